This is an optimization exercise on Yosys and OpenROAD, whose aim is small area, not a production implementation. At most, simulation tests tie the RTL to the original design; equivalence was not proved. Order is by start time. A run may have started before the one above it ended, and the first run may already hold edits. Some runs may be left out. An edit can pass the tests and still lose a function that they never use. No functional check of the RTL was part of runs 2 to 5. The clock cells of runs 8 to 13 come from the design's own scripts or RTL, not from TritonCTS. The clock input has no modelled driver; a real chip could not lean on it and would need a root buffer or a full tree. Power figures rest on the tool's default switching activity, not on a simulated workload.

===== design/flow/constraint.sdc =====
create_clock -name core_clock -period 10.0 [get_ports {PCLK}]
set_input_delay 2.0000 -clock core_clock [delete_from_list [all_inputs] [get_ports {PCLK}]]
set_output_delay 2.0000 -clock core_clock [all_outputs]
set_load 0.01 [all_outputs]

===== design/flow/run.sh =====
#!/bin/bash
# synth_recipe.tcl (not shown) runs the flow's synth.tcl, then flattens the netlist and writes it again
# the make line also repeats each setting of config.mk as NAME=value (left out here)
make -C /OpenROAD-flow-scripts/flow DESIGN_CONFIG=/design/flow/config.mk WORK_HOME=/design/flow/orfs CLKGATE_MAP_FILE= SYNTH_SCRIPT=/design/flow/synth_recipe.tcl finish

===== design/flow/config.mk =====
export PLATFORM = sky130hd
export DESIGN_NAME = apb_uart
export DESIGN_NICKNAME = apb_uart
export VERILOG_FILES = /design/flow/design.v
export SDC_FILE = /design/flow/constraint.sdc
export NUM_CORES = 4
export LEC_CHECK = 0
export CAP_MARGIN = 20
export CORE_MARGIN = 2
export CORE_UTILIZATION = 40
export PLACE_DENSITY = 0.6
export SLEW_MARGIN = 20

===== design/flow/design.v =====
module baudrate_gen #(
    parameter integer BAUDRATE = 9600,
    parameter integer CLK_FREQ = 100_000_000
)(
    input  wire clk,
    input  wire reset,
    output reg  tick
);
    localparam integer DIVISOR = (CLK_FREQ + (16*BAUDRATE - 1)) / (16*BAUDRATE);
    reg [15:0] cnt;
    always @(posedge clk or posedge reset) begin
        if (reset) begin
            cnt  <= 0;
            tick <= 0;
        end else if (cnt == DIVISOR-1) begin
            cnt  <= 0;
            tick <= 1;
        end else begin
            cnt  <= cnt + 1;
            tick <= 0;
        end
    end
endmodule
module uart_tx #(
    parameter DATAWIDTH = 8,
    parameter SB_TICK   = 16
)(
    input  wire clk,
    input  wire rst_n,
    input  wire tx_rst,
    input  wire tx_en,
    input  wire tx_start,
    input  wire [DATAWIDTH-1:0] din,
    input  wire s_tick,
    output reg tx,
    output reg tx_done,
    output reg tx_busy
);
    localparam IDLE  = 2'b00,
               START = 2'b01,
               DATA  = 2'b10,
               STOP  = 2'b11;
    reg [1:0] state, state_n;
    reg [7:0] s_cnt, s_cnt_n;
    reg [3:0] bit_cnt, bit_cnt_n;
    reg [DATAWIDTH-1:0] shift, shift_n;
    reg tx_n, done_n;
    always @(posedge clk or negedge rst_n) begin
        if (!rst_n) begin
            state   <= IDLE;
            s_cnt   <= 0;
            bit_cnt <= 0;
            shift   <= 0;
            tx      <= 1;
            tx_done <= 0;
            tx_busy <= 0;
        end else if (tx_rst) begin
            state   <= IDLE;
            s_cnt   <= 0;
            bit_cnt <= 0;
            shift   <= 0;
            tx      <= 1;
            tx_done <= 0;
            tx_busy <= 0;
        end else begin
            state   <= state_n;
            s_cnt   <= s_cnt_n;
            bit_cnt <= bit_cnt_n;
            shift   <= shift_n;
            tx      <= tx_n;
            tx_done <= done_n;
            tx_busy <= (state_n != IDLE);
        end
    end
    always @* begin
        state_n   = state;
        s_cnt_n   = s_cnt;
        bit_cnt_n = bit_cnt;
        shift_n   = shift;
        tx_n      = tx;
        done_n    = 0;
        if (tx_en) begin
            case (state)
                IDLE: begin
                    tx_n = 1;
                    if (tx_start) begin
                        shift_n = din;
                        s_cnt_n = 0;
                        state_n = START;
                    end
                end
                START: begin
                    tx_n = 0;
                    if (s_tick) begin
                        if (s_cnt == SB_TICK-1) begin
                            s_cnt_n   = 0;
                            bit_cnt_n = 0;
                            state_n   = DATA;
                        end else s_cnt_n = s_cnt + 1;
                    end
                end
                DATA: begin
                    tx_n = shift[bit_cnt];
                    if (s_tick) begin
                        if (s_cnt == SB_TICK-1) begin
                            s_cnt_n = 0;
                            if (bit_cnt == DATAWIDTH-1)
                                state_n = STOP;
                            else
                                bit_cnt_n = bit_cnt + 1;
                        end else s_cnt_n = s_cnt + 1;
                    end
                end
                STOP: begin
                    tx_n = 1;
                    if (s_tick) begin
                        if (s_cnt == SB_TICK-1) begin
                            state_n = IDLE;
                            done_n  = 1;
                            s_cnt_n = 0;
                        end else s_cnt_n = s_cnt + 1;
                    end
                end
            endcase
        end
    end
endmodule
module uart_rx #(
    parameter DATAWIDTH = 8,
    parameter SB_TICK   = 16
)(
    input  wire clk,
    input  wire rst_n,
    input  wire rx_rst,
    input  wire rx_en,
    input  wire rx,
    input  wire s_tick,
    output reg [DATAWIDTH-1:0] dout,
    output reg rx_done,
    output reg rx_busy,
    output reg rx_error
);
    localparam IDLE  = 2'b00,
               START = 2'b01,
               DATA  = 2'b10,
               STOP  = 2'b11;
    reg [1:0] state, state_n;
    reg [DATAWIDTH-1:0] data, data_n;
    reg [3:0] bit_cnt, bit_cnt_n;
    reg [7:0] s_cnt, s_cnt_n;
    always @(posedge clk or negedge rst_n) begin
        if (!rst_n) begin
            state   <= IDLE;
            data    <= 0;
            bit_cnt <= 0;
            s_cnt   <= 0;
            dout    <= 0;
        end else if (rx_rst) begin
            state   <= IDLE;
            data    <= 0;
            bit_cnt <= 0;
            s_cnt   <= 0;
            dout    <= 0;
        end else begin
            state   <= state_n;
            data    <= data_n;
            bit_cnt <= bit_cnt_n;
            s_cnt   <= s_cnt_n;
            dout    <= data;
        end
    end
  always @(*) begin
        state_n   = state;
        data_n    = data;
        bit_cnt_n = bit_cnt;
        s_cnt_n   = s_cnt;
        rx_done   = 0;
        rx_busy   = (state != IDLE);
        rx_error  = 0;
        if (rx_en) begin
            case (state)
                IDLE: if (!rx) begin
                          state_n = START;
                          s_cnt_n = 0;
                      end
                START: if (s_tick) begin
                           if (s_cnt == 7) begin
                               state_n   = DATA;
                               s_cnt_n   = 0;
                               bit_cnt_n = 0;
                           end else s_cnt_n = s_cnt + 1;
                       end
                DATA: if (s_tick) begin
                          if (s_cnt == 15) begin
                              data_n = {rx, data[DATAWIDTH-1:1]};
                              s_cnt_n = 0;
                              if (bit_cnt == DATAWIDTH-1)
                                  state_n = STOP;
                              else
                                  bit_cnt_n = bit_cnt + 1;
                          end else s_cnt_n = s_cnt + 1;
                      end
                STOP: if (s_tick) begin
                          if (s_cnt == SB_TICK-1) begin
                              if (!rx) rx_error = 1;
                              state_n = IDLE;
                              rx_done = 1;
                          end else s_cnt_n = s_cnt + 1;
                      end
            endcase
        end
    end
endmodule
module apb_uart #(
    parameter DATAWIDTH = 8,
    parameter CLK_FREQ  = 100_000_000
)(
    input  wire        PCLK,
    input  wire        PRESETn,
    input  wire [31:0] PADDR,
    input  wire        PSEL,
    input  wire        PENABLE,
    input  wire        PWRITE,
    input  wire [31:0] PWDATA,
    output reg  [31:0] PRDATA,
    output reg         PREADY,
    input  wire        rx,
    output wire        tx
);
    reg        tx_en, rx_en;
    reg        tx_rst, rx_rst;
    reg [DATAWIDTH-1:0] tx_buf;
    wire [DATAWIDTH-1:0] rx_buf;
    wire tx_done, tx_busy;
    wire rx_done, rx_busy, rx_err;
    reg [31:0] bauddiv;
    reg tx_start;
    wire s_tick;
    baudrate_gen #(
        .BAUDRATE (9600),
        .CLK_FREQ (CLK_FREQ)
    ) baud_i (
        .clk   (PCLK),
        .reset (~PRESETn),
        .tick  (s_tick)
    );
    uart_tx #(
        .DATAWIDTH(DATAWIDTH)
    ) tx_i (
        .clk      (PCLK),
        .rst_n    (PRESETn),
        .tx_rst   (tx_rst),
        .tx_en    (tx_en),
        .tx_start (tx_start),
        .din      (tx_buf),
        .s_tick   (s_tick),
        .tx       (tx),
        .tx_done  (tx_done),
        .tx_busy  (tx_busy)
    );
    uart_rx #(
        .DATAWIDTH(DATAWIDTH)
    ) rx_i (
        .clk     (PCLK),
        .rst_n   (PRESETn),
        .rx_rst  (rx_rst),
        .rx_en   (rx_en),
        .rx      (rx),
        .s_tick  (s_tick),
        .dout    (rx_buf),
        .rx_done (rx_done),
        .rx_busy (rx_busy),
        .rx_error(rx_err)
    );
    always @(posedge PCLK or negedge PRESETn) begin
        if (!PRESETn) begin
            {tx_en, rx_en, tx_rst, rx_rst} <= 4'b0;
            tx_buf    <= 0;
            bauddiv   <= 0;
            tx_start  <= 0;
            PREADY    <= 0;
            PRDATA    <= 0;
        end else begin
            PREADY    <= 0;
            tx_start  <= 0;
            if (PSEL && PENABLE) begin
                PREADY <= 1;
                if (PWRITE) begin
                    case (PADDR[4:0])
                        5'h00: {tx_en, rx_en, tx_rst, rx_rst} <= PWDATA[3:0];
                        5'h02: begin
                            tx_buf   <= PWDATA[DATAWIDTH-1:0];
                            tx_start <= 1;
                        end
                        5'h04: bauddiv <= PWDATA;
                    endcase
                end else begin
                    case (PADDR[4:0])
                        5'h00: PRDATA <= {28'b0, tx_en, rx_en, tx_rst, rx_rst};
                        5'h01: PRDATA <= {27'b0, rx_err, tx_done, rx_done, tx_busy, rx_busy};
                        5'h02: PRDATA <= {24'b0, tx_buf};
                        5'h03: PRDATA <= {24'b0, rx_buf};
                        5'h04: PRDATA <= bauddiv;
                        default: PRDATA <= 0;
                    endcase
                end
            end
        end
    end
endmodule

==> impl_metrics.py, run 1 <==
metrics = {
    "clocking": {
        "cts_post_setup_buffers_inserted": 0,
        "tritoncts_num_sinks": 150,
        "postCtsHoldBufs": 0,
        "post_cts_resize_count": 0,
        "number_of_h_tree_branching_levels": 4,
        "clk_transition_reported_paths_ps": 70,
        "clock-root-buffer": "sky130_fd_sc_hd__clkbuf_16",
        "cts-buffers-inserted": 17,
        "clock_tree.buffer_depth": 2,
        "clkLatencyLatePin_ps": 420,
        "clock_tree_from_tritoncts": "done",
    },
    "power_and_ir_drop": {
        "cellLeakagePower_nw": 3.87,
        "power.ir.vdd_worst_mv": 0.129,
        "power-per-cell-area_nw_per_um2": 165,
        "power_mw": 1.41,
    },
    "place": {
        "routabilityCongestion": 0.846,
        "post-place-ws_ps": 5250,
        "placement.cell_area_um2": 7920,
        "post-dp-hpwl_mm": 10.5,
        "io_buffers": 76,
    },
    "finish": {
        "areaGrowthSynthToFinish_pct": 22.3,
        "layout.cell_area.non_filler_um2": 8510,
        "multi_input_area_um2": 3040,
        "diodes": 0,
        "ff_latch_area_um2": 3750,
        "drive_gt1_share_pct": 15.6,
        "n_fill_cell": 1599,
        "final_nets": 801,
    },
    "drt": {
        "top_layer_used": "met4",
        "antenna_left": 0,
        "vias": 5117,
        "route.layer.met1.wl_mm": 7.14,
        "drt_drc_violations_left": 0,
        "routedWlPerCell_um": 16.0,
        "first_pass_iters": 5,
        "detailroute.wirelength.met2_mm": 7.49,
        "drt_iter0_drc": 331,
        "met3WireLength_um": 519,
        "wirelength_mm": 15.3,
        "detail_routed_via_count_per_cell": 5.36,
    },
    "global_route": {
        "overflow": 0,
        "via_count_of_the_first_global_routing_pass": 5107,
        "grt.total_usage_pct": 17.6,
        "first_pass_grt_wire_length_mm": 25.6,
        "maximum_number_of_pins_on_one_net_before_global_route_repair": 80,
        "initial_antenna_violation_count": 0,
    },
    "logic_synthesis": {
        "yosys.area.top_type_share_pct": 53.6,
        "synth.top_cells.by_area": "sky130_fd_sc_hd__dfrtp_1, sky130_fd_sc_hd__mux2_2, sky130_fd_sc_hd__nand2_1, sky130_fd_sc_hd__nand3_1, sky130_fd_sc_hd__ha_1",
        "avgSynthCellArea_um2": 10.7,
        "synth-seq-area-share_pct": 54.0,
        "synthesis.nets": 733,
        "synth-edff-count": 0,
        "synthesis.instances": 648,
        "yosysMostFrequentCell": "sky130_fd_sc_hd__dfrtp_1",
        "synth.distinct_cells": 65,
        "postSynth.topFlopCell": "sky130_fd_sc_hd__dfrtp_1",
        "yosys_warnings": 4,
        "yosys_reg_bits": 150,
        "synthArstFlopShare_pct": 100,
        "post_synth_instance_area_um2": 6960,
        "synth_commonest_cells": "sky130_fd_sc_hd__dfrtp_1, sky130_fd_sc_hd__nand2_1, sky130_fd_sc_hd__mux2_2",
        "yosys.area.top_type": "sky130_fd_sc_hd__dfrtp_1",
    },
    "critical_path": {
        "worst_ep_required_time_ps": 10310,
        "worstSetupStartpointType": "input pin",
        "cp.depth": 6,
        "worst_path_max_delay_cell": "sky130_fd_sc_hd__clkdlybuf4s50_1",
        "cp_data_arrival_time_ps": 4650,
        "critical_path.endpoint_type": "flop",
        "crit_path_max_delay_family": "simple AND/OR/NAND/NOR gates",
        "crit_path_cell_trace": "clkdlybuf4s50_1 -> nor2_1 -> and3_1 -> nand3_1 -> buf_4 -> mux2_2",
        "timing.critical_path.buf_inv": 2,
        "cpPeakStageDelay_ps": 640,
        "critical_path.max_fanout": 17,
        "r2r.worst_path.cells": 5,
        "worst-setup-path-type": "in -> reg",
    },
    "hold_path": {
        "holdCritPathClass": "reg -> reg",
        "whs_path_depth": 2,
    },
    "timing": {
        "timing.final.crit_share_pct": 43.4,
        "achievable-frequency_ghz": 0.230,
        "fin_setup_tns_ps": 0,
        "worst_clock_skew_ps": 7.31,
        "timing.final.hold_violations": 0,
        "final.min_clock_period_ps": 4340,
        "final_max_slew_viol_count": 0,
        "tightest_slew_ps": 984,
        "unrepaired_setup_endpoints_after_global_routing": "false",
        "postLayoutSetupSlackWorst_ps": 5660,
        "setup_viol": 0,
        "relSlewSlack_pct": 34.1,
    },
    "floorplan": {
        "std_cell_rows": 48,
        "initial_core_util_pct": 40.5,
        "core_region_area_um2": 17200,
        "ios": 104,
        "die-width_um": 136,
        "die_h_um": 136,
        "dieArea_um2": 18500,
    },
    "run": {
        "timing.max_cap.violations": 0,
    },
    "status": {
        "result_of_the_run": "timing/DRC/antenna clean",
    },
}
## metrics by stage
stage,hold slack [ps],cells,utilization (%)
finish,466,954,49.5
floorplan,445,648,-
CTS,469,954,49.5
global placement,450,922,46.1
detailed placement,455,922,46.1
global route,486,954,49.5
## cell usage in the layout (no fill, tap or decap), drive strengths merged, types with 11 or more instances in the layout
cell type        n
dfrtp          149
nand2           88
clkdlybuf4s50   75
mux2            52
nand3           41
nor2            36
o21ai           33
inv             23
nand2b          19
clkbuf          17
ha              15
nor3            13
nor2b           12
and3            11
xnor2           11
## sequential cells by signal (all words and copies together) (netlist names)
name,cells
PRDATA,32
bauddiv,32
baud_i.cnt,16
rx_i.data,8
rx_i.dout,8
rx_i.s_cnt,8
tx_buf,8
tx_i.s_cnt,8
tx_i.shift,8
rx_i.bit_cnt,4
tx_i.bit_cnt,4
rx_i.state,2
tx_i.state,2
PREADY,1
baud_i.tick,1
rx_en,1
rx_rst,1
tx_en,1
tx_i.tx,1
tx_i.tx_busy,1
tx_i.tx_done,1
tx_rst,1
tx_start,1
## power breakdown
group          leakage [nW]  switching (mW)  internal, mW
Clock                 0.284           0.278         0.354
Combinational          1.55          0.0549        0.0546
Sequential             2.04          0.0277         0.637
Total                  3.87           0.361          1.05
## worst min-delay path, stage by stage, from the launching register on
cell and delay [ps]:
sky130_fd_sc_hd__dfrtp_1 340, sky130_fd_sc_hd__nand2_1 50, sky130_fd_sc_hd__nand2_1 50
## cell families after synthesis
kind of cell | Yosys count | synth area share, %
xor+xnor | 17 | 2.14
flops | 150 | 54.0
mux | 60 | 10.1
simple gates | 267 | 19.5
buf+inv | 46 | 2.50
fa+ha+maj | 15 | 2.70
compound gates | 93 | 9.05
## final cells by class
cell class                 instances  area share (%)
inverter                          14           0.618
tap                              225            3.31
clock inverter                    15            1.87
clock buffer                      17            5.00
multi-input combinational        452            35.7
timing repair buffer              81            9.40
sequential                       150            44.1
## routing by layer
metal / vias up / track usage (%)
li1: 2439 / -
met1: 2573 / 24.1
met2: 91 / 27.8
met3: 14 / 4.14
met4: 0 / 5.61
met5: - / 0
## worst paths after layout
path / from / slack [ps] / end
worst min register to register: PRDATA[20] / 470 / PRDATA[20]
min in group asynchronous: PRESETn / 1620 / baud_i.cnt[4]
worst max register to register: rx_i.s_cnt[5] / 7550 / rx_i.bit_cnt[0]
max in group asynchronous: PRESETn / 6990 / tx_buf[2]
worst max-delay path: PADDR[0] / 5660 / bauddiv[26]
worst min-delay path: PRDATA[20] / 470 / PRDATA[20]
==> inputs of run 2 (changes only) <==
==> design/flow/design.v (replaced) <==
module baudrate_gen (
    input  wire clk,
    input  wire rst_n,
    output wire tick
);
    reg [9:0] s;
    assign tick = s[9] & ~s[7] & s[6] & s[4] & s[3] & ~s[2] & ~s[1] & ~s[0];
    always @(posedge clk or negedge rst_n) begin
        if (!rst_n) s <= 10'h078;
        else        s <= {s[8:0], s[9] ^ s[0] ^ tick};
    end
endmodule
module uart_tx (
    input  wire       clk,
    input  wire       rst_n,
    input  wire       tx_rst,
    input  wire       tx_en,
    input  wire       tx_start,
    input  wire [7:0] din,
    input  wire       s_tick,
    output reg        tx,
    output wire       tx_done,
    output wire       tx_busy
);
    reg [3:0] pos;
    reg       s_hi;
    reg [2:0] s_lo;
    reg [7:0] shift;
    wire idle = ~pos[3] & ~pos[2] & pos[0];
    wire take = tx_en & idle & tx_start;
    wire inc  = tx_en & ~idle & s_tick;
    wire [7:0] cnt_inc = {pos, s_hi, s_lo} + 8'd1;
    assign tx_busy = ~idle;
    assign tx_done = idle & ~s_hi;
    always @(posedge clk or negedge rst_n) begin
        if (!rst_n) begin
            pos  <= 4'd1;
            s_hi <= 1'b1;
            tx   <= 1'b1;
        end else if (tx_rst) begin
            pos  <= 4'd1;
            s_hi <= 1'b1;
            tx   <= 1'b1;
        end else begin
            if (idle) begin
                s_hi <= ~take;
                if (take) pos <= 4'd7;
            end else if (inc) begin
                {pos, s_hi} <= cnt_inc[7:3];
            end
            if (tx_en) tx <= pos[3] ? shift[pos[2:0]] : ~pos[2];
        end
    end
    always @(posedge clk) begin
        if (idle)     s_lo  <= 3'd0;
        else if (inc) s_lo  <= cnt_inc[2:0];
        if (take)     shift <= din;
    end
endmodule
module uart_rx (
    input  wire       clk,
    input  wire       rst_n,
    input  wire       rx_rst,
    input  wire       rx_en,
    input  wire       rx,
    input  wire       s_tick,
    output reg  [7:0] data,
    output wire       rx_done,
    output wire       rx_busy,
    output wire       rx_error
);
    reg [3:0] pos;
    reg [3:0] s_cnt;
    wire idle = ~pos[3] & ~pos[2] & pos[0];
    wire inc  = rx_en & ~idle & s_tick;
    wire last = inc & (s_cnt == 4'd15);
    assign rx_busy  = ~idle;
    assign rx_done  = last & ~pos[3] & ~pos[0];
    assign rx_error = rx_done & ~rx;
    always @(posedge clk or negedge rst_n) begin
        if (!rst_n) begin
            pos  <= 4'd1;
            data <= 8'd0;
        end else if (rx_rst) begin
            pos  <= 4'd1;
            data <= 8'd0;
        end else begin
            if (idle) begin
                if (rx_en & ~rx) pos <= 4'd7;
            end else if (last) begin
                pos <= pos + 4'd1;
            end
            if (last & pos[3]) data <= {rx, data[7:1]};
        end
    end
    always @(posedge clk) begin
        if (idle)     s_cnt <= 4'd8;
        else if (inc) s_cnt <= s_cnt + 4'd1;
    end
endmodule
module apb_uart #(
    parameter DATAWIDTH = 8,
    parameter CLK_FREQ  = 100_000_000
)(
    input  wire        PCLK,
    input  wire        PRESETn,
    input  wire [31:0] PADDR,
    input  wire        PSEL,
    input  wire        PENABLE,
    input  wire        PWRITE,
    input  wire [31:0] PWDATA,
    output wire [31:0] PRDATA,
    output reg         PREADY,
    input  wire        rx,
    output wire        tx
);
    reg        tx_en, rx_en, tx_rst, rx_rst;
    reg  [7:0] tx_buf;
    reg        tx_buf_set;       
    reg [31:0] bauddiv;
    reg        bauddiv_set;      
    reg        tx_start;
    reg  [7:0] snap;             
    wire [7:0] rx_data;
    wire       tx_done, tx_busy;
    wire       rx_done, rx_busy, rx_err;
    wire       s_tick;
    wire [4:0] addr   = PADDR[4:0];
    wire       access = PSEL & PENABLE;
    wire       wr     = access & PWRITE;
    baudrate_gen baud_i (
        .clk   (PCLK),
        .rst_n (PRESETn),
        .tick  (s_tick)
    );
    uart_tx tx_i (
        .clk      (PCLK),
        .rst_n    (PRESETn),
        .tx_rst   (tx_rst),
        .tx_en    (tx_en),
        .tx_start (tx_start),
        .din      (tx_buf),
        .s_tick   (s_tick),
        .tx       (tx),
        .tx_done  (tx_done),
        .tx_busy  (tx_busy)
    );
    uart_rx rx_i (
        .clk     (PCLK),
        .rst_n   (PRESETn),
        .rx_rst  (rx_rst),
        .rx_en   (rx_en),
        .rx      (rx),
        .s_tick  (s_tick),
        .data    (rx_data),
        .rx_done (rx_done),
        .rx_busy (rx_busy),
        .rx_error(rx_err)
    );
    always @(posedge PCLK or negedge PRESETn) begin
        if (!PRESETn) begin
            {tx_en, rx_en, tx_rst, rx_rst} <= 4'b0;
            tx_buf_set  <= 1'b0;
            bauddiv_set <= 1'b0;
            PREADY      <= 1'b0;
        end else begin
            PREADY <= access;
            if (wr && addr == 5'h00) {tx_en, rx_en, tx_rst, rx_rst} <= PWDATA[3:0];
            if (wr && addr == 5'h02) tx_buf_set  <= 1'b1;
            if (wr && addr == 5'h04) bauddiv_set <= 1'b1;
        end
    end
    always @(posedge PCLK) begin
        tx_start <= wr && addr == 5'h02;
        if (wr && addr == 5'h02) tx_buf  <= PWDATA[7:0];
        if (wr && addr == 5'h04) bauddiv <= PWDATA;
        if (!access)                snap      <= rx_data;
        else if (addr == 5'h01)     snap[4:0] <= {rx_err, tx_done, rx_done, tx_busy, rx_busy};
    end
    wire sel_ctl  = addr == 5'h00;
    wire sel_stat = addr == 5'h01;
    wire sel_txd  = addr == 5'h02 && tx_buf_set;
    wire sel_rxd  = addr == 5'h03;
    wire sel_div  = addr == 5'h04 && bauddiv_set;
    assign PRDATA = ({32{sel_div}} & bauddiv)
                  | ({32{sel_txd}} & {24'b0, tx_buf})
                  | ({32{sel_rxd}} & {24'b0, snap})
                  | ({32{sel_stat}} & {27'b0, snap[4:0]})
                  | ({32{sel_ctl}} & {28'b0, tx_en, rx_en, tx_rst, rx_rst});
endmodule
==> impl_metrics.py, run 2 <==
metrics = {
    "power_and_ir_drop": {
        "seqPwrFrac_pct": 59.3,
        "power.share.switching_pct": 22.4,
        "total_switching_power_uw": 174,
        "cellLeakagePower_nw": 1.98,
        "internal_dissipation_uw": 603,
        "power_frac_comb_pct": 8.5,
        "power-per-cell-area_nw_per_um2": 151,
        "power.ir.vdd_worst_mv": 0.0741,
        "power_frac_clock_pct": 32.2,
    },
    "global_route": {
        "grt.total_usage_pct": 16.0,
        "initial_antenna_violation_count": 0,
        "first_pass_grt_wire_length_mm": 13.8,
        "via_count_of_the_first_global_routing_pass": 2705,
        "overflow": 0,
        "maximum_number_of_pins_on_one_net_before_global_route_repair": 36,
    },
    "drt": {
        "detail_routed_via_count_per_cell": 5.20,
        "routedWlPerCell_um": 16.3,
        "antenna_left": 0,
        "vias": 2686,
        "drt_drc_violations_left": 0,
        "first_pass_iters": 4,
        "drt_iter0_drc": 156,
        "wirelength_mm": 8.44,
    },
    "clocking": {
        "clock-root-buffer": "sky130_fd_sc_hd__clkbuf_8",
        "clkLatencyLatePin_ps": 350,
        "tritoncts_num_sinks": 99,
        "clk_transition_reported_paths_ps": 80,
        "cts-buffers-inserted": 9,
        "postCtsHoldBufs": 0,
        "clock_tree.buffer_depth": 2,
        "number_of_h_tree_branching_levels": 3,
        "cts_post_setup_buffers_inserted": 0,
        "post_cts_resize_count": 0,
        "clock_tree_from_tritoncts": "done",
    },
    "timing": {
        "relSlewSlack_pct": 37.5,
        "tightest_slew_ps": 936,
        "timing.final.hold_violations": 0,
        "unrepaired_setup_endpoints_after_global_routing": "false",
        "timing.final.crit_share_pct": 63.7,
        "worst_clock_skew_ps": 9.43,
        "setup_viol": 0,
        "final.min_clock_period_ps": 6370,
        "fin_setup_tns_ps": 0,
        "final_max_slew_viol_count": 0,
        "achievable-frequency_ghz": 0.157,
    },
    "finish": {
        "layout.cell_area.non_filler_um2": 5130,
        "leading_cell_type_in_the_layout_fill_and_taps_excluded": "sky130_fd_sc_hd__clkdlybuf4s50_1",
        "commonest_non_fill_non_tap_cells_in_the_layout": "sky130_fd_sc_hd__clkdlybuf4s50_1, sky130_fd_sc_hd__edfxtp_1, sky130_fd_sc_hd__and2_1",
        "areaGrowthSynthToFinish_pct": 26.3,
        "reg.largest.list": "bauddiv (32), baud_i.s (10)",
        "largest_register": "bauddiv",
        "drive_gt1_share_pct": 9.64,
        "diodes": 0,
        "final_nets": 452,
        "largest_reg_flops": 32,
    },
    "floorplan": {
        "die_h_um": 105,
        "ios": 104,
        "initial_core_util_pct": 41.4,
        "die-width_um": 105,
        "std_cell_rows": 36,
        "dieArea_um2": 11000,
        "core_region_area_um2": 9820,
    },
    "logic_synthesis": {
        "synth.top_cells.by_area": "sky130_fd_sc_hd__edfxtp_1, sky130_fd_sc_hd__dfrtp_1, sky130_fd_sc_hd__dfstp_2, sky130_fd_sc_hd__and2_1, sky130_fd_sc_hd__dfxtp_1",
        "avgSynthCellArea_um2": 13.3,
        "synth-seq-area-share_pct": 67.1,
        "synth-edff-count": 56,
        "synthesis.nets": 378,
        "yosys.area.top_type": "sky130_fd_sc_hd__edfxtp_1",
        "yosys_reg_bits": 99,
        "yosysMostFrequentCell": "sky130_fd_sc_hd__edfxtp_1",
        "synthesis.instances": 305,
        "synth.distinct_cells": 47,
        "postSynth.topFlopCell": "sky130_fd_sc_hd__edfxtp_1",
        "yosys.area.top_type_share_pct": 41.4,
        "yosys_warnings": 4,
        "synthArstFlopShare_pct": 35.4,
        "synth_commonest_cells": "sky130_fd_sc_hd__edfxtp_1, sky130_fd_sc_hd__and2_1, sky130_fd_sc_hd__dfrtp_1",
        "post_synth_instance_area_um2": 4060,
    },
    "critical_path": {
        "worst_ep_required_time_ps": 8000,
        "r2r.worst_path.cells": 4,
        "critical_path.endpoint_type": "output pin",
        "internal_reg_to_reg_setup_slack_ps": 7620,
        "worst-setup-path-type": "in -> out",
        "worstSetupStartpointType": "input pin",
        "critical_path.max_fanout": 32,
        "cp_data_arrival_time_ps": 4370,
        "launching_point_of_the_worst_reg2reg_path": "tx_i.pos[0]",
        "regToRegEndpoint": "tx_i.pos[0]",
    },
    "hold_path": {
        "min_to": "baud_i.s[6]",
        "holdCritPathClass": "reg -> reg",
        "whs_path_depth": 0,
        "holdCritStartpoint": "baud_i.s[5]",
    },
    "run": {
        "timing.max_cap.violations": 0,
    },
    "status": {
        "result_of_the_run": "timing/DRC/antenna clean",
    },
    "place": {
        "io_buffers": 76,
        "placement.cell_area_um2": 4940,
        "routabilityCongestion": 0.732,
        "post-dp-hpwl_mm": 5.96,
    },
}
==> run 2: power groups by stage <==
stage	registers, mW	clock network [mW]	logic (mW)
floorplan	0.461	0	0.0397
global placement	0.470	0	0.0645
detailed placement	0.470	0	0.0662
CTS	0.461	0.259	0.0667
global route	0.463	0.275	0.0740
finish	0.461	0.250	0.0659
==> run 2: kinds of logic (layout without fill, tap and decap cells) <==
family                   Yosys count  in the layout  share of synthesized area (%)
flip-flops                        99             99                           67.1
AND/OR/NAND/NOR                  122            122                           17.2
XOR/XNOR                           6              6                           1.29
AO/OA/AOI/OAI                     38             38                           7.11
multiplexers                      17             17                           4.34
adder cells (fa/ha/maj)            3              3                          0.924
buffers and inverters             20             99                           1.97
==> run 2: how the worst max path moves through the flow <==
stage                  start   endpoint  cells after the start
global placement    PADDR[1]  PRDATA[2]                      5
floorplan           PADDR[3]  PRDATA[0]                      5
CTS                 PADDR[1]  PRDATA[2]                      5
finish              PADDR[1]  PRDATA[2]                      5
global route        PADDR[1]  PRDATA[2]                      5
detailed placement  PADDR[1]  PRDATA[2]                      5
==> run 2: final cells by class <==
cell class / instances / area, um2
Sequential cell: 99 / 2730
Tap cell: 133 / 166
Clock buffer: 14 / 153
Multi-Input combinational cell: 186 / 1250
Clock inverter: 2 / 35.0
Timing Repair Buffer: 78 / 776
Inverter: 5 / 18.8
Fill cell: 904 / 4690
==> run 2: routing by layer <==
metal  up-vias  track usage, %  wire length (um)  share of wire (%)
met5         -               0                 0                  0
met4         0            7.43               186                2.2
met3        14            2.25               322                3.8
met2        54            24.9              3990                 47
met1      1338            22.3              3940                 47
li1       1280               -                 -                  -
==> run 2: worst max-delay path, cell delays in order <==
cell                              delay [ps]
sky130_fd_sc_hd__clkdlybuf4s50_1         480
sky130_fd_sc_hd__nor2_1                  180
sky130_fd_sc_hd__and4_1                  840
sky130_fd_sc_hd__a221o_1                 320
sky130_fd_sc_hd__clkdlybuf4s50_1         540
==> run 2: stage by stage <==
| stage | util, % | power [mW] | hold slack, ps | setup WS (ps) | instances |
|---|---|---|---|---|---|
| after floorplan | - | 0.501 | 331 | 5010 | 305 |
| after global placement | 50.3 | 0.534 | 336 | 3590 | 501 |
| after detailed placement | 50.3 | 0.536 | 343 | 3570 | 501 |
| after CTS | 52.3 | 0.786 | 361 | 3560 | 517 |
| after global routing | 52.3 | 0.813 | 363 | 3330 | 517 |
| final | 52.3 | 0.777 | 359 | 3630 | 517 |
==> inputs of run 3 (changes only) <==
==> design/flow/flow/run.sh (new file) <==
#!/bin/bash
# Standard layout (standard.sh, unchanged synthesis) with three changes:
#  - port buffers are buf_1 cells instead of the default pick,
#  - clock tree: no dummy load cells, small clock buffers, larger sink clusters,
#  - after CTS, cells on paths with slack are sized down (power recovery).
# Each tool's output goes to a log file in this folder.
set -uo pipefail
F=$PWD/flow
cat >> config.mk <<EOC
export BUFFER_PORTS_ARGS = -buffer_cell sky130_fd_sc_hd__buf_1
export CTS_ARGS = -sink_clustering_enable -repair_clock_nets -dont_use_dummy_load -buf_list {sky130_fd_sc_hd__clkbuf_4 sky130_fd_sc_hd__clkbuf_8} -sink_clustering_size 30 -sink_clustering_max_diameter 60
export POST_CTS_TCL = $F/post_cts.tcl
EOC
bash standard.sh > standard.log 2>&1
==> design/flow/flow/post_cts.tcl (new file) <==
# Size down cells on paths with timing slack.
repair_timing -recover_power 100 -setup_margin 0.5
==> design/flow/standard.sh (new file) <==
#!/bin/bash
# synth_recipe.tcl (not shown) runs the flow's synth.tcl, then flattens the netlist and writes it again
# the make line also repeats each setting of config.mk as NAME=value (left out here)
make -C /OpenROAD-flow-scripts/flow DESIGN_CONFIG=/design/flow/config.mk WORK_HOME=/design/flow/orfs CLKGATE_MAP_FILE= SYNTH_SCRIPT=/design/flow/synth_recipe.tcl "${@:-finish}"
--- a/design/flow/config.mk
+++ b/design/flow/config.mk
@@ -12 +12,4 @@
 export SLEW_MARGIN = 20
+export BUFFER_PORTS_ARGS = -buffer_cell sky130_fd_sc_hd__buf_1
+export CTS_ARGS = -sink_clustering_enable -repair_clock_nets -dont_use_dummy_load -buf_list {sky130_fd_sc_hd__clkbuf_4 sky130_fd_sc_hd__clkbuf_8} -sink_clustering_size 30 -sink_clustering_max_diameter 60
+export POST_CTS_TCL = /design/flow/flow/post_cts.tcl
removed: design/flow/run.sh
==> impl_metrics.py, run 3 <==
metrics = {
    "status": {
        "result_of_the_run": "timing/DRC/antenna clean",
    },
    "logic_synthesis": {
        "yosys.area.top_type_share_pct": 41.4,
        "avgSynthCellArea_um2": 13.3,
        "yosys.area.top_type": "sky130_fd_sc_hd__edfxtp_1",
        "synth-edff-count": 56,
        "yosys_warnings": 4,
        "synthesis.instances": 305,
        "synth-seq-area-share_pct": 67.1,
        "yosysMostFrequentCell": "sky130_fd_sc_hd__edfxtp_1",
        "synth.top_cells.by_area": "sky130_fd_sc_hd__edfxtp_1, sky130_fd_sc_hd__dfrtp_1, sky130_fd_sc_hd__dfstp_2, sky130_fd_sc_hd__and2_1, sky130_fd_sc_hd__dfxtp_1",
        "synthesis.nets": 378,
        "post_synth_instance_area_um2": 4060,
        "synthArstFlopShare_pct": 35.4,
        "synth_commonest_cells": "sky130_fd_sc_hd__edfxtp_1, sky130_fd_sc_hd__and2_1, sky130_fd_sc_hd__dfrtp_1",
        "synth.distinct_cells": 47,
        "yosys_reg_bits": 99,
        "postSynth.topFlopCell": "sky130_fd_sc_hd__edfxtp_1",
    },
    "hold_path": {
        "holdCritPathClass": "reg -> reg",
    },
    "finish": {
        "largest_reg_flops": 32,
        "commonest_non_fill_non_tap_cells_in_the_layout": "sky130_fd_sc_hd__buf_1, sky130_fd_sc_hd__edfxtp_1, sky130_fd_sc_hd__dfrtp_1",
        "reg.largest.list": "bauddiv (32), baud_i.s (10)",
        "areaGrowthSynthToFinish_pct": 13.1,
        "leading_cell_type_in_the_layout_fill_and_taps_excluded": "sky130_fd_sc_hd__buf_1",
        "diodes": 0,
        "layout.cell_area.non_filler_um2": 4600,
        "final_nets": 452,
        "drive_gt1_share_pct": 7.96,
        "largest_register": "bauddiv",
        "finish.cell_count_without_fillers": 510,
    },
    "timing": {
        "timing.final.hold_violations": 0,
        "relSlewSlack_pct": 32.3,
        "final_max_slew_viol_count": 0,
        "fin_setup_tns_ps": 0,
        "worst_clock_skew_ps": 20.8,
        "setup_viol": 0,
        "timing.final.crit_share_pct": 55.9,
        "final.min_clock_period_ps": 5590,
        "tightest_slew_ps": 1000,
        "fin_worst_hold_slack_ps": 345,
        "unrepaired_setup_endpoints_after_global_routing": "false",
        "achievable-frequency_ghz": 0.179,
    },
    "drt": {
        "vias": 2592,
        "routedWlPerCell_um": 15.9,
        "wirelength_mm": 8.09,
        "antenna_left": 0,
        "first_pass_iters": 4,
        "detail_routed_via_count_per_cell": 5.08,
        "drt_iter0_drc": 105,
        "drt_drc_violations_left": 0,
    },
    "global_route": {
        "first_pass_grt_wire_length_mm": 13.2,
        "maximum_number_of_pins_on_one_net_before_global_route_repair": 36,
        "grt.total_usage_pct": 15.5,
        "overflow": 0,
        "via_count_of_the_first_global_routing_pass": 2610,
        "initial_antenna_violation_count": 0,
    },
    "run": {
        "timing.max_cap.violations": 0,
    },
    "floorplan": {
        "core_region_area_um2": 9820,
        "die-width_um": 105,
        "die_h_um": 105,
        "initial_core_util_pct": 41.4,
        "std_cell_rows": 36,
        "ios": 104,
        "dieArea_um2": 11000,
    },
    "critical_path": {
        "critical_path.endpoint_type": "output pin",
        "cpPeakStageDelay_ps": 820,
        "most_used_cell_cp": "sky130_fd_sc_hd__buf_1",
        "worst_ep_required_time_ps": 8000,
        "crit_path_cell_trace": "buf_1 -> nor2_1 -> and4_1 -> a221o_1 -> buf_1",
        "launching_point_of_the_worst_reg2reg_path": "baud_i.s[3]",
        "regToRegEndpoint": "tx_i.pos[0]",
        "timing.critical_path.buf_inv": 2,
        "critical_path.endpoint": "PRDATA[0]",
        "worstSetupStartpointType": "input pin",
        "critical_path.max_fanout": 32,
        "crit_path_max_delay_family": "simple AND/OR/NAND/NOR gates",
        "worst-setup-path-type": "in -> out",
        "cp.depth": 5,
        "r2r.worst_path.cells": 4,
        "cp_data_arrival_time_ps": 3590,
        "internal_reg_to_reg_setup_slack_ps": 7420,
        "worst_setup_path_startpoint": "PADDR[1]",
        "worst_path_max_delay_cell": "sky130_fd_sc_hd__and4_1",
    },
    "clocking": {
        "clkLatencyLatePin_ps": 360,
        "clk_transition_reported_paths_ps": 80,
        "tritoncts_num_sinks": 99,
        "clock_tree_from_tritoncts": "done",
    },
    "power_and_ir_drop": {
        "power-per-cell-area_nw_per_um2": 156,
        "power.ir.vdd_worst_mv": 0.0538,
        "cellLeakagePower_nw": 1.76,
        "power_uw": 718,
    },
    "place": {
        "post-dp-hpwl_mm": 5.79,
        "place.detailed.instances": 500,
        "routabilityCongestion": 0.758,
        "io_buffers": 76,
        "placement.cell_area_um2": 4460,
    },
}
[run 3: cell count changes in the layout (fill, tap and decap cells not counted), moves of 2 or more]
cell and delta:
sky130_fd_sc_hd__and2_0 +3, sky130_fd_sc_hd__and2_1 -3, sky130_fd_sc_hd__buf_1 +75, sky130_fd_sc_hd__buf_4 -2, sky130_fd_sc_hd__clkbuf_1 -4, sky130_fd_sc_hd__clkbuf_2 +2
sky130_fd_sc_hd__clkdlybuf4s50_1 -76, sky130_fd_sc_hd__dfstp_1 +2, sky130_fd_sc_hd__dfstp_2 -2
[run 3: worst min-delay path by stage]
stage / startpoint / end / slack, ps / cells after the start
finish: baud_i.s[5] / baud_i.s[6] / 340 / 0
global route: baud_i.s[5] / baud_i.s[6] / 350 / 0
detailed placement: baud_i.s[8] / baud_i.s[9] / 340 / 0
global placement: baud_i.s[8] / baud_i.s[9] / 340 / 0
floorplan: baud_i.s[8] / baud_i.s[9] / 330 / 0
[run 3: final cells by class]
class                           instances  area (um2)
Sequential cell                        99        2730
Timing Repair Buffer                   78         319
Clock buffer                            9         124
Multi-Input combinational cell        186        1240
Fill cell                             966        5220
Tap cell                              133         166
Inverter                                5        18.8
[run 3: worst register-to-register path, stage by stage, from the launching register on]
cell and delay, ps:
sky130_fd_sc_hd__dfstp_2 540, sky130_fd_sc_hd__nor4b_1 810, sky130_fd_sc_hd__nand4_1 460, sky130_fd_sc_hd__o21ai_0 250
sky130_fd_sc_hd__or3b_2 460
[run 3: logic make-up after synthesis]
logic type,Yosys count,share of synthesized area (%)
and+or+nand+nor,122,17.2
DFF,99,67.1
AOI/OAI and AO/OA,38,7.11
buffers and inverters,20,1.97
muxes,17,4.34
xor gates and xnor gates,6,1.29
adders and majority gates,3,0.924
[run 3: power breakdown]
| group | switching (mW) | leakage (nW) | internal (mW) |
|---|---|---|---|
| clock | 0.121 | 0.0647 | 0.0810 |
| combinational | 0.0312 | 0.657 | 0.0239 |
| sequential | 0.0156 | 1.04 | 0.445 |
| total | 0.168 | 1.76 | 0.550 |
[run 3: through the flow]
stage	util, %	worst slack, ps
2_1_floorplan	-	5010
3_3_place_gp	45.4	4380
3_5_place_dp	45.4	4360
5_1_grt	46.8	4180
6_report	46.8	4410
[run 3: metal layers]
metal / GRT usage, % / vias to the layer above / part of all wire (%)
li1: - / 1266 / -
met1: 21.5 / 1263 / 48
met2: 23.7 / 51 / 47
met3: 2.68 / 12 / 3.7
met4: 7.14 / 0 / 2.1
met5: 0 / - / 0
==> inputs of run 4 (changes only) <==
==> design/flow/flow/run.sh (replaced) <==
#!/bin/bash
# Layout flow: standard.sh with these changes.
#  - Synthesis: synth_recipe.tcl unchanged, except that the final abc call
#    (combinational mapping, after flip-flop mapping) uses flow/area.abc, an
#    area-oriented script, and no delay target. Registers are untouched.
#  - Port buffers are buf_1 cells.
#  - Clock tree without dummy load cells.
#  - After CTS, cells on paths with slack are sized down (power recovery).
# Each tool's output goes to a log file in this folder.
set -uo pipefail
W=$PWD
F=$W/flow
{
  cat <<EOT
proc abc {args} {
  set i [lsearch \$args -script]
  if {\$i >= 0} { set args [lreplace \$args \$i [expr {\$i + 1}] -script $F/area.abc] }
  set j [lsearch \$args -D]
  if {\$j >= 0} { set args [lreplace \$args \$j [expr {\$j + 1}]] }
  yosys abc {*}\$args
}
EOT
  cat synth_recipe.tcl
} > my_synth.tcl
sed "s#SYNTH_SCRIPT=[^ ]*#SYNTH_SCRIPT=$W/my_synth.tcl#" standard.sh > my_standard.sh
cat >> config.mk <<EOC
export BUFFER_PORTS_ARGS = -buffer_cell sky130_fd_sc_hd__buf_1
export CTS_ARGS = -sink_clustering_enable -repair_clock_nets -dont_use_dummy_load
export POST_CTS_TCL = $F/post_cts.tcl
EOC
bash my_standard.sh > standard.log 2>&1
==> design/flow/flow/area.abc (new file) <==
strash
dc2
balance
rewrite
refactor
balance
rewrite
rewrite -z
balance
refactor -z
rewrite -z
balance
dch -f
amap
--- a/design/flow/config.mk
+++ b/design/flow/config.mk
@@ -13,3 +13,3 @@
 export BUFFER_PORTS_ARGS = -buffer_cell sky130_fd_sc_hd__buf_1
-export CTS_ARGS = -sink_clustering_enable -repair_clock_nets -dont_use_dummy_load -buf_list {sky130_fd_sc_hd__clkbuf_4 sky130_fd_sc_hd__clkbuf_8} -sink_clustering_size 30 -sink_clustering_max_diameter 60
+export CTS_ARGS = -sink_clustering_enable -repair_clock_nets -dont_use_dummy_load
 export POST_CTS_TCL = /design/flow/flow/post_cts.tcl
==> impl_metrics.py, run 4 <==
metrics = {
    "status": {
        "result_of_the_run": "timing/DRC/antenna clean",
    },
    "finish": {
        "diodes": 0,
        "n_fill_cell": 881,
        "commonest_non_fill_non_tap_cells_in_the_layout": "sky130_fd_sc_hd__buf_1, sky130_fd_sc_hd__edfxtp_1, sky130_fd_sc_hd__clkinv_1",
        "drive_gt1_share_pct": 5.68,
        "ff_latch_area_um2": 2730,
        "reg.largest.list": "bauddiv (32), baud_i.s (10)",
        "layout.cell_area.non_filler_um2": 4500,
        "largest_register": "bauddiv",
        "final_nets": 462,
        "finish.cell_count_without_fillers": 516,
        "largest_reg_flops": 32,
        "multi_input_area_um2": 1000,
        "leading_cell_type_in_the_layout_fill_and_taps_excluded": "sky130_fd_sc_hd__buf_1",
        "areaGrowthSynthToFinish_pct": 16.7,
    },
    "place": {
        "routabilityCongestion": 0.797,
        "post-place-ws_ps": 3700,
        "io_buffers": 76,
        "post-dp-hpwl_mm": 5.42,
        "place.detailed.instances": 504,
        "placement.cell_area_um2": 4320,
    },
    "logic_synthesis": {
        "synth_commonest_cells": "sky130_fd_sc_hd__edfxtp_1, sky130_fd_sc_hd__clkinv_1, sky130_fd_sc_hd__dfrtp_1, sky130_fd_sc_hd__nor2_1, sky130_fd_sc_hd__nor2b_1",
        "synthArstFlopShare_pct": 35.4,
        "synth-seq-area-share_pct": 70.8,
        "avgSynthCellArea_um2": 13.0,
        "yosys_reg_bits": 99,
        "synthesis.nets": 370,
        "yosys.area.top_type_share_pct": 43.6,
        "yosysMostFrequentCell": "sky130_fd_sc_hd__edfxtp_1",
        "synth-edff-count": 56,
        "post_synth_instance_area_um2": 3850,
        "postSynth.topFlopCell": "sky130_fd_sc_hd__edfxtp_1",
        "synth.distinct_cells": 36,
        "synthesis.instances": 297,
        "yosys_warnings": 4,
        "yosys.area.top_type": "sky130_fd_sc_hd__edfxtp_1",
        "synth.top_cells.by_area": "sky130_fd_sc_hd__edfxtp_1, sky130_fd_sc_hd__dfrtp_1, sky130_fd_sc_hd__dfstp_2, sky130_fd_sc_hd__nor2b_1, sky130_fd_sc_hd__dfxtp_1",
    },
    "timing": {
        "final.min_clock_period_ps": 5950,
        "final_max_slew_viol_count": 0,
        "postLayoutSetupSlackWorst_ps": 4050,
        "unrepaired_setup_endpoints_after_global_routing": "false",
        "timing.final.crit_share_pct": 59.5,
        "relSlewSlack_pct": 44.6,
        "timing.final.hold_violations": 0,
        "tightest_slew_ps": 829,
        "fin_setup_tns_ps": 0,
        "setup_viol": 0,
        "achievable-frequency_ghz": 0.168,
        "worst_clock_skew_ps": 18.3,
    },
    "global_route": {
        "first_pass_grt_wire_length_mm": 12.3,
        "via_count_of_the_first_global_routing_pass": 2506,
        "maximum_number_of_pins_on_one_net_before_global_route_repair": 36,
        "overflow": 0,
        "initial_antenna_violation_count": 0,
        "grt.total_usage_pct": 15.4,
    },
    "power_and_ir_drop": {
        "power_frac_clock_pct": 28.6,
        "power_frac_comb_pct": 6.2,
        "seqPwrFrac_pct": 65.2,
        "power-per-cell-area_nw_per_um2": 153,
        "power.ir.vdd_worst_mv": 0.0623,
        "internal_dissipation_uw": 536,
        "total_switching_power_uw": 150,
        "power.share.switching_pct": 21.9,
        "cellLeakagePower_nw": 1.50,
    },
    "clocking": {
        "clkLatencyLatePin_ps": 350,
        "clock_tree_from_tritoncts": "done",
        "tritoncts_num_sinks": 99,
        "clk_transition_reported_paths_ps": 90,
    },
    "critical_path": {
        "worst_ep_required_time_ps": 8000,
        "critical_path.max_fanout": 8,
        "r2r.worst_path.cells": 12,
        "worst-setup-path-type": "in -> out",
        "critical_path.endpoint_type": "output pin",
        "cp_data_arrival_time_ps": 3950,
        "worstSetupStartpointType": "input pin",
    },
    "drt": {
        "routedWlPerCell_um": 14.5,
        "vias": 2585,
        "detail_routed_via_count_per_cell": 5.01,
        "drt_drc_violations_left": 0,
        "wirelength_mm": 7.50,
        "first_pass_iters": 4,
        "antenna_left": 0,
        "drt_iter0_drc": 123,
    },
    "floorplan": {
        "die-width_um": 102,
        "std_cell_rows": 35,
        "ios": 104,
        "initial_core_util_pct": 41.5,
        "core_region_area_um2": 9280,
        "die_h_um": 102,
        "dieArea_um2": 10400,
    },
    "hold_path": {
        "holdCritPathClass": "reg -> reg",
        "whs_path_depth": 0,
    },
    "run": {
        "timing.max_cap.violations": 0,
    },
}
-- run 4: worst paths after layout --
kind                        startpoint           end  slack, ps
setup / recovery              PADDR[3]     PRDATA[4]       4050
hold / removal             baud_i.s[4]   baud_i.s[5]        360
setup reg to reg           baud_i.s[6]  rx_i.data[0]       6930
hold reg to reg            baud_i.s[4]   baud_i.s[5]        360
max in group asynchronous      PRESETn   rx_i.pos[0]       7970
min in group asynchronous      PRESETn   baud_i.s[7]       1520
-- run 4: metal layers --
| metal | global-route usage, % | share of wire [%] | wire [um] |
|---|---|---|---|
| met1 | 21.3 | 47 | 3540 |
| met2 | 23.6 | 47 | 3540 |
| met3 | 3.83 | 4.0 | 297 |
| met4 | 5.85 | 1.6 | 123 |
| met5 | 0 | 0 | 0 |
-- run 4: logic make-up (layout without fill, tap and decap cells) --
family	after synthesis	count (layout)	synth area share [%]
buffers and inverters	34	124	3.31
flip-flops	99	99	70.8
adder cells (fa/ha/maj)	3	3	0.974
AO/OA/AOI/OAI	71	71	13.0
AND/OR/NAND/NOR	90	90	11.9
-- run 4: cell type report --
cell class,instances,share of cell area (%)
sequential,99,60.7
multi-input combinational,164,22.3
timing repair buffer,81,7.87
tap,129,3.59
inverter,34,2.84
clock buffer,9,2.75
-- run 4: power by group through the flow --
stage | clock [mW] | sequential, mW | combinational, mW
after floorplan | 0 | 0.454 | 0.0239
after global placement | 0 | 0.456 | 0.0416
after detailed placement | 0 | 0.456 | 0.0428
after global routing | 0.220 | 0.448 | 0.0494
final | 0.196 | 0.447 | 0.0426
-- run 4: critical path, cell delays in order --
cell and delay, ps:
sky130_fd_sc_hd__buf_1 80, sky130_fd_sc_hd__or3_1 400, sky130_fd_sc_hd__or3_1 380, sky130_fd_sc_hd__nor2b_1 550, sky130_fd_sc_hd__a22oi_1 190, sky130_fd_sc_hd__o21ai_0 150, sky130_fd_sc_hd__buf_1 190
-- run 4: stage by stage --
stage                     hold slack, ps  power [mW]  util (%)
after global routing                 363       0.717      48.4
after detailed placement             343       0.498      46.5
after global placement               337       0.497      46.5
after floorplan                      331       0.478         -
final                                359       0.686      48.4
==> inputs of run 5 (changes only) <==
==> design/flow/flow/area.abc (replaced) <==
strash
&get -n
&deepsyn -T 40
&put
dch -f
&get -n
&nf -a
&put
==> impl_metrics.py, run 5 <==
metrics = {
    "status": {
        "result_of_the_run": "timing/DRC/antenna clean",
    },
    "logic_synthesis": {
        "yosys_warnings": 4,
        "synth.distinct_cells": 36,
        "synth_top_family_by_area": "simple AND/OR/NAND/NOR gates",
        "adder_cell_fraction_of_synth_area_pct": 0.988,
        "post_synth_instance_area_um2": 3800,
        "avgSynthCellArea_um2": 13.7,
        "synth-seq-area-share_pct": 71.8,
        "yosysMostFrequentCell": "sky130_fd_sc_hd__edfxtp_1",
        "post_synth_xor_area_fraction_pct": 0.231,
        "yosys.area.top_type": "sky130_fd_sc_hd__edfxtp_1",
        "synthArstFlopShare_pct": 35.4,
        "synth_commonest_cells": "sky130_fd_sc_hd__edfxtp_1, sky130_fd_sc_hd__dfrtp_1, sky130_fd_sc_hd__nand2_1",
        "synthesis.instances": 278,
        "synthMuxAreaShare_pct": 1.98,
        "synthesis.nets": 351,
        "postSynth.topFlopCell": "sky130_fd_sc_hd__edfxtp_1",
        "synth.top_cells.by_area": "sky130_fd_sc_hd__edfxtp_1, sky130_fd_sc_hd__dfrtp_1, sky130_fd_sc_hd__dfstp_2, sky130_fd_sc_hd__and2_0, sky130_fd_sc_hd__dfxtp_1",
        "synthesized_area_fraction_occupied_by_ao_oa_aoi_and_oai_cells_pct": 9.13,
        "yosys_reg_bits": 99,
        "synth-edff-count": 56,
        "synthSimpleGateAreaFrac_pct": 14.7,
        "yosys.area.top_type_share_pct": 44.3,
    },
    "hold_path": {
        "holdCritPathClass": "reg -> reg",
        "holdCritStartpoint": "baud_i.s[3]",
    },
    "power_and_ir_drop": {
        "power_frac_clock_pct": 28.3,
        "internal_dissipation_uw": 547,
        "total_switching_power_uw": 162,
        "power_frac_comb_pct": 7.2,
        "cellLeakagePower_nw": 1.59,
        "power.share.switching_pct": 22.9,
        "power-per-cell-area_nw_per_um2": 161,
        "power.ir.vdd_worst_mv": 0.0758,
        "seqPwrFrac_pct": 64.6,
    },
    "global_route": {
        "first_pass_grt_wire_length_mm": 12.5,
        "via_count_of_the_first_global_routing_pass": 2449,
        "overflow": 0,
        "initial_antenna_violation_count": 0,
        "maximum_number_of_pins_on_one_net_before_global_route_repair": 36,
        "grt.total_usage_pct": 16.1,
    },
    "timing": {
        "setup_viol": 0,
        "timing.final.crit_share_pct": 60.7,
        "fin_setup_tns_ps": 0,
        "timing.final.hold_violations": 0,
        "achievable-frequency_ghz": 0.165,
        "final.min_clock_period_ps": 6070,
        "tightest_slew_ps": 1060,
        "relSlewSlack_pct": 28.9,
        "worst_clock_skew_ps": 21.1,
        "unrepaired_setup_endpoints_after_global_routing": "false",
        "final_max_slew_viol_count": 0,
        "fin_worst_hold_slack_ps": 368,
    },
    "floorplan": {
        "initial_core_util_pct": 41.1,
        "die-width_um": 101,
        "die_h_um": 101,
        "dieArea_um2": 10300,
        "ios": 104,
        "std_cell_rows": 35,
        "core_region_area_um2": 9240,
    },
    "clocking": {
        "clkLatencyLatePin_ps": 350,
        "tritoncts_num_sinks": 99,
        "clk_transition_reported_paths_ps": 90,
        "clock_tree_from_tritoncts": "done",
    },
    "place": {
        "post-dp-hpwl_mm": 5.38,
        "io_buffers": 76,
        "routabilityCongestion": 0.836,
    },
    "drt": {
        "detail_routed_via_count_per_cell": 4.99,
        "wirelength_mm": 7.62,
        "drt_iter0_drc": 127,
        "vias": 2475,
        "first_pass_iters": 4,
        "routedWlPerCell_um": 15.4,
        "antenna_left": 0,
        "drt_drc_violations_left": 0,
    },
    "finish": {
        "areaGrowthSynthToFinish_pct": 16.1,
        "largest_reg_flops": 32,
        "diodes": 0,
        "drive_gt1_share_pct": 5.18,
        "largest_register": "bauddiv",
        "reg.largest.list": "bauddiv (32), baud_i.s (10)",
        "final_nets": 442,
        "leading_cell_type_in_the_layout_fill_and_taps_excluded": "sky130_fd_sc_hd__buf_1",
        "commonest_non_fill_non_tap_cells_in_the_layout": "sky130_fd_sc_hd__buf_1, sky130_fd_sc_hd__edfxtp_1, sky130_fd_sc_hd__dfrtp_1, sky130_fd_sc_hd__nand2_1, sky130_fd_sc_hd__and2_0",
    },
    "critical_path": {
        "cp_data_arrival_time_ps": 4070,
        "worstSetupStartpointType": "input pin",
        "critical_path.endpoint_type": "output pin",
        "launching_point_of_the_worst_reg2reg_path": "baud_i.s[3]",
        "worst_ep_required_time_ps": 8000,
        "critical_path.max_fanout": 28,
        "worst-setup-path-type": "in -> out",
        "worst_setup_path_startpoint": "PADDR[0]",
    },
    "run": {
        "timing.max_cap.violations": 0,
    },
}
==> run 5: logic make-up (layout without fill, tap and decap cells) <==
group | count (synthesis) | count (layout)
AO/OA/AOI/OAI | 48 | 48
XOR/XNOR | 1 | 1
adder cells (fa/ha/maj) | 3 | 3
buffers and inverters | 12 | 101
flip-flops | 99 | 99
multiplexers | 7 | 7
AND/OR/NAND/NOR | 108 | 108
==> run 5: metal layers <==
metal / global-route usage, % / vias up / wire [um] / share of wire (%)
li1: - / 1210 / - / -
met1: 21.8 / 1218 / 3490 / 46
met2: 25.9 / 37 / 3790 / 50
met3: 2.35 / 10 / 230 / 3.0
met4: 7.48 / 0 / 107 / 1.4
met5: 0 / - / 0 / 0
==> run 5: critical path, stage by stage <==
cell	delay (ps)
sky130_fd_sc_hd__buf_1	130
sky130_fd_sc_hd__nor2_1	140
sky130_fd_sc_hd__nand3_1	110
sky130_fd_sc_hd__nor2_1	330
sky130_fd_sc_hd__clkbuf_1	790
sky130_fd_sc_hd__a222oi_1	330
sky130_fd_sc_hd__clkinv_1	90
sky130_fd_sc_hd__buf_1	150
==> run 5: stage by stage <==
step | cell area, um2 | power, mW | instances | utilization, % | setup WS [ps]
final | 4410 | 0.710 | 496 | 47.7 | 3930
after global routing | 4410 | 0.743 | 496 | 47.7 | 3630
after global placement | 4270 | 0.516 | 486 | 46.2 | 3990
after floorplan | 3800 | 0.494 | 278 | - | 4610
after detailed placement | 4270 | 0.517 | 486 | 46.2 | 3980
==> run 5: area by class of cell <==
cell class              instances  area [um2]
fillers                       851        4830
well taps                     129         161
inverters                      12        45.0
multi-input cells             167        1020
flip-flops and latches         99        2730
repair buffers                 80         327
clock buffers                   9         124
==> run 5: worst paths after layout <==
check | endpoint | slack [ps] | cells past startpoint
min in group asynchronous | baud_i.s[1] | 1590 | 1
worst min register to register | baud_i.s[4] | 370 | 0
max in group asynchronous | rx_i.pos[0] | 7850 | 2
worst max-delay path | PRDATA[4] | 3930 | 8
worst max register to register | rx_i.data[1] | 6930 | 5
worst min-delay path | baud_i.s[4] | 370 | 0
==> run 5: power by group through the flow <==
stage	sequential [mW]	clock [mW]	combinational [mW]
2_1_floorplan	0.464	0	0.0299
3_3_place_gp	0.467	0	0.0493
3_5_place_dp	0.467	0	0.0504
5_1_grt	0.461	0.224	0.0587
6_report	0.458	0.201	0.0511
==> inputs of run 6 (changes only) <==
--- a/design/flow/design.v
+++ b/design/flow/design.v
@@ -22,3 +22,5 @@
     output wire       tx_done,
-    output wire       tx_busy
+    output wire       tx_busy,
+    output wire       tx_done_prev,    
+    output wire       tx_busy_prev     
 );
@@ -32,4 +34,6 @@
     wire [7:0] cnt_inc = {pos, s_hi, s_lo} + 8'd1;
-    assign tx_busy = ~idle;
-    assign tx_done = idle & ~s_hi;
+    assign tx_busy      = ~idle;
+    assign tx_done      = idle & ~s_hi;
+    assign tx_done_prev = idle & s_lo[0];
+    assign tx_busy_prev = ~idle | ~s_hi;
     always @(posedge clk or negedge rst_n) begin
@@ -54,3 +58,3 @@
     always @(posedge clk) begin
-        if (idle)     s_lo  <= 3'd0;
+        if (idle)     s_lo  <= {2'b0, ~s_hi & ~take};
         else if (inc) s_lo  <= cnt_inc[2:0];
@@ -69,3 +73,6 @@
     output wire       rx_busy,
-    output wire       rx_error
+    output wire       rx_error,
+    output wire       rx_done_prev,    
+    output wire       rx_error_prev,   
+    output reg        rx_busy_prev     
 );
@@ -73,2 +80,4 @@
     reg [3:0] s_cnt;
+    reg       sh1, sh2;      
+    reg       rx1, rx2;      
     wire idle = ~pos[3] & ~pos[2] & pos[0];
@@ -76,5 +85,7 @@
     wire last = inc & (s_cnt == 4'd15);
-    assign rx_busy  = ~idle;
-    assign rx_done  = last & ~pos[3] & ~pos[0];
-    assign rx_error = rx_done & ~rx;
+    assign rx_busy       = ~idle;
+    assign rx_done       = last & ~pos[3] & ~pos[0];
+    assign rx_error      = rx_done & ~rx;
+    assign rx_done_prev  = idle & ~s_cnt[3];
+    assign rx_error_prev = rx_done_prev & ~rx1;
     always @(posedge clk or negedge rst_n) begin
@@ -83,12 +94,18 @@
             data <= 8'd0;
-        end else if (rx_rst) begin
-            pos  <= 4'd1;
-            data <= 8'd0;
+            sh1  <= 1'b0;
+            sh2  <= 1'b0;
         end else begin
-            if (idle) begin
-                if (rx_en & ~rx) pos <= 4'd7;
-            end else if (last) begin
-                pos <= pos + 4'd1;
+            sh1 <= last & pos[3];
+            sh2 <= sh1;
+            if (rx_rst) begin
+                pos  <= 4'd1;
+                data <= 8'd0;
+            end else begin
+                if (idle) begin
+                    if (rx_en & ~rx) pos <= 4'd7;
+                end else if (last) begin
+                    pos <= pos + 4'd1;
+                end
+                if (sh2) data <= {rx2, data[7:1]};
             end
-            if (last & pos[3]) data <= {rx, data[7:1]};
         end
@@ -96,2 +113,5 @@
     always @(posedge clk) begin
+        rx1 <= rx;
+        rx2 <= rx1;
+        rx_busy_prev <= ~idle;
         if (idle)     s_cnt <= 4'd8;
@@ -122,3 +142,2 @@
     reg        tx_start;
-    reg  [7:0] snap;             
     wire [7:0] rx_data;
@@ -126,2 +145,3 @@
     wire       rx_done, rx_busy, rx_err;
+    wire       tx_done_p, tx_busy_p, rx_done_p, rx_err_p, rx_busy_p;
     wire       s_tick;
@@ -145,3 +165,5 @@
         .tx_done  (tx_done),
-        .tx_busy  (tx_busy)
+        .tx_busy  (tx_busy),
+        .tx_done_prev (tx_done_p),
+        .tx_busy_prev (tx_busy_p)
     );
@@ -157,3 +179,6 @@
         .rx_busy (rx_busy),
-        .rx_error(rx_err)
+        .rx_error(rx_err),
+        .rx_done_prev (rx_done_p),
+        .rx_error_prev(rx_err_p),
+        .rx_busy_prev (rx_busy_p)
     );
@@ -176,4 +201,2 @@
         if (wr && addr == 5'h04) bauddiv <= PWDATA;
-        if (!access)                snap      <= rx_data;
-        else if (addr == 5'h01)     snap[4:0] <= {rx_err, tx_done, rx_done, tx_busy, rx_busy};
     end
@@ -186,4 +209,4 @@
                   | ({32{sel_txd}} & {24'b0, tx_buf})
-                  | ({32{sel_rxd}} & {24'b0, snap})
-                  | ({32{sel_stat}} & {27'b0, snap[4:0]})
+                  | ({32{sel_rxd}} & {24'b0, rx_data})
+                  | ({32{sel_stat}} & {27'b0, rx_err_p, tx_done_p, rx_done_p, tx_busy_p, rx_busy_p})
                   | ({32{sel_ctl}} & {28'b0, tx_en, rx_en, tx_rst, rx_rst});
==> design/flow/flow/area.abc (replaced) <==
strash
&get -n
&deepsyn -T 40
&put
dch -f
amap
==> impl_metrics.py, run 6 <==
metrics = {
    "status": {
        "result_of_the_run": "timing/DRC/antenna clean",
    },
    "clocking": {
        "clk_transition_reported_paths_ps": 60,
        "tritoncts_num_sinks": 96,
        "clkLatencyLatePin_ps": 350,
        "clock_tree_from_tritoncts": "done",
    },
    "drt": {
        "drt_drc_violations_left": 0,
        "route.layer.met1.wl_mm": 3.40,
        "detail_routed_via_count_per_cell": 5.11,
        "vias": 2454,
        "antenna_left": 0,
        "met3WireLength_um": 269,
        "routedWlPerCell_um": 15.3,
        "first_pass_iters": 4,
        "top_layer_used": "met4",
        "drt_iter0_drc": 124,
        "wirelength_mm": 7.33,
        "detailroute.wirelength.met2_mm": 3.55,
    },
    "global_route": {
        "via_count_of_the_first_global_routing_pass": 2428,
        "grt.total_usage_pct": 15.4,
        "overflow": 0,
        "first_pass_grt_wire_length_mm": 11.7,
        "maximum_number_of_pins_on_one_net_before_global_route_repair": 38,
        "initial_antenna_violation_count": 0,
    },
    "logic_synthesis": {
        "synth.distinct_cells": 34,
        "synth-seq-area-share_pct": 71.2,
        "yosys_warnings": 4,
        "yosysMostFrequentCell": "sky130_fd_sc_hd__edfxtp_1",
        "yosys_reg_bits": 96,
        "synth-edff-count": 49,
        "synth_commonest_cells": "sky130_fd_sc_hd__edfxtp_1, sky130_fd_sc_hd__clkinv_1, sky130_fd_sc_hd__nor2_1",
        "synthArstFlopShare_pct": 38.5,
        "yosys.area.top_type": "sky130_fd_sc_hd__edfxtp_1",
        "avgSynthCellArea_um2": 12.9,
        "post_synth_instance_area_um2": 3660,
        "synthesis.nets": 358,
        "postSynth.topFlopCell": "sky130_fd_sc_hd__edfxtp_1",
        "synthesis.instances": 285,
        "synth.top_cells.by_area": "sky130_fd_sc_hd__edfxtp_1, sky130_fd_sc_hd__dfrtp_1, sky130_fd_sc_hd__dfstp_2, sky130_fd_sc_hd__dfxtp_1, sky130_fd_sc_hd__nor2b_1",
        "yosys.area.top_type_share_pct": 40.2,
    },
    "critical_path": {
        "worst-setup-path-type": "in -> out",
        "crit_path_max_delay_family": "simple AND/OR/NAND/NOR gates",
        "critical_path.endpoint": "PRDATA[20]",
        "worstSetupStartpointType": "input pin",
        "critical_path.endpoint_type": "output pin",
        "cp.depth": 7,
        "timing.critical_path.buf_inv": 3,
        "cp_data_arrival_time_ps": 4210,
        "worst_setup_path_startpoint": "PADDR[3]",
        "worst_path_max_delay_cell": "sky130_fd_sc_hd__clkinv_1",
        "regToRegEndpoint": "rx_i.pos[3]",
        "critical_path.max_fanout": 24,
        "internal_reg_to_reg_setup_slack_ps": 7380,
        "r2r.worst_path.cells": 11,
        "launching_point_of_the_worst_reg2reg_path": "baud_i.s[3]",
        "cpPeakStageDelay_ps": 750,
        "worst_ep_required_time_ps": 8000,
        "crit_path_cell_trace": "buf_1 -> nor2_1 -> nand4_1 -> nor2b_1 -> clkinv_1 -> nor2b_1 -> buf_1",
    },
    "timing": {
        "achievable-frequency_ghz": 0.161,
        "timing.final.crit_share_pct": 62.1,
        "worst_clock_skew_ps": 15.8,
        "unrepaired_setup_endpoints_after_global_routing": "false",
        "final.min_clock_period_ps": 6210,
        "timing.final.hold_violations": 0,
        "tightest_slew_ps": 844,
        "setup_viol": 0,
        "fin_setup_tns_ps": 0,
        "final_max_slew_viol_count": 0,
        "relSlewSlack_pct": 43.5,
    },
    "finish": {
        "largest_register": "bauddiv",
        "leading_cell_type_in_the_layout_fill_and_taps_excluded": "sky130_fd_sc_hd__buf_1",
        "reg.largest.list": "bauddiv (32), baud_i.s (10)",
        "commonest_non_fill_non_tap_cells_in_the_layout": "sky130_fd_sc_hd__buf_1, sky130_fd_sc_hd__edfxtp_1, sky130_fd_sc_hd__clkinv_1, sky130_fd_sc_hd__nor2_1, sky130_fd_sc_hd__dfrtp_1",
        "diodes": 0,
        "final_nets": 447,
        "drive_gt1_share_pct": 4.84,
        "areaGrowthSynthToFinish_pct": 15.6,
        "largest_reg_flops": 32,
        "n_fill_cell": 796,
    },
    "power_and_ir_drop": {
        "power.ir.vdd_worst_mv": 0.0702,
        "power_uw": 638,
        "power-per-cell-area_nw_per_um2": 151,
        "cellLeakagePower_nw": 1.44,
    },
    "floorplan": {
        "initial_core_util_pct": 41.6,
        "die-width_um": 99.7,
        "die_h_um": 99.7,
        "dieArea_um2": 9940,
        "core_region_area_um2": 8810,
        "std_cell_rows": 34,
        "ios": 104,
    },
    "place": {
        "routabilityCongestion": 0.807,
        "post-dp-hpwl_mm": 5.33,
        "io_buffers": 76,
    },
    "run": {
        "timing.max_cap.violations": 0,
    },
    "hold_path": {
        "holdCritPathClass": "reg -> reg",
    },
}
[run 6: changes by cell type after synthesis, sizes merged, moves of 7 or more]
cell	before	now
a22o	8	0
and2	26	2
nand2	27	11
a22oi	0	7
nor2	19	31
edfxtp	56	49
o22ai	0	11
clkinv	12	31
a222oi	8	0
nor3	9	2
nor2b	0	28
[run 6: layout make-up]
| cell class | count | area, um2 | share of cell area, % |
|---|---|---|---|
| Multi-Input combinational cell | 158 | 938 | 22.2 |
| Clock buffer | 9 | 124 | 2.93 |
| Tap cell | 108 | 135 | 3.19 |
| Sequential cell | 96 | 2610 | 61.6 |
| Inverter | 31 | 116 | 2.75 |
| Timing Repair Buffer | 78 | 312 | 7.36 |
[run 6: logic make-up after synthesis]
group                    Yosys count  share of synthesized area (%)
AND/OR/NAND/NOR                   96                           13.5
flip-flops                        96                           71.2
AO/OA/AOI/OAI                     59                           11.1
buffers and inverters             31                           3.18
adder cells (fa/ha/maj)            3                           1.03
[run 6: report_power, final]
group	switching, mW	internal [mW]	total, mW	leakage, nW
combinational	0.0138	0.00865	0.0225	0.386
clock	0.114	0.0809	0.195	0.0647
sequential	0.00250	0.419	0.421	0.989
[run 6: how the worst min path moves through the flow]
| stage | from | endpoint | cells past startpoint |
|---|---|---|---|
| 6_report | rx_i.sh1 | rx_i.sh2 | 0 |
| 3_3_place_gp | baud_i.s[8] | baud_i.s[9] | 0 |
| 5_1_grt | rx_i.sh1 | rx_i.sh2 | 0 |
| 3_5_place_dp | rx_i.sh1 | rx_i.sh2 | 0 |
| 2_1_floorplan | rx_i.rx1 | rx_i.rx2 | 0 |
[run 6: worst register-to-register path, cell delays in order, from the launching register on]
cell and delay, ps:
sky130_fd_sc_hd__dfstp_2 530, sky130_fd_sc_hd__nor4b_1 240, sky130_fd_sc_hd__nand4_1 260, sky130_fd_sc_hd__nor2_1 290, sky130_fd_sc_hd__nand2_1 120, sky130_fd_sc_hd__nor2_1 170
sky130_fd_sc_hd__nand2_1 100, sky130_fd_sc_hd__nor2_1 210, sky130_fd_sc_hd__clkinv_1 120, sky130_fd_sc_hd__nor3_1 240, sky130_fd_sc_hd__nor2_1 70, sky130_fd_sc_hd__a211oi_1 160
[run 6: through the flow]
stage          setup WS (ps)  cell area [um2]  std cells  util [%]  hold WS (ps)
5_1_grt                 3440             4230        480      48.1           362
3_5_place_dp            3700             4090        470      46.5           342
6_report                3790             4230        480      48.1           355
2_1_floorplan           4560             3660        285         -           331
3_3_place_gp            3730             4090        470      46.5           336
[run 6: per-layer routing]
metal	vias to the layer above	GRT usage, %
li1	1203	-
met1	1186	20.8
met2	57	24.5
met3	8	3.23
met4	0	5.90
met5	-	0
==> inputs of run 7 (changes only) <==
--- a/design/flow/flow/run.sh
+++ b/design/flow/flow/run.sh
@@ -6,2 +6,4 @@
 #  - Port buffers are buf_1 cells.
+#  - No timing-driven global placement; no buffers larger than 4x drive
+#    outside the clock tree.
 #  - Clock tree without dummy load cells.
@@ -27,2 +29,4 @@
 export BUFFER_PORTS_ARGS = -buffer_cell sky130_fd_sc_hd__buf_1
+export GPL_TIMING_DRIVEN = 0
+export DONT_USE_CELLS += sky130_fd_sc_hd__buf_8 sky130_fd_sc_hd__buf_12 sky130_fd_sc_hd__buf_16 sky130_fd_sc_hd__bufbuf_8 sky130_fd_sc_hd__bufbuf_16 sky130_fd_sc_hd__clkbuf_16
 export CTS_ARGS = -sink_clustering_enable -repair_clock_nets -dont_use_dummy_load
--- a/design/flow/config.mk
+++ b/design/flow/config.mk
@@ -13,2 +13,4 @@
 export BUFFER_PORTS_ARGS = -buffer_cell sky130_fd_sc_hd__buf_1
+export GPL_TIMING_DRIVEN = 0
+export DONT_USE_CELLS += sky130_fd_sc_hd__buf_8 sky130_fd_sc_hd__buf_12 sky130_fd_sc_hd__buf_16 sky130_fd_sc_hd__bufbuf_8 sky130_fd_sc_hd__bufbuf_16 sky130_fd_sc_hd__clkbuf_16
 export CTS_ARGS = -sink_clustering_enable -repair_clock_nets -dont_use_dummy_load
==> impl_metrics.py, run 7 <==
metrics = {
    "status": {
        "result_of_the_run": "timing/DRC/antenna clean",
    },
    "place": {
        "post-place-ws_ps": 3620,
        "post-dp-hpwl_mm": 5.31,
        "routabilityCongestion": 0.815,
        "io_buffers": 76,
        "placement.cell_area_um2": 4110,
    },
    "drt": {
        "detail_routed_via_count_per_cell": 5.10,
        "antenna_left": 0,
        "drt_iter0_drc": 98,
        "routedWlPerCell_um": 15.1,
        "vias": 2446,
        "first_pass_iters": 4,
        "wirelength_mm": 7.26,
        "drt_drc_violations_left": 0,
    },
    "finish": {
        "largest_register": "bauddiv",
        "commonest_non_fill_non_tap_cells_in_the_layout": "sky130_fd_sc_hd__buf_1, sky130_fd_sc_hd__edfxtp_1, sky130_fd_sc_hd__clkinv_1, sky130_fd_sc_hd__nor2_1, sky130_fd_sc_hd__dfrtp_1",
        "ff_latch_area_um2": 2610,
        "n_fill_cell": 806,
        "areaGrowthSynthToFinish_pct": 15.1,
        "reg.largest.list": "bauddiv (32), baud_i.s (10)",
        "final_nets": 447,
        "layout.cell_area.non_filler_um2": 4220,
        "leading_cell_type_in_the_layout_fill_and_taps_excluded": "sky130_fd_sc_hd__buf_1",
        "diodes": 0,
        "drive_gt1_share_pct": 4.57,
        "largest_reg_flops": 32,
        "multi_input_area_um2": 938,
    },
    "floorplan": {
        "std_cell_rows": 34,
        "core_region_area_um2": 8810,
        "dieArea_um2": 9940,
        "die-width_um": 99.7,
        "ios": 104,
        "initial_core_util_pct": 41.6,
        "die_h_um": 99.7,
    },
    "global_route": {
        "maximum_number_of_pins_on_one_net_before_global_route_repair": 29,
        "via_count_of_the_first_global_routing_pass": 2411,
        "grt.total_usage_pct": 15.3,
        "initial_antenna_violation_count": 0,
        "first_pass_grt_wire_length_mm": 11.7,
        "overflow": 0,
    },
    "critical_path": {
        "worst_ep_required_time_ps": 8000,
        "worst_path_max_delay_cell": "sky130_fd_sc_hd__clkinv_1",
        "r2r.worst_path.cells": 11,
        "cpPeakStageDelay_ps": 770,
        "cp_data_arrival_time_ps": 4230,
        "critical_path.endpoint_type": "output pin",
        "regToRegEndpoint": "rx_i.pos[3]",
        "critical_path.max_fanout": 24,
        "worst-setup-path-type": "in -> out",
        "launching_point_of_the_worst_reg2reg_path": "baud_i.s[3]",
        "crit_path_cell_trace": "buf_1 -> nor2_1 -> nand4_1 -> nor2b_1 -> clkinv_1 -> nor2b_1 -> buf_1",
        "internal_reg_to_reg_setup_slack_ps": 7350,
        "worstSetupStartpointType": "input pin",
    },
    "logic_synthesis": {
        "yosys.area.top_type": "sky130_fd_sc_hd__edfxtp_1",
        "post_synth_instance_area_um2": 3660,
        "synthArstFlopShare_pct": 38.5,
        "yosys_reg_bits": 96,
        "synth.distinct_cells": 34,
        "avgSynthCellArea_um2": 12.9,
        "yosysMostFrequentCell": "sky130_fd_sc_hd__edfxtp_1",
        "synth-seq-area-share_pct": 71.2,
        "synth-edff-count": 49,
        "yosys_warnings": 4,
        "yosys.area.top_type_share_pct": 40.2,
        "synth.top_cells.by_area": "sky130_fd_sc_hd__edfxtp_1, sky130_fd_sc_hd__dfrtp_1, sky130_fd_sc_hd__dfstp_2, sky130_fd_sc_hd__dfxtp_1, sky130_fd_sc_hd__nor2b_1",
        "synthesis.nets": 358,
        "postSynth.topFlopCell": "sky130_fd_sc_hd__edfxtp_1",
        "synthesis.instances": 285,
        "synth_commonest_cells": "sky130_fd_sc_hd__edfxtp_1, sky130_fd_sc_hd__clkinv_1, sky130_fd_sc_hd__nor2_1",
    },
    "timing": {
        "final_max_slew_viol_count": 0,
        "final.min_clock_period_ps": 6230,
        "tightest_slew_ps": 848,
        "unrepaired_setup_endpoints_after_global_routing": "false",
        "fin_worst_hold_slack_ps": 355,
        "relSlewSlack_pct": 43.3,
        "fin_setup_tns_ps": 0,
        "achievable-frequency_ghz": 0.160,
        "setup_viol": 0,
        "postLayoutSetupSlackWorst_ps": 3770,
        "timing.final.hold_violations": 0,
        "worst_clock_skew_ps": 30.2,
        "timing.final.crit_share_pct": 62.3,
    },
    "clocking": {
        "tritoncts_num_sinks": 96,
        "clk_transition_reported_paths_ps": 90,
        "clock_tree_from_tritoncts": "done",
        "clkLatencyLatePin_ps": 360,
    },
    "power_and_ir_drop": {
        "cellLeakagePower_nw": 1.43,
        "power.ir.vdd_worst_mv": 0.0773,
        "power-per-cell-area_nw_per_um2": 151,
    },
    "run": {
        "timing.max_cap.violations": 0,
    },
    "hold_path": {
        "holdCritPathClass": "reg -> reg",
        "whs_path_depth": 0,
        "holdCritStartpoint": "baud_i.s[8]",
        "min_to": "baud_i.s[9]",
    },
}
-- run 7: how the worst max path moves through the flow --
stage	endpoint	slack, ps	startpoint	depth (start not counted)
after floorplan	PRDATA[10]	4560	PADDR[3]	5
after global placement	PRDATA[15]	3790	PADDR[3]	7
after global routing	PRDATA[26]	3470	PADDR[3]	7
final	PRDATA[24]	3770	PADDR[3]	7
after detailed placement	PRDATA[24]	3620	PADDR[3]	7
-- run 7: report_power, final --
part,internal [mW],switching [mW]
Combinational,0.00796,0.0134
Clock,0.0808,0.114
Sequential,0.419,0.00243
-- run 7: per-stage QoR --
stage	instances	utilization (%)	power, mW
after floorplan	285	-	0.438
after global placement	469	46.4	0.451
after detailed placement	471	46.7	0.452
after global routing	480	47.9	0.662
final	480	47.9	0.638
-- run 7: cell families (layout without fill, tap and decap cells) --
| group | after synthesis | count (layout) | share of synthesized area, % |
|---|---|---|---|
| DFF | 96 | 96 | 71.2 |
| and+or+nand+nor | 96 | 96 | 13.5 |
| AOI/OAI and AO/OA | 59 | 59 | 11.1 |
| buffers and inverters | 31 | 118 | 3.18 |
| adders and majority gates | 3 | 3 | 1.03 |
-- run 7: critical path: cells and delay by family --
family                 cells  cell delay, ps
and+or+nand+nor            4            1220
buffers and inverters      3            1010
-- run 7: layout make-up --
cell class | count | share of cell area (%)
well taps | 108 | 3.20
inverters | 31 | 2.76
clock buffers | 9 | 2.94
repair buffers | 78 | 7.00
multi-input cells | 158 | 22.3
flip-flops and latches | 96 | 61.8
-- run 7: routing by layer --
layer  GRT usage, %  up-vias  wire length (um)
li1               -     1203                 -
met4           7.17        0               212
met2           23.3       58              3440
met5              0        -                 0
met3           3.72       17               307
met1           20.7     1168              3290
==> inputs of run 8 (changes only) <==
--- a/design/flow/flow/run.sh
+++ b/design/flow/flow/run.sh
@@ -8,3 +8,4 @@
 #    outside the clock tree.
-#  - Clock tree without dummy load cells.
+#  - Clock tree: CTS runs as usual (no dummy loads), then its tree is
+#    replaced by one root buffer driving six leaf buffers (clock_tree.tcl).
 #  - After CTS, cells on paths with slack are sized down (power recovery).
==> design/flow/flow/clock_tree.tcl (new file) <==
# Replace the clock tree of net PCLK with: PCLK -> one root buffer -> N leaf
# buffers -> the clock sinks, the sinks split into N groups by k-means on
# their positions, each leaf buffer at its group's centre.
proc my_clock_tree { nleaf leaf_cell root_cell } {
  set db [ord::get_db]
  set block [ord::get_db_block]
  set src [$block findNet PCLK]
  set sinks {}
  set old_insts {}
  set old_nets {}
  set todo [list $src]
  while {[llength $todo]} {
    set net [lindex $todo 0]
    set todo [lrange $todo 1 end]
    foreach it [$net getITerms] {
      if {![$it isInputSignal]} { continue }
      set inst [$it getInst]
      set mname [[$inst getMaster] getName]
      if {[regexp {__(clkbuf|clkinv|buf|inv|clkinvlp|bufinv)_} $mname]} {
        lappend old_insts $inst
        foreach o [$inst getITerms] {
          if {[$o isOutputSignal] && [$o getNet] ne "NULL"} { lappend todo [$o getNet]; lappend old_nets [$o getNet] }
        }
      } else {
        lappend sinks $it
      }
    }
  }
  set pts {}
  foreach it $sinks {
    set b [[$it getInst] getBBox]
    lappend pts [list [expr {([$b xMin] + [$b xMax]) / 2}] [expr {([$b yMin] + [$b yMax]) / 2}]]
  }
  set n [llength $pts]
  # k-means, seeded with points spread along the sorted order
  set order [lsort -integer -indices [lmap p $pts {expr {[lindex $p 0] + [lindex $p 1]}}]]
  set cent {}
  for {set k 0} {$k < $nleaf} {incr k} {
    lappend cent [lindex $pts [lindex $order [expr {int(($k + 0.5) * $n / $nleaf)}]]]
  }
  for {set iter 0} {$iter < 50} {incr iter} {
    set asg {}
    foreach p $pts {
      set best 0; set bd 1e30
      for {set k 0} {$k < $nleaf} {incr k} {
        set c [lindex $cent $k]
        set d [expr {abs([lindex $p 0] - [lindex $c 0]) + abs([lindex $p 1] - [lindex $c 1])}]
        if {$d < $bd} { set bd $d; set best $k }
      }
      lappend asg $best
    }
    set nc {}
    for {set k 0} {$k < $nleaf} {incr k} {
      set sx 0; set sy 0; set m 0
      foreach p $pts a $asg { if {$a == $k} { incr sx [lindex $p 0]; incr sy [lindex $p 1]; incr m } }
      if {$m > 0} { lappend nc [list [expr {$sx / $m}] [expr {$sy / $m}]] } else { lappend nc [lindex $cent $k] }
    }
    set cent $nc
  }
  puts "my_clock_tree: $n sinks, $nleaf leaves, removing [llength $old_insts] cells"
  foreach it $sinks { $it disconnect }
  foreach inst $old_insts { odb::dbInst_destroy $inst }
  foreach net $old_nets { odb::dbNet_destroy $net }
  set rootnet [odb::dbNet_create $block clknet_root]
  $rootnet setSigType CLOCK
  set root [odb::dbInst_create $block [$db findMaster $root_cell] clkbuf_root]
  [$root findITerm A] connect $src
  [$root findITerm X] connect $rootnet
  set rx 0; set ry 0
  for {set k 0} {$k < $nleaf} {incr k} {
    set net [odb::dbNet_create $block clknet_leaf_$k]
    $net setSigType CLOCK
    set buf [odb::dbInst_create $block [$db findMaster $leaf_cell] clkbuf_leaf_$k]
    [$buf findITerm A] connect $rootnet
    [$buf findITerm X] connect $net
    set c [lindex $cent $k]
    $buf setLocation [lindex $c 0] [lindex $c 1]
    $buf setPlacementStatus PLACED
    incr rx [lindex $c 0]; incr ry [lindex $c 1]
    set m 0
    foreach it $sinks a $asg { if {$a == $k} { $it connect $net; incr m } }
    puts "  leaf $k: $m sinks at $c"
  }
  $root setLocation [expr {$rx / $nleaf}] [expr {$ry / $nleaf}]
  $root setPlacementStatus PLACED
}
==> design/flow/flow/post_cts.tcl (replaced) <==
# Replace CTS's clock tree with a smaller two-level one (see clock_tree.tcl),
# legalize, then size down cells on paths with timing slack.
source [file dirname [info script]]/clock_tree.tcl
my_clock_tree 6 sky130_fd_sc_hd__clkbuf_8 sky130_fd_sc_hd__clkbuf_2
detailed_placement
estimate_parasitics -placement
repair_timing -recover_power 100 -setup_margin 0.5
==> impl_metrics.py, run 8 <==
metrics = {
    "logic_synthesis": {
        "yosys.area.top_type": "sky130_fd_sc_hd__edfxtp_1",
        "yosys_reg_bits": 96,
        "yosys_warnings": 4,
        "synthMuxAreaShare_pct": 0,
        "avgSynthCellArea_um2": 12.9,
        "post_synth_instance_area_um2": 3660,
        "synth_commonest_cells": "sky130_fd_sc_hd__edfxtp_1, sky130_fd_sc_hd__clkinv_1, sky130_fd_sc_hd__nor2_1",
        "synthesized_area_fraction_occupied_by_ao_oa_aoi_and_oai_cells_pct": 11.1,
        "synth-seq-area-share_pct": 71.2,
        "synthArstFlopShare_pct": 38.5,
        "synth.top_cells.by_area": "sky130_fd_sc_hd__edfxtp_1, sky130_fd_sc_hd__dfrtp_1, sky130_fd_sc_hd__dfstp_2, sky130_fd_sc_hd__dfxtp_1, sky130_fd_sc_hd__nor2b_1",
        "yosys.area.top_type_share_pct": 40.2,
        "synth_top_family_by_area": "simple AND/OR/NAND/NOR gates",
        "synthesis.nets": 358,
        "synth-edff-count": 49,
        "synthSimpleGateAreaFrac_pct": 13.5,
        "adder_cell_fraction_of_synth_area_pct": 1.02,
        "synthesis.instances": 285,
        "yosysMostFrequentCell": "sky130_fd_sc_hd__edfxtp_1",
        "synth.distinct_cells": 34,
        "postSynth.topFlopCell": "sky130_fd_sc_hd__edfxtp_1",
        "post_synth_xor_area_fraction_pct": 0,
    },
    "finish": {
        "areaGrowthSynthToFinish_pct": 14.1,
        "diodes": 0,
        "commonest_non_fill_non_tap_cells_in_the_layout": "sky130_fd_sc_hd__buf_1, sky130_fd_sc_hd__edfxtp_1, sky130_fd_sc_hd__clkinv_1, sky130_fd_sc_hd__nor2_1, sky130_fd_sc_hd__dfrtp_1",
        "n_fill_cell": 807,
        "largest_reg_flops": 32,
        "leading_cell_type_in_the_layout_fill_and_taps_excluded": "sky130_fd_sc_hd__buf_1",
        "reg.largest.list": "bauddiv (32), baud_i.s (10)",
        "finish.cell_count_without_fillers": 478,
        "largest_register": "bauddiv",
        "final_nets": 445,
        "drive_gt1_share_pct": 4.05,
    },
    "critical_path": {
        "r2r.worst_path.cells": 11,
        "internal_reg_to_reg_setup_slack_ps": 7380,
        "launching_point_of_the_worst_reg2reg_path": "baud_i.s[3]",
        "worst_path_max_delay_cell": "sky130_fd_sc_hd__clkinv_1",
        "cp_data_arrival_time_ps": 4240,
        "critical_path.max_fanout": 24,
        "critical_path.endpoint_type": "output pin",
        "crit_path_cell_trace": "buf_1 -> nor2_1 -> nand4_1 -> nor2b_1 -> clkinv_1 -> nor2b_1 -> buf_1",
        "cpPeakStageDelay_ps": 770,
        "worst-setup-path-type": "in -> out",
        "critical_path.endpoint": "PRDATA[24]",
        "worst_setup_path_startpoint": "PADDR[3]",
        "worstSetupStartpointType": "input pin",
        "worst_ep_required_time_ps": 8000,
        "regToRegEndpoint": "rx_i.pos[3]",
    },
    "drt": {
        "routedWlPerCell_um": 15.0,
        "vias": 2434,
        "first_pass_iters": 4,
        "detail_routed_via_count_per_cell": 5.09,
        "wirelength_mm": 7.16,
        "antenna_left": 0,
        "drt_drc_violations_left": 0,
        "drt_iter0_drc": 103,
    },
    "timing": {
        "timing.final.crit_share_pct": 62.4,
        "setup_viol": 0,
        "achievable-frequency_ghz": 0.160,
        "fin_setup_tns_ps": 0,
        "worst_clock_skew_ps": 19.2,
        "timing.final.hold_violations": 0,
        "postLayoutSetupSlackWorst_ps": 3760,
        "relSlewSlack_pct": 45.5,
        "final.min_clock_period_ps": 6240,
        "unrepaired_setup_endpoints_after_global_routing": "false",
        "fin_worst_hold_slack_ps": 357,
        "tightest_slew_ps": 815,
        "final_max_slew_viol_count": 0,
    },
    "floorplan": {
        "initial_core_util_pct": 41.6,
        "die_h_um": 99.7,
        "dieArea_um2": 9940,
        "die-width_um": 99.7,
        "core_region_area_um2": 8810,
        "std_cell_rows": 34,
        "ios": 104,
    },
    "power_and_ir_drop": {
        "power-per-cell-area_nw_per_um2": 145,
        "power.ir.vdd_worst_mv": 0.0838,
        "cellLeakagePower_nw": 1.41,
        "power.share.switching_pct": 20.6,
        "power_uw": 608,
        "power_frac_clock_pct": 27.2,
        "total_switching_power_uw": 125,
        "internal_dissipation_uw": 482,
        "power_frac_comb_pct": 3.5,
        "seqPwrFrac_pct": 69.3,
    },
    "run": {
        "timing.max_cap.violations": 0,
    },
    "place": {
        "post-place-ws_ps": 3620,
        "place.detailed.instances": 471,
        "post-dp-hpwl_mm": 5.31,
        "routabilityCongestion": 0.815,
        "io_buffers": 76,
    },
    "global_route": {
        "grt.total_usage_pct": 14.6,
        "initial_antenna_violation_count": 0,
        "first_pass_grt_wire_length_mm": 11.7,
        "maximum_number_of_pins_on_one_net_before_global_route_repair": 29,
        "overflow": 0,
        "via_count_of_the_first_global_routing_pass": 2401,
    },
    "clocking": {
        "clkLatencyLatePin_ps": 520,
        "tritoncts_num_sinks": 96,
        "clk_transition_reported_paths_ps": 100,
    },
    "hold_path": {
        "holdCritPathClass": "reg -> reg",
    },
    "status": {
        "result_of_the_run": "timing/DRC/antenna clean",
    },
}
[run 8: cells by family (layout without fill, tap and decap cells)]
group | Yosys count | count (layout)
flops | 96 | 96
simple gates | 96 | 96
compound gates | 59 | 59
buf+inv | 31 | 116
fa+ha+maj | 3 | 3
[run 8: critical path: cells and delay by family]
kind,cells,cell delay (ps)
AND/OR/NAND/NOR,4,1220
buffers and inverters,3,1010
[run 8: worst min-delay path by stage]
stage                              to  depth (start not counted)         from
after floorplan              rx_i.rx2                          0     rx_i.rx1
after global placement    baud_i.s[9]                          0  baud_i.s[8]
after detailed placement  baud_i.s[9]                          0  baud_i.s[8]
after global routing      baud_i.s[6]                          0  baud_i.s[5]
final                     baud_i.s[9]                          0  baud_i.s[8]
[run 8: routing by layer]
layer	share of wire [%]	global-route usage [%]
met5	0	0
met4	3.1	5.27
met3	4.8	2.25
met2	48	23.4
met1	44	20.4
[run 8: cell type report]
type	count	area (um2)	share of cell area, %
sequential	96	2610	62.4
multi-input combinational	158	938	22.4
timing repair buffer	78	295	7.06
tap	108	135	3.23
inverter	31	116	2.78
buffer	7	87.6	2.10
[run 8: power by group through the flow]
stage / clock network (mW) / logic [mW] / registers, mW
finish: 0.165 / 0.0214 / 0.421
global route: 0.187 / 0.0247 / 0.422
detailed placement: 0 / 0.0225 / 0.430
global placement: 0 / 0.0211 / 0.430
floorplan: 0 / 0.00858 / 0.429
[run 8: per-stage QoR]
| stage | area [um2] | util [%] |
|---|---|---|
| final | 4180 | 47.5 |
| after detailed placement | 4110 | 46.7 |
| after global placement | 4080 | 46.4 |
| after global routing | 4180 | 47.5 |
| after floorplan | 3660 | - |
==> inputs of run 9 (changes only) <==
==> design/flow/flow/area.abc (replaced) <==
strash
&get -n
&deepsyn -T 40
&put
dch
amap -F 2 -A 40
==> impl_metrics.py, run 9 <==
metrics = {
    "floorplan": {
        "core_region_area_um2": 8810,
        "dieArea_um2": 9950,
        "std_cell_rows": 34,
        "ios": 104,
        "die_h_um": 99.7,
        "die-width_um": 99.7,
        "initial_core_util_pct": 41.6,
    },
    "logic_synthesis": {
        "postSynth.topFlopCell": "sky130_fd_sc_hd__edfxtp_1",
        "synth.distinct_cells": 36,
        "synth-seq-area-share_pct": 71.1,
        "post_synth_instance_area_um2": 3670,
        "yosysMostFrequentCell": "sky130_fd_sc_hd__edfxtp_1",
        "synthArstFlopShare_pct": 38.5,
        "yosys_reg_bits": 96,
        "synth.top_cells.by_area": "sky130_fd_sc_hd__edfxtp_1, sky130_fd_sc_hd__dfrtp_1, sky130_fd_sc_hd__dfstp_2, sky130_fd_sc_hd__dfxtp_1, sky130_fd_sc_hd__nor2b_1",
        "synthesis.nets": 360,
        "synth_commonest_cells": "sky130_fd_sc_hd__edfxtp_1, sky130_fd_sc_hd__clkinv_1, sky130_fd_sc_hd__nor2_1",
        "yosys.area.top_type_share_pct": 40.1,
        "yosys.area.top_type": "sky130_fd_sc_hd__edfxtp_1",
        "avgSynthCellArea_um2": 12.8,
        "synth-edff-count": 49,
        "yosys_warnings": 4,
        "synthesis.instances": 287,
    },
    "drt": {
        "antenna_left": 0,
        "routedWlPerCell_um": 14.6,
        "first_pass_iters": 4,
        "drt_iter0_drc": 139,
        "vias": 2414,
        "drt_drc_violations_left": 0,
        "wirelength_mm": 7.01,
        "detail_routed_via_count_per_cell": 5.02,
    },
    "timing": {
        "timing.final.hold_violations": 0,
        "fin_worst_hold_slack_ps": 354,
        "setup_viol": 0,
        "final_max_slew_viol_count": 0,
        "postLayoutSetupSlackWorst_ps": 3880,
        "timing.final.crit_share_pct": 61.2,
        "final.min_clock_period_ps": 6120,
        "worst_clock_skew_ps": 15.1,
        "tightest_slew_ps": 994,
        "achievable-frequency_ghz": 0.163,
        "unrepaired_setup_endpoints_after_global_routing": "false",
        "fin_setup_tns_ps": 0,
        "relSlewSlack_pct": 33.5,
    },
    "global_route": {
        "via_count_of_the_first_global_routing_pass": 2345,
        "grt.total_usage_pct": 14.2,
        "initial_antenna_violation_count": 0,
        "first_pass_grt_wire_length_mm": 11.3,
        "overflow": 0,
        "maximum_number_of_pins_on_one_net_before_global_route_repair": 32,
    },
    "critical_path": {
        "worst_path_max_delay_cell": "sky130_fd_sc_hd__clkinv_1",
        "worst_ep_required_time_ps": 8000,
        "worstSetupStartpointType": "input pin",
        "timing.critical_path.buf_inv": 3,
        "internal_reg_to_reg_setup_slack_ps": 7390,
        "cp_data_arrival_time_ps": 4120,
        "crit_path_cell_trace": "buf_1 -> nor2_1 -> nand4_1 -> nor2b_1 -> clkinv_1 -> nor2b_1 -> buf_1",
        "crit_path_max_delay_family": "simple AND/OR/NAND/NOR gates",
        "worst-setup-path-type": "in -> out",
        "critical_path.endpoint_type": "output pin",
        "cpPeakStageDelay_ps": 730,
        "critical_path.max_fanout": 24,
    },
    "finish": {
        "final_nets": 448,
        "commonest_non_fill_non_tap_cells_in_the_layout": "sky130_fd_sc_hd__buf_1, sky130_fd_sc_hd__edfxtp_1, sky130_fd_sc_hd__clkinv_1",
        "largest_reg_flops": 32,
        "areaGrowthSynthToFinish_pct": 14.4,
        "leading_cell_type_in_the_layout_fill_and_taps_excluded": "sky130_fd_sc_hd__buf_1",
        "drive_gt1_share_pct": 4.29,
        "reg.largest.list": "bauddiv (32), baud_i.s (10)",
        "diodes": 0,
        "largest_register": "bauddiv",
    },
    "power_and_ir_drop": {
        "power.ir.vdd_worst_mv": 0.0979,
        "power_uw": 606,
        "power-per-cell-area_nw_per_um2": 144,
        "cellLeakagePower_nw": 1.42,
    },
    "status": {
        "result_of_the_run": "timing/DRC/antenna clean",
    },
    "clocking": {
        "tritoncts_num_sinks": 96,
        "clk_transition_reported_paths_ps": 100,
        "clkLatencyLatePin_ps": 500,
    },
    "place": {
        "io_buffers": 76,
        "post-dp-hpwl_mm": 5.27,
        "routabilityCongestion": 0.764,
        "post-place-ws_ps": 3710,
    },
    "run": {
        "timing.max_cap.violations": 0,
    },
    "hold_path": {
        "holdCritPathClass": "reg -> reg",
    },
}
[run 9: cell count changes after synthesis, sizes merged, moves of 3 or more]
cell,before,now
nand3,0,3
o21ai,9,12
a22oi,7,2
a221oi,2,5
clkinv,31,36
and3,5,1
[run 9: through the flow]
| step | util [%] | cells | cell area [um2] |
|---|---|---|---|
| 2_1_floorplan | - | 287 | 3670 |
| 3_3_place_gp | 46.4 | 471 | 4090 |
| 3_5_place_dp | 46.8 | 473 | 4120 |
| 6_report | 47.6 | 481 | 4200 |
| 5_1_grt | 47.6 | 481 | 4200 |
[run 9: layout make-up]
| cell class | count | area, um2 |
|---|---|---|
| fill | 818 | 4610 |
| sequential | 96 | 2610 |
| multi-input combinational | 155 | 923 |
| timing repair buffer | 79 | 307 |
| inverter | 36 | 135 |
| tap | 108 | 135 |
| buffer | 7 | 87.6 |
[run 9: logic make-up (layout without fill, tap and decap cells)]
family	after synthesis	in the layout	synth area share, %
compound gates	59	59	11.1
fa+ha+maj	3	3	1.02
buf+inv	36	122	3.69
flops	96	96	71.1
simple gates	93	93	13.0
[run 9: report_power, final]
group | internal, mW | total, mW | leakage, nW | switching, mW
logic | 0.00864 | 0.0227 | 0.386 | 0.0140
clock network | 0.0558 | 0.163 | 0.0473 | 0.107
registers | 0.419 | 0.421 | 0.989 | 0.00210
total | 0.483 | 0.606 | 1.42 | 0.123
[run 9: worst paths after layout]
check,start,to,cells after the start
min in group asynchronous,PRESETn,baud_i.s[9],1
hold reg to reg,rx_i.rx1,rx_i.rx2,0
hold / removal,rx_i.rx1,rx_i.rx2,0
setup reg to reg,baud_i.s[3],rx_i.pos[3],11
max in group asynchronous,PRESETn,tx_i.s_hi,3
setup / recovery,PADDR[3],PRDATA[25],7
[run 9: metal layers]
| layer | GRT usage (%) | vias up | routed length (um) |
|---|---|---|---|
| met5 | 0 | - | 0 |
| met4 | 3.58 | 0 | 137 |
| met3 | 1.76 | 9 | 389 |
| met2 | 23.6 | 65 | 3430 |
| met1 | 20.0 | 1140 | 3050 |
| li1 | - | 1200 | - |
==> inputs of run 10 (changes only) <==
--- a/design/flow/config.mk
+++ b/design/flow/config.mk
@@ -9,4 +9,4 @@
 export CORE_MARGIN = 2
-export CORE_UTILIZATION = 40
-export PLACE_DENSITY = 0.6
+export CORE_UTILIZATION = 65
+export PLACE_DENSITY = 0.75
 export SLEW_MARGIN = 20
==> impl_metrics.py, run 10 <==
metrics = {
    "status": {
        "result_of_the_run": "timing/DRC/antenna clean",
    },
    "global_route": {
        "overflow": 0,
        "grt_use_met3_pct": 3.75,
        "globalRouteMet1Util_pct": 28.2,
        "grt.total_usage_pct": 22.0,
        "groute.layer.met2.usage_pct": 39.4,
        "maximum_number_of_pins_on_one_net_before_global_route_repair": 31,
        "via_count_of_the_first_global_routing_pass": 2309,
        "initial_antenna_violation_count": 0,
        "first_pass_grt_wire_length_mm": 10.6,
        "grt.busiest_layer": "met2",
    },
    "timing": {
        "setup_viol": 0,
        "final.min_clock_period_ps": 6110,
        "fin_setup_tns_ps": 0,
        "unrepaired_setup_endpoints_after_global_routing": "false",
        "relSlewSlack_pct": 45.2,
        "timing.final.crit_share_pct": 61.1,
        "tightest_slew_ps": 819,
        "timing.final.hold_violations": 0,
        "achievable-frequency_ghz": 0.164,
        "final_max_slew_viol_count": 0,
        "worst_clock_skew_ps": 37.6,
    },
    "floorplan": {
        "die_h_um": 79.1,
        "core_region_area_um2": 5470,
        "initial_core_util_pct": 67.0,
        "std_cell_rows": 27,
        "die-width_um": 79.1,
        "ios": 104,
        "dieArea_um2": 6260,
    },
    "power_and_ir_drop": {
        "internal_dissipation_uw": 483,
        "power.share.switching_pct": 20.0,
        "power_frac_comb_pct": 3.7,
        "cellLeakagePower_nw": 1.42,
        "seqPwrFrac_pct": 69.7,
        "power_frac_clock_pct": 26.6,
        "total_switching_power_uw": 121,
        "power.ir.vdd_worst_mv": 0.116,
        "power-per-cell-area_nw_per_um2": 146,
    },
    "logic_synthesis": {
        "synth-edff-count": 49,
        "synth_commonest_cells": "sky130_fd_sc_hd__edfxtp_1, sky130_fd_sc_hd__clkinv_1, sky130_fd_sc_hd__nor2_1",
        "yosys_warnings": 4,
        "synth.distinct_cells": 36,
        "synth-seq-area-share_pct": 71.1,
        "synthesis.instances": 287,
        "yosys_reg_bits": 96,
        "postSynth.topFlopCell": "sky130_fd_sc_hd__edfxtp_1",
        "synthArstFlopShare_pct": 38.5,
        "post_synth_instance_area_um2": 3670,
        "yosys.area.top_type_share_pct": 40.1,
        "avgSynthCellArea_um2": 12.8,
        "synthesis.nets": 360,
        "yosysMostFrequentCell": "sky130_fd_sc_hd__edfxtp_1",
        "yosys.area.top_type": "sky130_fd_sc_hd__edfxtp_1",
        "synth.top_cells.by_area": "sky130_fd_sc_hd__edfxtp_1, sky130_fd_sc_hd__dfrtp_1, sky130_fd_sc_hd__dfstp_2, sky130_fd_sc_hd__dfxtp_1, sky130_fd_sc_hd__nor2b_1",
    },
    "finish": {
        "diodes": 0,
        "largest_reg_flops": 32,
        "commonest_non_fill_non_tap_cells_in_the_layout": "sky130_fd_sc_hd__buf_1, sky130_fd_sc_hd__edfxtp_1, sky130_fd_sc_hd__clkinv_1",
        "final_nets": 448,
        "reg.largest.list": "bauddiv (32), baud_i.s (10)",
        "largest_register": "bauddiv",
        "areaGrowthSynthToFinish_pct": 13.2,
        "finish.cell_count_without_fillers": 445,
        "leading_cell_type_in_the_layout_fill_and_taps_excluded": "sky130_fd_sc_hd__buf_1",
        "drive_gt1_share_pct": 4.02,
        "layout.cell_area.non_filler_um2": 4150,
    },
    "critical_path": {
        "worst_path_max_delay_cell": "sky130_fd_sc_hd__clkinv_1",
        "worstSetupStartpointType": "input pin",
        "worst_setup_path_startpoint": "PADDR[3]",
        "cp.depth": 7,
        "cpPeakStageDelay_ps": 720,
        "worst_ep_required_time_ps": 8000,
        "regToRegEndpoint": "rx_i.pos[3]",
        "crit_path_max_delay_family": "simple AND/OR/NAND/NOR gates",
        "cp_data_arrival_time_ps": 4110,
        "worst-setup-path-type": "in -> out",
        "crit_path_cell_trace": "buf_1 -> nor2_1 -> nand4_1 -> nor2b_1 -> clkinv_1 -> nor2b_1 -> buf_1",
        "timing.critical_path.buf_inv": 3,
        "critical_path.endpoint": "PRDATA[22]",
        "r2r.worst_path.cells": 11,
        "launching_point_of_the_worst_reg2reg_path": "baud_i.s[3]",
        "critical_path.endpoint_type": "output pin",
        "critical_path.max_fanout": 24,
        "internal_reg_to_reg_setup_slack_ps": 7450,
    },
    "run": {
        "timing.max_cap.violations": 0,
    },
    "drt": {
        "detail_routed_via_count_per_cell": 5.44,
        "vias": 2419,
        "wirelength_mm": 6.57,
        "drt_drc_violations_left": 0,
        "first_pass_iters": 4,
        "routedWlPerCell_um": 14.8,
        "drt_iter0_drc": 112,
        "antenna_left": 0,
    },
    "place": {
        "post-dp-hpwl_mm": 4.91,
        "routabilityCongestion": 0.805,
        "io_buffers": 76,
        "place.detailed.instances": 437,
        "placement.cell_area_um2": 4070,
    },
    "clocking": {
        "clk_transition_reported_paths_ps": 110,
        "tritoncts_num_sinks": 96,
        "clkLatencyLatePin_ps": 510,
    },
    "hold_path": {
        "whs_path_depth": 0,
        "holdCritPathClass": "reg -> reg",
    },
}
run 10: cell counts after synthesis:
Identical to the previous run, type by type.
run 10: kinds of logic after synthesis:
kind of cell	after synthesis	share of synthesized area, %
buf+inv	36	3.69
simple gates	93	13.0
compound gates	59	11.1
flops	96	71.1
fa+ha+maj	3	1.02
run 10: layout make-up:
| class | count | area [um2] |
|---|---|---|
| plain buffers | 7 | 87.6 |
| fillers | 383 | 1320 |
| inverters | 36 | 135 |
| multi-input cells | 155 | 923 |
| flip-flops and latches | 96 | 2610 |
| well taps | 72 | 90.1 |
| repair buffers | 79 | 307 |
run 10: power groups by stage:
stage | Combinational (mW) | Sequential, mW | Clock [mW]
6_report | 0.0224 | 0.421 | 0.161
5_1_grt | 0.0258 | 0.421 | 0.180
3_5_place_dp | 0.0228 | 0.429 | 0
3_3_place_gp | 0.0212 | 0.429 | 0
2_1_floorplan | 0.00927 | 0.429 | 0
run 10: worst min-delay path by stage:
stage	from	to
6_report	rx_i.rx1	rx_i.rx2
5_1_grt	rx_i.rx1	rx_i.rx2
3_5_place_dp	rx_i.rx1	rx_i.rx2
3_3_place_gp	rx_i.rx1	rx_i.rx2
2_1_floorplan	rx_i.rx1	rx_i.rx2
run 10: through the flow:
| step | utilization [%] | hold WS (ps) | power [mW] | setup slack, ps |
|---|---|---|---|---|
| after detailed placement | 74.4 | 331 | 0.452 | 3770 |
| final | 75.8 | 354 | 0.604 | 3890 |
| after global routing | 75.8 | 360 | 0.627 | 3490 |
| after global placement | 73.8 | 329 | 0.451 | 3860 |
| after floorplan | - | 326 | 0.438 | 4560 |
run 10: metal layers:
layer  share of wire, %  up-vias
li1                   -     1204
met3                4.4        8
met4                1.0        0
met5                  0        -
met1                 42     1161
met2                 52       46
==> inputs of run 11 (changes only) <==
==> design/flow/flow/area.abc (replaced) <==
strash
&get -n
&deepsyn -T 40
&put
dch -f
amap -F 2 -A 40
--- a/design/flow/config.mk
+++ b/design/flow/config.mk
@@ -9,4 +9,4 @@
 export CORE_MARGIN = 2
-export CORE_UTILIZATION = 65
-export PLACE_DENSITY = 0.75
+export CORE_UTILIZATION = 40
+export PLACE_DENSITY = 0.6
 export SLEW_MARGIN = 20
==> impl_metrics.py, run 11 <==
metrics = {
    "finish": {
        "final_nets": 444,
        "largest_register": "bauddiv",
        "commonest_non_fill_non_tap_cells_in_the_layout": "sky130_fd_sc_hd__buf_1, sky130_fd_sc_hd__edfxtp_1, sky130_fd_sc_hd__clkinv_1",
        "drive_gt1_share_pct": 4.34,
        "largest_reg_flops": 32,
        "leading_cell_type_in_the_layout_fill_and_taps_excluded": "sky130_fd_sc_hd__buf_1",
        "reg.largest.list": "bauddiv (32), baud_i.s (10)",
        "layout.cell_area.non_filler_um2": 4170,
        "areaGrowthSynthToFinish_pct": 14.7,
    },
    "timing": {
        "postLayoutSetupSlackWorst_ps": 3720,
        "final.min_clock_period_ps": 6280,
        "achievable-frequency_ghz": 0.159,
        "unrepaired_setup_endpoints_after_global_routing": "false",
        "timing.final.hold_violations": 0,
        "timing.final.crit_share_pct": 62.8,
        "fin_setup_tns_ps": 0,
        "final_max_slew_viol_count": 0,
        "setup_viol": 0,
        "tightest_slew_ps": 1030,
        "worst_clock_skew_ps": 28.2,
        "relSlewSlack_pct": 31.3,
    },
    "hold_path": {
        "whs_path_depth": 0,
        "holdCritPathClass": "reg -> reg",
    },
    "logic_synthesis": {
        "synth.distinct_cells": 31,
        "synth-seq-area-share_pct": 71.7,
        "post_synth_instance_area_um2": 3630,
        "synth_commonest_cells": "sky130_fd_sc_hd__edfxtp_1, sky130_fd_sc_hd__clkinv_1, sky130_fd_sc_hd__dfrtp_1",
        "yosys.area.top_type": "sky130_fd_sc_hd__edfxtp_1",
        "synth-edff-count": 49,
        "yosys.area.top_type_share_pct": 40.5,
        "synth.top_cells.by_area": "sky130_fd_sc_hd__edfxtp_1, sky130_fd_sc_hd__dfrtp_1, sky130_fd_sc_hd__dfstp_2, sky130_fd_sc_hd__dfxtp_1, sky130_fd_sc_hd__nor2b_1",
        "avgSynthCellArea_um2": 12.8,
        "yosys_reg_bits": 96,
        "yosys_warnings": 4,
        "postSynth.topFlopCell": "sky130_fd_sc_hd__edfxtp_1",
        "synthesis.nets": 356,
        "synthesis.instances": 283,
        "synthArstFlopShare_pct": 38.5,
        "yosysMostFrequentCell": "sky130_fd_sc_hd__edfxtp_1",
    },
    "drt": {
        "detail_routed_via_count_per_cell": 5.07,
        "routedWlPerCell_um": 15.6,
        "drt_drc_violations_left": 0,
        "vias": 2423,
        "antenna_left": 0,
        "drt_iter0_drc": 189,
        "first_pass_iters": 4,
        "wirelength_mm": 7.45,
    },
    "power_and_ir_drop": {
        "internal_dissipation_uw": 483,
        "total_switching_power_uw": 125,
        "power_uw": 608,
        "power_frac_clock_pct": 27.0,
        "power-per-cell-area_nw_per_um2": 146,
        "seqPwrFrac_pct": 69.3,
        "cellLeakagePower_nw": 1.39,
        "power.ir.vdd_worst_mv": 0.0874,
        "power_frac_comb_pct": 3.7,
        "power.share.switching_pct": 20.6,
    },
    "critical_path": {
        "worst_path_max_delay_cell": "sky130_fd_sc_hd__clkinv_1",
        "cp.depth": 7,
        "cp_data_arrival_time_ps": 4280,
        "critical_path.max_fanout": 24,
        "crit_path_cell_trace": "buf_1 -> nor2_1 -> nand4_1 -> nor2b_1 -> clkinv_1 -> nor2b_1 -> buf_1",
        "worst_ep_required_time_ps": 8000,
        "cpPeakStageDelay_ps": 750,
        "timing.critical_path.buf_inv": 3,
        "crit_path_max_delay_family": "simple AND/OR/NAND/NOR gates",
        "r2r.worst_path.cells": 9,
        "critical_path.endpoint_type": "output pin",
        "worst-setup-path-type": "in -> out",
        "worstSetupStartpointType": "input pin",
    },
    "floorplan": {
        "die_h_um": 99.3,
        "initial_core_util_pct": 41.5,
        "dieArea_um2": 9870,
        "ios": 104,
        "core_region_area_um2": 8760,
        "die-width_um": 99.3,
        "std_cell_rows": 34,
    },
    "clocking": {
        "clkLatencyLatePin_ps": 500,
        "tritoncts_num_sinks": 96,
        "clk_transition_reported_paths_ps": 100,
    },
    "global_route": {
        "maximum_number_of_pins_on_one_net_before_global_route_repair": 30,
        "grt.total_usage_pct": 14.9,
        "via_count_of_the_first_global_routing_pass": 2275,
        "overflow": 0,
        "initial_antenna_violation_count": 1,
        "first_pass_grt_wire_length_mm": 11.8,
    },
    "place": {
        "post-dp-hpwl_mm": 5.49,
        "io_buffers": 76,
        "post-place-ws_ps": 3620,
        "routabilityCongestion": 0.766,
        "placement.cell_area_um2": 4090,
    },
    "run": {
        "timing.max_cap.violations": 0,
    },
    "status": {
        "result_of_the_run": "timing/DRC/antenna clean",
    },
}
## run 11: cell types whose count changed after synthesis, moves of 3 or more
cell | previous run | this run
sky130_fd_sc_hd__a222oi_1 | 2 | 6
sky130_fd_sc_hd__nor2_1 | 31 | 25
sky130_fd_sc_hd__nor3_1 | 4 | 9
sky130_fd_sc_hd__clkinv_1 | 36 | 33
sky130_fd_sc_hd__or3_1 | 6 | 1
sky130_fd_sc_hd__nand2_1 | 9 | 15
## run 11: worst paths after layout
path / from / end / slack [ps]
max in group asynchronous: PRESETn / baud_i.s[5] / 7720
min in group asynchronous: PRESETn / tx_en / 1440
worst min-delay path: baud_i.s[5] / baud_i.s[6] / 340
worst max register to register: baud_i.s[0] / tx_i.pos[2] / 7240
worst max-delay path: PADDR[3] / PRDATA[25] / 3720
worst min register to register: baud_i.s[5] / baud_i.s[6] / 340
## run 11: cell type report
cell class                      count  area [um2]
Fill cell                         840        4600
Sequential cell                    96        2610
Multi-Input combinational cell    154         906
Timing Repair Buffer               79         305
Tap cell                          108         135
Inverter                           33         124
Buffer                              7        87.6
Antenna cell                        1        2.50
## run 11: stage by stage
stage | instances | util, % | hold slack, ps
after floorplan | 283 | - | 326
after global placement | 467 | 46.3 | 334
after detailed placement | 469 | 46.6 | 339
after global routing | 478 | 47.6 | 356
final | 478 | 47.6 | 341
## run 11: cell families after synthesis
| family | Yosys count | share of synthesized area (%) |
|---|---|---|
| AO/OA/AOI/OAI | 58 | 10.9 |
| adder cells (fa/ha/maj) | 3 | 1.03 |
| buffers and inverters | 33 | 3.41 |
| flip-flops | 96 | 71.7 |
| AND/OR/NAND/NOR | 93 | 12.9 |
## run 11: routing by layer
layer	share of wire, %	global-route usage, %
met1	45	21.2
met4	2.2	4.43
met3	3.5	1.48
met5	0	0
met2	50	24.5
## run 11: power groups by stage
stage,registers [mW],clock network (mW),logic [mW]
6_report,0.421,0.164,0.0225
5_1_grt,0.422,0.184,0.0258
3_5_place_dp,0.430,0,0.0228
3_3_place_gp,0.430,0,0.0214
2_1_floorplan,0.429,0,0.00888
==> inputs of run 12 (changes only) <==
==> design/flow/flow/area.abc (replaced) <==
strash
&get -n
&deepsyn -T 40
&put
dch -f
amap -m -F 2 -A 40
==> impl_metrics.py, run 12 <==
metrics = {
    "logic_synthesis": {
        "postSynth.topFlopCell": "sky130_fd_sc_hd__edfxtp_1",
        "synth-edff-count": 49,
        "synthesis.instances": 278,
        "synth.distinct_cells": 33,
        "yosysMostFrequentCell": "sky130_fd_sc_hd__edfxtp_1",
        "synthesis.nets": 351,
        "synth-seq-area-share_pct": 71.9,
        "synthArstFlopShare_pct": 38.5,
        "synth_commonest_cells": "sky130_fd_sc_hd__edfxtp_1, sky130_fd_sc_hd__clkinv_1, sky130_fd_sc_hd__dfrtp_1",
        "synth.top_cells.by_area": "sky130_fd_sc_hd__edfxtp_1, sky130_fd_sc_hd__dfrtp_1, sky130_fd_sc_hd__dfstp_2, sky130_fd_sc_hd__dfxtp_1, sky130_fd_sc_hd__nor2b_1",
        "yosys_warnings": 4,
        "post_synth_instance_area_um2": 3630,
        "avgSynthCellArea_um2": 13.0,
        "yosys_reg_bits": 96,
        "yosys.area.top_type": "sky130_fd_sc_hd__edfxtp_1",
        "yosys.area.top_type_share_pct": 40.6,
    },
    "global_route": {
        "overflow": 0,
        "maximum_number_of_pins_on_one_net_before_global_route_repair": 30,
        "first_pass_grt_wire_length_mm": 11.7,
        "grt.total_usage_pct": 15.0,
        "initial_antenna_violation_count": 0,
        "via_count_of_the_first_global_routing_pass": 2376,
    },
    "finish": {
        "leading_cell_type_in_the_layout_fill_and_taps_excluded": "sky130_fd_sc_hd__buf_1",
        "commonest_non_fill_non_tap_cells_in_the_layout": "sky130_fd_sc_hd__buf_1, sky130_fd_sc_hd__edfxtp_1, sky130_fd_sc_hd__dfrtp_1, sky130_fd_sc_hd__clkinv_1, sky130_fd_sc_hd__nor2b_1",
        "drive_gt1_share_pct": 3.86,
        "largest_register": "bauddiv",
        "final_nets": 438,
        "reg.largest.list": "bauddiv (32), baud_i.s (10)",
        "largest_reg_flops": 32,
        "layout.cell_area.non_filler_um2": 4150,
        "areaGrowthSynthToFinish_pct": 14.3,
        "diodes": 0,
        "final_util_pct": 47.3,
    },
    "floorplan": {
        "ios": 104,
        "std_cell_rows": 34,
        "dieArea_um2": 9850,
        "die_h_um": 99.2,
        "die-width_um": 99.2,
        "initial_core_util_pct": 41.4,
        "core_region_area_um2": 8760,
    },
    "timing": {
        "fin_setup_tns_ps": 0,
        "tightest_slew_ps": 818,
        "achievable-frequency_ghz": 0.163,
        "timing.final.hold_violations": 0,
        "final.min_clock_period_ps": 6130,
        "worst_clock_skew_ps": 32.8,
        "unrepaired_setup_endpoints_after_global_routing": "false",
        "fin_worst_hold_slack_ps": 353,
        "setup_viol": 0,
        "timing.final.crit_share_pct": 61.3,
        "final_max_slew_viol_count": 0,
        "relSlewSlack_pct": 45.3,
    },
    "critical_path": {
        "worstSetupStartpointType": "input pin",
        "crit_path_cell_trace": "buf_1 -> nor2_1 -> nand4_1 -> nor2b_1 -> clkinv_1 -> nor2b_1 -> buf_1",
        "timing.critical_path.buf_inv": 3,
        "cpPeakStageDelay_ps": 720,
        "cp_data_arrival_time_ps": 4130,
        "worst_path_max_delay_cell": "sky130_fd_sc_hd__clkinv_1",
        "worst_ep_required_time_ps": 8000,
        "critical_path.max_fanout": 24,
        "internal_reg_to_reg_setup_slack_ps": 7340,
        "critical_path.endpoint_type": "output pin",
        "crit_path_max_delay_family": "simple AND/OR/NAND/NOR gates",
        "worst-setup-path-type": "in -> out",
    },
    "clocking": {
        "clkLatencyLatePin_ps": 520,
        "tritoncts_num_sinks": 96,
        "clk_transition_reported_paths_ps": 80,
    },
    "power_and_ir_drop": {
        "power-per-cell-area_nw_per_um2": 154,
        "cellLeakagePower_nw": 1.42,
        "power_uw": 638,
        "power.ir.vdd_worst_mv": 0.118,
    },
    "drt": {
        "antenna_left": 0,
        "routedWlPerCell_um": 15.6,
        "vias": 2428,
        "detail_routed_via_count_per_cell": 5.15,
        "drt_iter0_drc": 164,
        "drt_drc_violations_left": 0,
        "first_pass_iters": 4,
        "wirelength_mm": 7.37,
    },
    "place": {
        "post-dp-hpwl_mm": 5.37,
        "io_buffers": 76,
        "placement.cell_area_um2": 4080,
        "routabilityCongestion": 0.788,
    },
    "run": {
        "timing.max_cap.violations": 0,
    },
    "status": {
        "result_of_the_run": "timing/DRC/antenna clean",
    },
    "hold_path": {
        "holdCritPathClass": "reg -> reg",
    },
}
==> run 12: cell count changes in the layout (fill, tap and decap cells not counted), moves of 2 or more <==
cell                       previous run  this run
sky130_fd_sc_hd__and3_1               1         4
sky130_fd_sc_hd__clkinv_1            33        29
sky130_fd_sc_hd__nor2_1              24        22
sky130_fd_sc_hd__nor2b_1             28        26
sky130_fd_sc_hd__or3_1                1         4
==> run 12: cells by family (layout without fill, tap and decap cells) <==
family / after synthesis / in the layout / synth area share, %
flops: 96 / 96 / 71.9
simple gates: 94 / 94 / 13.3
compound gates: 55 / 55 / 10.5
buf+inv: 29 / 114 / 3.00
fa+ha+maj: 3 / 3 / 1.03
mux: 1 / 1 / 0.310
==> run 12: final cells by class <==
type | count | area, um2
inverter | 29 | 109
fill | 798 | 4620
tap | 108 | 135
buffer | 7 | 87.6
timing repair buffer | 78 | 295
sequential | 96 | 2610
multi-input combinational | 153 | 911
==> run 12: metrics by stage <==
stage	worst slack (ps)	std cells
3_5_place_dp	3680	464
2_1_floorplan	4570	278
3_3_place_gp	3790	462
6_report	3870	471
5_1_grt	3530	471
==> run 12: worst paths after layout <==
| path | cells past startpoint | to | from |
|---|---|---|---|
| min | 0 | rx_i.sh2 | rx_i.sh1 |
| max in group asynchronous | 2 | rx_i.pos[1] | PRESETn |
| min reg2reg | 0 | rx_i.sh2 | rx_i.sh1 |
| min in group asynchronous | 1 | tx_en | PRESETn |
| max reg2reg | 10 | rx_i.pos[3] | baud_i.s[3] |
| max | 7 | PRDATA[30] | PADDR[3] |
==> run 12: worst register-to-register path: stages, from the launching register on <==
cell and delay, ps:
sky130_fd_sc_hd__dfstp_2 550, sky130_fd_sc_hd__nor4b_1 260, sky130_fd_sc_hd__nand4_1 300, sky130_fd_sc_hd__nor2_1 350
sky130_fd_sc_hd__and3_1 270, sky130_fd_sc_hd__nand2_1 90, sky130_fd_sc_hd__nor2_1 200, sky130_fd_sc_hd__nand2_1 100
sky130_fd_sc_hd__nor3_1 200, sky130_fd_sc_hd__nor2_1 60, sky130_fd_sc_hd__a211oi_1 170
==> run 12: power by group <==
part           internal (mW)  switching (mW)
combinational         0.0149          0.0255
sequential             0.426         0.00606
clock                 0.0557           0.110
total                  0.496           0.141
==> run 12: layer usage <==
metal | up-vias | part of all wire [%] | track usage [%]
met5 | - | 0 | 0
met3 | 7 | 4.9 | 2.67
met4 | 0 | 1.6 | 3.79
li1 | 1184 | - | -
met1 | 1179 | 43 | 20.4
met2 | 58 | 51 | 25.2
==> inputs of run 13 (changes only) <==
--- a/design/flow/flow/run.sh
+++ b/design/flow/flow/run.sh
@@ -9,3 +9,3 @@
 #  - Clock tree: CTS runs as usual (no dummy loads), then its tree is
-#    replaced by one root buffer driving six leaf buffers (clock_tree.tcl).
+#    replaced by one root buffer driving a few leaf buffers (clock_tree.tcl).
 #  - After CTS, cells on paths with slack are sized down (power recovery).
--- a/design/flow/flow/clock_tree.tcl
+++ b/design/flow/flow/clock_tree.tcl
@@ -1,5 +1,6 @@
 # Replace the clock tree of net PCLK with: PCLK -> one root buffer -> N leaf
-# buffers -> the clock sinks, the sinks split into N groups by k-means on
-# their positions, each leaf buffer at its group's centre.
-proc my_clock_tree { nleaf leaf_cell root_cell } {
+# buffers -> the clock sinks, the sinks split into N groups of nearly equal
+# size by k-means on their positions (each point goes to the nearest centre
+# that still has room), each leaf buffer at its group's centre.
+proc my_clock_tree { nleaf leaf_cell root_cell {seed 0} } {
   set db [ord::get_db]
@@ -35,3 +36,5 @@
   # k-means, seeded with points spread along the sorted order
-  set order [lsort -integer -indices [lmap p $pts {expr {[lindex $p 0] + [lindex $p 1]}}]]
+  # seed 0..3: spread the initial centres along x+y, x-y, x or y
+  set key [lindex {{$x + $y} {$x - $y} {$x} {$y}} $seed]
+  set order [lsort -integer -indices [lmap p $pts {lassign $p x y; expr $key}]]
   set cent {}
@@ -41,11 +44,19 @@
   for {set iter 0} {$iter < 50} {incr iter} {
-    set asg {}
+    set cap [expr {int(ceil(double($n) / $nleaf))}]
+    set pairs {}
+    set idx 0
     foreach p $pts {
-      set best 0; set bd 1e30
       for {set k 0} {$k < $nleaf} {incr k} {
         set c [lindex $cent $k]
-        set d [expr {abs([lindex $p 0] - [lindex $c 0]) + abs([lindex $p 1] - [lindex $c 1])}]
-        if {$d < $bd} { set bd $d; set best $k }
+        lappend pairs [list [expr {abs([lindex $p 0] - [lindex $c 0]) + abs([lindex $p 1] - [lindex $c 1])}] $idx $k]
       }
-      lappend asg $best
+      incr idx
+    }
+    set asg [lrepeat $n -1]
+    set used [lrepeat $nleaf 0]
+    foreach pr [lsort -real -index 0 $pairs] {
+      lassign $pr d i k
+      if {[lindex $asg $i] >= 0 || [lindex $used $k] >= $cap} { continue }
+      lset asg $i $k
+      lset used $k [expr {[lindex $used $k] + 1}]
     }
@@ -86 +97,33 @@
 }
+
+# Largest slew at a register clock pin, with placement-estimated parasitics.
+proc max_clock_pin_slew { } {
+  estimate_parasitics -placement
+  set worst 0.0
+  foreach pin [get_pins -hierarchical */CLK] {
+    set s [get_property $pin slew_max]
+    if {$s > $worst} { set worst $s }
+  }
+  return $worst
+}
+
+# Build the smallest tree (fewest leaves, from nmin up) whose estimated clock
+# pin slew is at most limit (in the library's time unit, ns); for each leaf
+# count, four seedings of the clustering are tried and the best one is kept.
+proc fit_clock_tree { nmin nmax limit leaf_cell root_cell } {
+  for {set n $nmin} {$n <= $nmax} {incr n} {
+    set best -1
+    set best_s 1e9
+    for {set seed 0} {$seed < 4} {incr seed} {
+      my_clock_tree $n $leaf_cell $root_cell $seed
+      set s [max_clock_pin_slew]
+      puts "fit_clock_tree: $n leaves, seeding $seed, estimated worst clock pin slew $s"
+      if {$s < $best_s} { set best_s $s; set best $seed }
+    }
+    if {$best_s <= $limit || $n == $nmax} {
+      my_clock_tree $n $leaf_cell $root_cell $best
+      puts "fit_clock_tree: chose $n leaves, seeding $best ($best_s)"
+      return $n
+    }
+  }
+}
==> design/flow/flow/post_cts.tcl (replaced) <==
source [file dirname [info script]]/clock_tree.tcl
fit_clock_tree 5 12 0.115 sky130_fd_sc_hd__clkbuf_8 sky130_fd_sc_hd__clkbuf_2
detailed_placement
estimate_parasitics -placement
repair_timing -recover_power 100 -setup_margin 0.5
==> impl_metrics.py, run 13 <==
metrics = {
    "drt": {
        "detail_routed_via_count_per_cell": 5.15,
        "vias": 2425,
        "antenna_left": 0,
        "drt_iter0_drc": 205,
        "routedWlPerCell_um": 15.7,
        "drt_drc_violations_left": 0,
        "first_pass_iters": 4,
        "wirelength_mm": 7.39,
    },
    "logic_synthesis": {
        "synth-edff-count": 49,
        "postSynth.topFlopCell": "sky130_fd_sc_hd__edfxtp_1",
        "post_synth_instance_area_um2": 3630,
        "yosys_reg_bits": 96,
        "yosys.area.top_type_share_pct": 40.6,
        "synth.distinct_cells": 33,
        "synthesis.instances": 278,
        "yosys_warnings": 4,
        "synth_commonest_cells": "sky130_fd_sc_hd__edfxtp_1, sky130_fd_sc_hd__clkinv_1, sky130_fd_sc_hd__dfrtp_1",
        "synthesis.nets": 351,
        "synthArstFlopShare_pct": 38.5,
        "synth.top_cells.by_area": "sky130_fd_sc_hd__edfxtp_1, sky130_fd_sc_hd__dfrtp_1, sky130_fd_sc_hd__dfstp_2, sky130_fd_sc_hd__dfxtp_1, sky130_fd_sc_hd__nor2b_1",
        "synth-seq-area-share_pct": 71.9,
        "yosys.area.top_type": "sky130_fd_sc_hd__edfxtp_1",
        "avgSynthCellArea_um2": 13.0,
        "yosysMostFrequentCell": "sky130_fd_sc_hd__edfxtp_1",
    },
    "timing": {
        "final_max_slew_viol_count": 0,
        "achievable-frequency_ghz": 0.163,
        "timing.final.crit_share_pct": 61.3,
        "relSlewSlack_pct": 39.7,
        "unrepaired_setup_endpoints_after_global_routing": "false",
        "timing.final.hold_violations": 0,
        "tightest_slew_ps": 901,
        "fin_setup_tns_ps": 0,
        "setup_viol": 0,
        "worst_clock_skew_ps": 26.6,
        "final.min_clock_period_ps": 6130,
    },
    "finish": {
        "areaGrowthSynthToFinish_pct": 14.3,
        "diodes": 0,
        "ff_latch_area_um2": 2610,
        "leading_cell_type_in_the_layout_fill_and_taps_excluded": "sky130_fd_sc_hd__buf_1",
        "multi_input_area_um2": 911,
        "commonest_non_fill_non_tap_cells_in_the_layout": "sky130_fd_sc_hd__buf_1, sky130_fd_sc_hd__edfxtp_1, sky130_fd_sc_hd__dfrtp_1, sky130_fd_sc_hd__clkinv_1, sky130_fd_sc_hd__nor2b_1",
        "n_fill_cell": 797,
        "final_nets": 438,
        "largest_reg_flops": 32,
        "drive_gt1_share_pct": 3.86,
        "largest_register": "bauddiv",
        "reg.largest.list": "bauddiv (32), baud_i.s (10)",
    },
    "floorplan": {
        "initial_core_util_pct": 41.4,
        "core_region_area_um2": 8760,
        "die_h_um": 99.2,
        "std_cell_rows": 34,
        "die-width_um": 99.2,
        "dieArea_um2": 9850,
        "ios": 104,
    },
    "clocking": {
        "clkLatencyLatePin_ps": 520,
        "tritoncts_num_sinks": 96,
        "clk_transition_reported_paths_ps": 90,
    },
    "power_and_ir_drop": {
        "power-per-cell-area_nw_per_um2": 155,
        "power.ir.vdd_worst_mv": 0.118,
        "power_uw": 642,
        "cellLeakagePower_nw": 1.42,
    },
    "global_route": {
        "initial_antenna_violation_count": 0,
        "grt.total_usage_pct": 15.1,
        "first_pass_grt_wire_length_mm": 11.8,
        "overflow": 0,
        "maximum_number_of_pins_on_one_net_before_global_route_repair": 30,
        "via_count_of_the_first_global_routing_pass": 2395,
    },
    "critical_path": {
        "worst_ep_required_time_ps": 8000,
        "cp_data_arrival_time_ps": 4130,
        "r2r.worst_path.cells": 10,
        "critical_path.max_fanout": 24,
        "critical_path.endpoint_type": "output pin",
        "worst-setup-path-type": "in -> out",
        "worstSetupStartpointType": "input pin",
        "regToRegEndpoint": "rx_i.pos[3]",
        "internal_reg_to_reg_setup_slack_ps": 7390,
        "launching_point_of_the_worst_reg2reg_path": "baud_i.s[3]",
    },
    "hold_path": {
        "whs_path_depth": 0,
        "holdCritStartpoint": "rx_i.rx1",
        "min_to": "rx_i.rx2",
        "holdCritPathClass": "reg -> reg",
    },
    "run": {
        "timing.max_cap.violations": 0,
    },
    "place": {
        "post-dp-hpwl_mm": 5.37,
        "io_buffers": 76,
        "routabilityCongestion": 0.788,
    },
    "status": {
        "result_of_the_run": "timing/DRC/antenna clean",
    },
}
## run 13: cell counts after synthesis
Identical to the previous run, type by type.
## run 13: stage by stage
stage	util, %	hold WS, ps	area [um2]	setup WS, ps	cells
final	47.3	355	4150	3870	471
after global routing	47.3	364	4150	3530	471
after detailed placement	46.5	336	4080	3680	464
after global placement	46.2	332	4050	3790	462
after floorplan	-	326	3630	4570	278
## run 13: worst max-delay path: stages
cell	delay [ps]
sky130_fd_sc_hd__buf_1	70
sky130_fd_sc_hd__nor2_1	160
sky130_fd_sc_hd__nand4_1	140
sky130_fd_sc_hd__nor2b_1	560
sky130_fd_sc_hd__clkinv_1	730
sky130_fd_sc_hd__nor2b_1	290
sky130_fd_sc_hd__buf_1	180
## run 13: area by class of cell
class                      instances  area share, %
sequential                        96           62.9
timing repair buffer              78           7.12
buffer                             7           2.11
multi-input combinational        153           22.0
inverter                          29           2.63
tap                              108           3.26
## run 13: worst max-delay path by stage
stage,cells after the start,slack [ps],endpoint,startpoint
floorplan,5,4570,PRDATA[10],PADDR[3]
global placement,7,3790,PRDATA[30],PADDR[3]
detailed placement,7,3680,PRDATA[30],PADDR[3]
global route,7,3530,PRDATA[30],PADDR[3]
finish,7,3870,PRDATA[30],PADDR[3]
## run 13: cells by family after synthesis
group                      synth area share, %
adders and majority gates                 1.03
AOI/OAI and AO/OA                         10.5
DFF                                       71.9
buffers and inverters                     3.00
and+or+nand+nor                           13.3
muxes                                    0.310
## run 13: power by group
group	internal, mW	switching, mW
combinational	0.0149	0.0256
sequential	0.426	0.00612
clock	0.0558	0.114
## run 13: metal layers
metal	part of all wire [%]	wire [um]	vias to the layer above	GRT usage [%]
met1	45	3320	1179	20.4
met4	1.9	144	0	3.69
met5	0	0	-	0
met2	50	3660	52	25.9
li1	-	-	1183	-
met3	3.5	258	11	2.25

## static timing again, ports no longer ideal
In the flow no input, the clock included, has a driving cell. The finished layouts below were timed again as built, in two steps. Step 1 sets driving cells, clkbuf_16 on the clock port and buf_2 on the other inputs (assumed; they add their load-dependent delay and slew). Step 2 adds t to the input delays and takes it off the output delays; t is the mean of the earliest and latest rising clock arrival at the registers after step 1. Input paths then give back, and output paths get back, about the clock's delay inside the block. Three values: ideal ports, drivers, drivers and shift; two values: the first two.
run | t, ns | slack for setup (ns) | worst setup path at the end
run 1 | 0.463 | 5.661 / 5.670 / 5.207 | input to register
run 2 | 0.376 | 3.635 / 3.603 / 3.603 | input to output
run 3 | 0.379 | 4.412 / 4.380 / 4.380 | input to output
run 4 | 0.373 | 4.048 / 4.028 / 4.028 | input to output
run 5 | 0.375 | 3.930 / 3.893 / 3.893 | input to output
run 6 | 0.370 | 3.791 / 3.771 / 3.771 | input to output
run 7 | 0.379 | 3.765 / 3.745 / 3.745 | input to output
run 8 | 0.528 | 3.763 / 3.742 / 3.742 | input to output
run 9 | 0.512 | 3.876 / 3.857 / 3.857 | input to output
run 10 | 0.512 | 3.886 / 3.866 / 3.866 | input to output
run 11 | 0.514 | 3.720 / 3.667 / 3.667 | input to output
run 12 | 0.538 | 3.870 / 3.845 / 3.845 | input to output
run 13 | 0.532 | 3.866 / 3.842 / 3.842 | input to output
After both steps setup and hold are still met in every run listed. For run 1, which loses most, drivers alone change the setup slack by +0.009 ns; drivers and shift together by -0.454 ns.
